Context: an optimization exercise on an open-source flow, tuned for a short achievable clock period and few clock cycles. The choices shown serve that exercise and are no tape-out recipe. At most, simulation tests tie the RTL to the original design; equivalence was not proved. Order is by start time. A run may have started before the one above it ended, and the first run may already hold edits. Not every run is shown, and edits may drop behaviour that the tests do not exercise. Function not checked in runs 1 to 3: the RTL went through the layout flow alone. Power figures rest on the tool's default switching activity, not on a simulated workload.

==> flow/design.v <==
module ALU (
    input [63:0] operand1,
    input [63:0] operand2,
    input [63:0] operand2_x,    
    input        carry_in,      
    input [4:0]  sh,
    input [15:0] imm,
    input [63:0] mem_data,
    input sel_add, sel_and, sel_or, sel_xor, sel_not,
    input sel_shl, sel_shr, sel_rol, sel_ror, sel_imm, sel_mem,
    output [63:0] result,
    output zero_flag,
    output lt_flag,
    output gt_flag
);
wire [63:0]  sum = operand1 + operand2_x + {63'b0, carry_in};
wire [127:0] dbl = {operand1, operand1};
wire [127:0] rl  = dbl << sh;
wire [127:0] rr  = dbl >> sh;
assign result = ({64{sel_add}} & sum)
              | ({64{sel_and}} & (operand1 & operand2))
              | ({64{sel_or }} & (operand1 | operand2))
              | ({64{sel_xor}} & (operand1 ^ operand2))
              | ({64{sel_not}} & ~operand1)
              | ({64{sel_shl}} & (operand1 << sh))
              | ({64{sel_shr}} & (operand1 >> sh))
              | ({64{sel_rol}} & rl[127:64])
              | ({64{sel_ror}} & rr[63:0])
              | ({64{sel_imm}} & {48'b0, imm})
              | ({64{sel_mem}} & mem_data);
assign zero_flag = (operand1 == operand2);
assign lt_flag   = ($signed(operand1) < $signed(operand2));
assign gt_flag   = ($signed(operand1) > $signed(operand2));
endmodule
module RegisterFile (
    input clk,
    input [4:0] read_reg1_addr,
    input [4:0] read_reg2_addr,
    input [4:0] write_reg_addr,
    input [63:0] write_data,
    input write_enable,
    output [63:0] read_data1,
    output [63:0] read_data2
);
reg [63:0] registers [1:31];
assign read_data1 = (read_reg1_addr == 0) ? 64'b0 : registers[read_reg1_addr];
assign read_data2 = (read_reg2_addr == 0) ? 64'b0 : registers[read_reg2_addr];
always @(posedge clk)
begin
    if (write_enable && write_reg_addr != 0)
        registers[write_reg_addr] <= write_data;
end
endmodule
module SpecialRegFile (
    input clk,
    input reset,
    input link_write,
    input [15:0] link_data,
    input flag_write,
    input [2:0] flag_data,
    output reg [15:0] link_reg_out,
    output reg [2:0] flag_reg_out
);
always @(posedge clk)
begin
    if (reset)
    begin
        link_reg_out <= 16'b0;
        flag_reg_out <= 3'b0;
    end
    else
    begin
        if (link_write)
            link_reg_out <= link_data;
        if (flag_write)
            flag_reg_out <= flag_data;
    end
end
endmodule
module InstructionDecoder (
    input [63:0] instruction,
    output [4:0] rs1,
    output [4:0] rs2,
    output [4:0] rd,
    output [15:0] imm,
    output writes_rd,      
    output is_sub,         
    output sel_add, sel_and, sel_or, sel_xor, sel_not,
    output sel_shl, sel_shr, sel_rol, sel_ror, sel_imm, sel_mem,
    output is_store,
    output is_branch,
    output is_call,
    output is_cmp,
    output is_halt
);
wire [5:0] t  = instruction[63:58];
wire [5:0] op = instruction[57:52];
assign rs1 = instruction[51:47];
assign rs2 = instruction[46:42];
assign rd  = instruction[41:37];
assign imm = instruction[36:21];
wire t_alu = (t == 6'd0);
wire t_shf = (t == 6'd1);
wire t_mem = (t == 6'd2);
wire is_load = t_mem && op == 6'd1;
assign writes_rd = (t_alu || t_shf || is_load || t == 6'd6) && rd != 5'd0;
assign is_sub  = (t_alu && op == 6'd2) || t == 6'd5;
assign sel_add = t_alu && (op == 6'd1 || op == 6'd2);
assign sel_and = t_alu && op == 6'd3;
assign sel_or  = t_alu && op == 6'd4;
assign sel_xor = t_alu && op == 6'd5;
assign sel_not = t_alu && op == 6'd7;
assign sel_shl = t_shf && op == 6'd1;
assign sel_shr = t_shf && op == 6'd2;
assign sel_rol = t_shf && op == 6'd3;
assign sel_ror = t_shf && op == 6'd4;
assign sel_imm = (t == 6'd6);
assign sel_mem = is_load;
assign is_store  = t_mem && op == 6'd2;
assign is_branch = (t == 6'd3) && (op >= 6'd1 && op <= 6'd4);
assign is_call   = (t == 6'd4) && op == 6'd2;
assign is_cmp    = (t == 6'd5);
assign is_halt   = (t == 6'd7);
endmodule
module ControlUnit (
    input clk,
    input reset,
    input [63:0] instruction,         
    output reg [15:0] pc,
    input stop,                       
    output reg d_valid,
    output reg [63:0] d_instr,
    output reg [15:0] d_pc,
    input d_is_call,
    input d_is_cmp,
    input d_is_branch,
    input e_cmp_valid,                
    input [2:0] flags_d,              
    input [2:0] flag_reg,             
    input [15:0] link_reg,
    output d_mispredict
);
wire [5:0]  f_type = instruction[63:58];
wire [5:0]  f_op   = instruction[57:52];
wire [15:0] f_imm  = instruction[36:21];
wire f_jmp_call = (f_type == 6'd4) && (f_op == 6'd1 || f_op == 6'd2);
wire f_ret      = (f_type == 6'd4) && (f_op == 6'd3);
wire f_branch   = (f_type == 6'd3) && (f_op >= 6'd1 && f_op <= 6'd4);
function cond;
    input [5:0] op;
    input [2:0] fl;    
    case (op)
        6'd1: cond = fl[0];
        6'd2: cond = !fl[0];
        6'd3: cond = fl[2];
        6'd4: cond = fl[1];
        default: cond = 1'b0;
    endcase
endfunction
wire flags_final = !(d_valid && d_is_cmp) && !e_cmp_valid;
wire f_static = f_imm[15] || (f_op == 6'd2);
wire f_pred = flags_final ? cond(f_op, flag_reg) : f_static;
wire [15:0] pc_inc = pc + 16'd1;
wire [15:0] f_btarget = pc + f_imm;
wire [15:0] f_lr = (d_valid && d_is_call) ? d_pc + 16'd1 : link_reg;
reg d_pred;           
reg d_same;           
reg [15:0] d_alt;     
assign d_mispredict = d_valid && d_is_branch && !d_same &&
                      (cond(d_instr[57:52], flags_d) != d_pred);
always @(posedge clk)
begin
    if (reset)
    begin
        pc <= 16'b0;
        d_valid <= 1'b0;
    end
    else
    begin
        d_valid <= !d_mispredict && !stop;
        if (d_mispredict)
            pc <= d_alt;
        else if (f_jmp_call)
            pc <= f_imm;
        else if (f_ret)
            pc <= f_lr;
        else if (f_branch && f_pred)
            pc <= f_btarget;
        else
            pc <= pc_inc;
    end
    d_instr <= instruction;
    d_pc <= pc;
    d_pred <= f_pred;
    d_same <= (f_imm == 16'd1);
    d_alt <= f_pred ? pc_inc : f_btarget;
end
endmodule
module InstructionProcessor (
    input clk,
    input reset,
    output [15:0] instr_addr,
    input [63:0] instr_data,
    input [63:0] mem_data_in,
    output [63:0] mem_data_out,
    output [15:0] mem_addr_out,
    output mem_write,
    output halted
);
reg        halted_r;
wire [15:0] link_reg;
wire [2:0]  flag_reg;
wire        d_valid;
wire [63:0] d_instr;
wire [15:0] d_pc;
wire        d_mispredict;
reg        e_valid;
reg        e_wr;
reg [4:0]  e_rd;
reg [63:0] e_a, e_b, e_bx;
reg        e_cin;
reg [15:0] e_imm;
reg [4:0]  e_sh;
reg        e_add, e_and, e_or, e_xor, e_not, e_shl, e_shr, e_rol, e_ror, e_movi, e_load;
reg        e_store, e_cmp, e_halt;
reg        w_wr;
reg [4:0]  w_rd;
reg [63:0] w_data;
wire [4:0]  d_rs1, d_rs2, d_rd;
wire [15:0] d_imm;
wire d_writes, d_sub;
wire d_add, d_and, d_or, d_xor, d_not, d_shl, d_shr, d_rol, d_ror, d_movi, d_load;
wire d_store, d_branch, d_call, d_cmp, d_halt;
InstructionDecoder instructionDecoder_inst (
    .instruction(d_instr),
    .rs1(d_rs1), .rs2(d_rs2), .rd(d_rd), .imm(d_imm),
    .writes_rd(d_writes), .is_sub(d_sub),
    .sel_add(d_add), .sel_and(d_and), .sel_or(d_or), .sel_xor(d_xor), .sel_not(d_not),
    .sel_shl(d_shl), .sel_shr(d_shr), .sel_rol(d_rol), .sel_ror(d_ror),
    .sel_imm(d_movi), .sel_mem(d_load),
    .is_store(d_store), .is_branch(d_branch), .is_call(d_call), .is_cmp(d_cmp),
    .is_halt(d_halt)
);
wire [63:0] rf_a, rf_b;
RegisterFile registerFile_inst (
    .clk(clk),
    .read_reg1_addr(d_rs1),
    .read_reg2_addr(d_rs2),
    .write_reg_addr(w_rd),
    .write_data(w_data),
    .write_enable(w_wr),
    .read_data1(rf_a),
    .read_data2(rf_b)
);
wire [63:0] e_result;
wire e_z, e_lt, e_gt;
ALU alu_inst (
    .operand1(e_a), .operand2(e_b), .operand2_x(e_bx), .carry_in(e_cin),
    .sh(e_sh), .imm(e_imm), .mem_data(mem_data_in),
    .sel_add(e_add), .sel_and(e_and), .sel_or(e_or), .sel_xor(e_xor), .sel_not(e_not),
    .sel_shl(e_shl), .sel_shr(e_shr), .sel_rol(e_rol), .sel_ror(e_ror),
    .sel_imm(e_movi), .sel_mem(e_load),
    .result(e_result), .zero_flag(e_z), .lt_flag(e_lt), .gt_flag(e_gt)
);
wire fa_e = e_valid && e_wr && e_rd == d_rs1;
wire fb_e = e_valid && e_wr && e_rd == d_rs2;
wire fa_w = w_wr && w_rd == d_rs1;
wire fb_w = w_wr && w_rd == d_rs2;
wire [63:0] op_a = fa_e ? e_result : fa_w ? w_data : rf_a;
wire [63:0] op_b = fb_e ? e_result : fb_w ? w_data : rf_b;
wire e_cmp_valid = e_valid && e_cmp;
wire e_halt_valid = e_valid && e_halt;
wire stop = halted_r || (d_valid && d_halt) || e_halt_valid;
ControlUnit controlUnit_inst (
    .clk(clk),
    .reset(reset),
    .instruction(instr_data),
    .pc(instr_addr),
    .stop(stop),
    .d_valid(d_valid),
    .d_instr(d_instr),
    .d_pc(d_pc),
    .d_is_call(d_call),
    .d_is_cmp(d_cmp),
    .d_is_branch(d_branch),
    .e_cmp_valid(e_cmp_valid),
    .flags_d(e_cmp_valid ? {e_lt, e_gt, e_z} : flag_reg),
    .flag_reg(flag_reg),
    .link_reg(link_reg),
    .d_mispredict(d_mispredict)
);
SpecialRegFile specialRegFile_inst (
    .clk(clk),
    .reset(reset),
    .link_write(d_valid && d_call),
    .link_data(d_pc + 16'd1),
    .flag_write(e_cmp_valid),
    .flag_data({e_lt, e_gt, e_z}),
    .link_reg_out(link_reg),
    .flag_reg_out(flag_reg)
);
always @(posedge clk)
begin
    if (reset)
    begin
        e_valid <= 1'b0;
        w_wr <= 1'b0;
        halted_r <= 1'b0;
    end
    else
    begin
        e_valid <= d_valid;
        w_wr <= e_valid && e_wr;
        if (e_halt_valid)
            halted_r <= 1'b1;
    end
    e_wr <= d_writes;
    e_rd <= d_rd;
    e_a <= op_a;
    e_b <= op_b;
    e_bx <= d_sub ? ~op_b : op_b;
    e_cin <= d_sub;
    e_imm <= d_imm;
    e_sh <= d_rs2;
    e_add <= d_add; e_and <= d_and; e_or <= d_or; e_xor <= d_xor; e_not <= d_not;
    e_shl <= d_shl; e_shr <= d_shr; e_rol <= d_rol; e_ror <= d_ror;
    e_movi <= d_movi; e_load <= d_load;
    e_store <= d_store; e_cmp <= d_cmp; e_halt <= d_halt;
    w_rd <= e_rd;
    w_data <= e_result;
end
assign mem_write = e_valid && e_store;
assign mem_addr_out = e_imm;
assign mem_data_out = e_a;
assign halted = halted_r || e_halt_valid;
endmodule
==> flow/run.sh <==
#!/bin/bash
# synth_recipe.tcl (not shown) runs the flow's synth.tcl, then flattens the netlist and writes it again
# the make line also repeats each setting of config.mk as NAME=value (left out here)
make -C /OpenROAD-flow-scripts/flow DESIGN_CONFIG=/design/flow/config.mk WORK_HOME=/design/flow/orfs CLKGATE_MAP_FILE= SYNTH_SCRIPT=/design/flow/synth_recipe.tcl finish
==> flow/config.mk <==
export PLATFORM = sky130hd
export DESIGN_NAME = InstructionProcessor
export DESIGN_NICKNAME = InstructionProcessor
export VERILOG_FILES = /design/flow/design.v
export SDC_FILE = /design/flow/constraint.sdc
export NUM_CORES = 4
export LEC_CHECK = 0
export ABC_CLOCK_PERIOD_IN_PS = 2500
export CAP_MARGIN = 20
export CORE_MARGIN = 2
export CORE_UTILIZATION = 25
export PLACE_DENSITY = 0.45
export SETUP_SLACK_MARGIN = 5
export SLEW_MARGIN = 20
==> flow/constraint.sdc <==
create_clock -name core_clock -period 10.0 [get_ports {clk}]
set_input_delay 2.0000 -clock core_clock [delete_from_list [all_inputs] [get_ports {clk}]]
set_output_delay 2.0000 -clock core_clock [all_outputs]
set_load 0.01 [all_outputs]
==> results.yml, run 1 <==
route:
  drt_iter0_drc: 10300
  vias: 89300
  antenna_left: 0
  wirelength_um: 528000
  drc_errors: 0
  drt-vias-per-instance: 5.51
  wl_per_cell_um: 32.6
  firstDrtPassIters: 9
placed_design:
  place_congestion: 0.942
  place.port_buffers: 206
  dpl.hpwl_um: 334000
  placed_area_mm2: 0.136
synthesis:
  syn_area_mm2: 0.126
  synthCells: 9168
  yosys_register_bits: 2403
  avgSynthCellArea_um2: 13.7
  synth_top_area_share_pct: 47.4
  yosysWarnings: 4
  ys_top_cells_by_area: "edfxtp_1 47%, mux4_2 15%, dfxtp_1 6.7%"
  seq_area_frac_synth_pct: 54.0
  synth_edf_count: 1984
  syn-num-nets: 9572
  async_reset_ff_share_pct: 0
  ys_types: 103
  synth_top_area_cell: "edfxtp_1"
  synthFlopType: "edfxtp_1"
sta:
  setup-violations-final: 0
  worst_pin_slew_ns: 1.29
  fin_setup_tns_ns: 0
  slew_violations: 0
  fin_crit_sh_pct: 50.3
  finClkSkew_ns: 0.0741
  fin_crit_ns: 5.03
  whs_ns: 0.323
  relSlewSlack_pct: 13.1
  hold_viol_final: 0
  rsz0062_at_grt: "no"
  max_freq_ghz: 0.199
clock_tree:
  cts_max_level: 5
  cts-root-buf: "clkbuf_16"
  cts_buffer_depth: 4
  cts_buffers: 293
  clkTransAtPathRegs_ns: 0.06
  clkSinkCount: 2403
  clk_latency_ns: 1.01
  cts_tree: "built"
  cts.hold.buffers_added: 0
global_routing:
  gr-total-overflow: 0
  globalRouteTotalUtil_pct: 20.0
  antenna_found_initial: 29
  grt_pass1_wl_um: 724000
  grt_max_degree: 106
  grt_pass1_vias: 89400
die:
  rows: 260
  coreArea_mm2: 0.501
  fp.dieH_um: 713
  dieArea_mm2: 0.509
  die_width_um: 713
  initial_core_util_pct: 25.1
  io_pins: 228
final_layout:
  layout_commonest_cell: "edfxtp_1"
  fin_nets: 9693
  drive_gt1_share_pct: 19.9
  layout_common_cells: "1984 x edfxtp_1, 840 x mux4_2, 745 x nor2_1"
  syn_to_final_growth_pct: 15.8
  fin_area_mm2: 0.146
  finish.utilization_pct: 29.1
status:
  outcome: "timing/DRC/antenna clean"
min_path:
  min_path_type: "reg -> reg"
setup_path:
  end_kind: "flip-flop"
  path_class: "reg -> reg"
  crit_path_max_fanout: 14
  required_ns: 10.89
  arrival_ns: 5.91
  cpMaxStageDelayCell: "dfxtp_1"
  startpoint_type: "flip-flop"
  crit_path_max_incr_delay_ns: 0.92
  path_cells: "ha_1, nand3_1, or3_1, a311oi_2, o2111ai_1, a211oi_1, nor3_1, o31ai_2, a2bb2oi_2, xor2_1"
power:
  p_total_mw: 24.2
  p_comb_share_pct: 11.8
  p_switching_mw: 6.49
  p_per_area_mw_per_mm2: 166
  leakagePower_nw: 52.0
  switching_share_pct: 26.8
  clockPowerShare_pct: 43.0
  peakVddDrop_uv: 135
  power.internal_mw: 17.7
  seqPwrFrac_pct: 45.2
job:
  drv_cap: 0
==> Yosys cell counts (34+ instances only) <==
cell      instances
nor3_1           95
ha_1            271
xor2_1          109
nand4_1          56
mux2_2          139
buf_2           121
mux4_2          840
a211oi_1         87
a21oi_1         628
a221oi_1        106
mux2i_1         742
nand2_1         342
a22oi_1          34
dfxtp_1         419
inv_1           211
o21a_1           42
nand2b_1         74
o211ai_1         77
o22ai_1         145
clkbuf_1        394
o221ai_1        224
buf_4            46
xnor2_1          48
edfxtp_1       1984
o21ai_0         421
a21o_1           60
buf_1           132
nor2_1          769
nor2b_1          35
nand3_1          67
==> metal layers <==
metal	vias up	part of all wire (%)	GRT usage (%)
li1	36900	-	-
met1	47200	41	26.5
met2	4387	47	32.7
met3	841	7.7	3.37
met4	8	4.1	7.59
met5	-	0.0098	0
==> critical path: cells and delay by family (launching register included) <==
kind                       cells  cell delay (ns)
adders and majority gates      1             0.43
DFF                            1             0.92
AOI/OAI and AO/OA              5             2.30
xor gates and xnor gates       1             0.19
and+or+nand+nor                3             1.07
==> path summary, 6_finish.rpt <==
| path | cells past startpoint | slack, ns | to | startpoint |
|---|---|---|---|---|
| max | 10 | 4.97 | e_bx[57] | e_a[34] |
| min | 0 | 0.32 | e_imm[14] | controlUnit_inst.d_instr[35] |
| max reg2reg | 10 | 4.97 | e_bx[57] | e_a[34] |
| min reg2reg | 0 | 0.32 | e_imm[14] | controlUnit_inst.d_instr[35] |
==> timing repair <==
item / in CTS / in global routing
endpoints found under the setup margin: 34 / 21
resized for setup: 10 / 9
pin swaps: 2 / 0
buffers inserted: 4 / 0
==> registers in the layout (all words and copies together) (netlist names), 43 cells and up <==
register                     count
e_bx                            64
e_a                             64
controlUnit_inst.d_instr        43
e_b                             64
w_data                          64
registerFile_inst.registers   1984
==> power groups by stage <==
stage / logic (mW) / clock network [mW] / registers, mW
floorplan: 1.69 / 0 / 11.1
global placement: 2.79 / 0 / 11.2
detailed placement: 2.79 / 0 / 11.2
CTS: 2.80 / 10.6 / 11.0
global route: 2.99 / 11.0 / 11.0
finish: 2.85 / 10.4 / 11.0
==> area by class of cell <==
type                            instances  area, um2
Inverter                              219        832
Sequential cell                      2403      68100
Clock buffer                          375       7900
Antenna cell                            9       22.5
Fill cell                           50300     356000
Tap cell                             6681       8360
Clock inverter                        147       1310
Multi-Input combinational cell       5839      54300
Timing Repair Buffer                  533       4830
==> kinds of logic (layout without fill, tap and decap cells) <==
kind of cell	Yosys count	count (layout)	share of synthesized area, %
other	0	9	0
multiplexers	1741	1741	22.6
XOR/XNOR	157	157	1.09
buffers and inverters	926	1274	3.12
adder cells (fa/ha/maj)	274	274	2.74
AND/OR/NAND/NOR	1576	1576	5.55
flip-flops	2403	2403	54.0
AO/OA/AOI/OAI	2091	2091	10.9
==> per-stage QoR <==
stage	cells	worst slack (ns)
global placement	15700	4.11
detailed placement	15700	4.08
global route	16200	5.00
floorplan	9168	4.25
CTS	16200	5.02
finish	16200	4.97
==> run 2: changes to the inputs <==
==> flow/flow/run.sh (new file) <==
#!/bin/bash
set -o pipefail
MARGIN=${MARGIN:-6.5}
sed "s/SETUP_SLACK_MARGIN=[0-9.]*/SETUP_SLACK_MARGIN=$MARGIN/" standard.sh > standard_margin.sh
bash standard_margin.sh > standard.log 2>&1
status=$?
cp -r orfs/logs flow_logs 2>/dev/null
exit $status
==> flow/standard.sh (new file) <==
#!/bin/bash
# synth_recipe.tcl (not shown) runs the flow's synth.tcl, then flattens the netlist and writes it again
# the make line also repeats each setting of config.mk as NAME=value (left out here)
make -C /OpenROAD-flow-scripts/flow DESIGN_CONFIG=/design/flow/config.mk WORK_HOME=/design/flow/orfs CLKGATE_MAP_FILE= SYNTH_SCRIPT=/design/flow/synth_recipe.tcl "${@:-finish}"
removed: flow/run.sh
==> run 2 against run 1 <==
Net effect: maximum frequency rose by 25%; sequential cell count did not move; combinational power rose by 36%; core utilization rose by 2.6 points; via count rose by 5.9%; clock skew fell by 0.019 ns; worst hold slack got worse by 0.0020 ns.
==> results.yml, run 2 <==
synthesis:
  yosysWarnings: 4
  avgSynthCellArea_um2: 13.7
  synth_top_area_share_pct: 47.4
  ys_types: 103
  yosysMostFrequentCell: "edfxtp_1"
  ys_top_cells_by_area: "edfxtp_1 47%, mux4_2 15%, dfxtp_1 6.7%"
  yosys_register_bits: 2403
  synthFlopType: "edfxtp_1"
  synth_edf_count: 1984
  ys_top_cells_by_count: "1984 x edfxtp_1, 840 x mux4_2, 769 x nor2_1, 742 x mux2i_1, 628 x a21oi_1"
  syn-num-nets: 9572
  seq_area_frac_synth_pct: 54.0
  synth_top_area_cell: "edfxtp_1"
  async_reset_ff_share_pct: 0
  synthCells: 9168
  syn_area_mm2: 0.126
sta:
  layout_setup_ws_ns: 5.99
  slew_violations: 0
  setup-violations-final: 0
  worst_pin_slew_ns: 1.23
  fin_crit_sh_pct: 40.1
  fin_setup_tns_ns: 0
  max_freq_ghz: 0.249
  relSlewSlack_pct: 18.0
  fin_crit_ns: 4.01
  rsz0062_at_grt: "yes"
  hold_viol_final: 0
  finClkSkew_ns: 0.0552
power:
  leakagePower_nw: 57.3
  p_per_area_mw_per_mm2: 161
  switching_share_pct: 27.3
  p_comb_share_pct: 15.2
  p_switching_mw: 6.95
  power.internal_mw: 18.5
  clockPowerShare_pct: 42.0
  p_total_mw: 25.5
  peakVddDrop_uv: 126
  seqPwrFrac_pct: 42.8
setup_path:
  r2r_cells: 15
  endpoint: "controlUnit_inst.pc[8]"
  reg2reg_slack_ns: 5.99
  cpMaxStageDelayCell: "o41ai_4"
  crit_path_max_fanout: 6
  timing.rr.end: "controlUnit_inst.pc[8]"
  cp_common_cell: "buf_12"
  regToRegStartpoint: "e_a[15]"
  arrival_ns: 4.80
  required_ns: 10.79
  startpoint: "e_a[15]"
  path_cells: "buf_12, inv_2, ha_4, nor4_2, nand3_2, a21oi_2, o41ai_4, o2111ai_4, or4b_4, a31o_1, o211ai_2, mux2i_4, buf_12, buf_16, mux2_4"
  crit_path_max_incr_delay_ns: 0.64
  path_class: "reg -> reg"
  startpoint_type: "flip-flop"
  end_kind: "flip-flop"
status:
  outcome: "timing/DRC/antenna clean"
job:
  drv_cap: 0
route:
  drt_iter0_drc: 12300
  wirelength_um: 576000
  drc_errors: 0
  firstDrtPassIters: 8
  drt-vias-per-instance: 5.63
  wl_per_cell_um: 34.3
  antenna_left: 0
  vias: 94600
final_layout:
  top_register: "registerFile_inst.registers"
  syn_to_final_growth_pct: 26.0
  finalNonFillerCells: 16800
  final-seq-area_mm2: 0.0683
  fin_nets: 10300
  largest_reg_flops: 1984
  multiInputGateArea_mm2: 0.0585
  drive_gt1_share_pct: 31.6
  layout_common_cells: "1984 x edfxtp_1, 845 x mux4_2, 702 x nor2_1"
  nFillCells: 49300
  layout_commonest_cell: "edfxtp_1"
placed_design:
  pre_cts_slack_ns: 4.29
  dpl.hpwl_um: 332000
  place_congestion: 0.943
  place.port_buffers: 206
  place_inst: 15600
die:
  initial_core_util_pct: 25.1
  dieArea_mm2: 0.509
  fp.dieH_um: 713
  rows: 260
  io_pins: 228
  coreArea_mm2: 0.501
  die_width_um: 713
clock_tree:
  clk_latency_ns: 0.93
  clkSinkCount: 2403
  cts.hold.buffers_added: 0
  cts_max_level: 5
  cts_buffer_depth: 4
  cts-root-buf: "clkbuf_16"
  clkTransAtPathRegs_ns: 0.06
  cts_buffers: 293
  cts_tree: "built"
global_routing:
  grt_max_degree: 96
  grt_pass1_wl_um: 772000
  globalRouteTotalUtil_pct: 21.5
  antenna_found_initial: 38
  gr-total-overflow: 0
  grt_pass1_vias: 92200
min_path:
  min_path_type: "reg -> reg"
==> run 2: worst min-delay path by stage <==
stage	from	end	slack [ns]	cells past startpoint
3_3_place_gp	controlUnit_inst.d_instr[32]	e_imm[11]	0.31	0
3_5_place_dp	controlUnit_inst.d_instr[21]	e_imm[0]	0.31	0
5_1_grt	controlUnit_inst.d_instr[30]	e_imm[9]	0.32	0
6_report	controlUnit_inst.d_instr[30]	e_imm[9]	0.32	0
2_1_floorplan	controlUnit_inst.d_instr[21]	e_imm[0]	0.31	0
4_1_cts	controlUnit_inst.d_instr[30]	e_imm[9]	0.32	0
==> run 2: routing by layer <==
metal  part of all wire [%]  wire, um  up-vias  GRT usage, %
met4                    4.8     27800       14          8.66
met2                     44    255000     5519          33.2
met3                    9.6     55200     1153          4.46
met1                     41    238000    49800          29.5
li1                       -         -    38100             -
met5                  0.015        88        -             0
==> run 2: what timing repair did <==
| item | in CTS | in global routing |
|---|---|---|
| gates cloned | 45 | 12 |
| buffers inserted | 409 | 151 |
| resized for setup | 1546 | 421 |
| pin swaps | 160 | 188 |
| setup endpoints to repair | 787 | 347 |
==> run 2: power by group through the flow <==
stage                     clock network [mW]  logic [mW]  registers [mW]
after floorplan                            0        1.69            11.1
after global placement                     0        2.83            11.2
after detailed placement                   0        2.81            11.2
after CTS                               10.9        3.52            10.9
after global routing                    11.3        3.99            10.9
final                                   10.7        3.87            10.9
==> run 2: cell families after synthesis <==
kind of cell | Yosys count | share of synthesized area, %
DFF | 2403 | 54.0
AOI/OAI and AO/OA | 2091 | 10.9
muxes | 1741 | 22.6
and+or+nand+nor | 1576 | 5.55
buffers and inverters | 926 | 3.12
adders and majority gates | 274 | 2.74
xor gates and xnor gates | 157 | 1.09
==> run 2: area by class of cell <==
cell class / instances / area share [%]
sequential: 2403 / 43.1
multi-input combinational: 5847 / 36.9
timing repair buffer: 1108 / 8.15
tap: 6681 / 5.28
clock buffer: 380 / 5.05
clock inverter: 149 / 0.933
inverter: 219 / 0.542
antenna: 11 / 0.0174
==> run 2: critical path, delay by kind of cell, from the launching register on <==
family,cells,cell delay (ns)
compound gates,5,1.35
simple gates,3,0.74
mux,2,0.62
flops,1,0.35
fa+ha+maj,1,0.29
buf+inv,4,0.49
==> run 2: through the flow <==
stage	cell area (um2)	hold WS (ns)	util (%)
after floorplan	126000	0.310	-
after global placement	136000	0.314	27.2
after detailed placement	136000	0.312	27.2
after CTS	155000	0.318	30.9
after global routing	158000	0.324	31.6
final	158000	0.321	31.6
==> run 3: changes to the inputs <==
--- a/flow/design.v
+++ b/flow/design.v
@@ -4,9 +4,9 @@
     input [63:0] operand2_x,    
     input        carry_in,      
-    input [4:0]  sh,
-    input [15:0] imm,
+    input [3:0]  lut,
+    input [5:0]  rot,
+    input [63:0] shift_mask,
     input [63:0] mem_data,
-    input sel_add, sel_and, sel_or, sel_xor, sel_not,
-    input sel_shl, sel_shr, sel_rol, sel_ror, sel_imm, sel_mem,
+    input sel_add, sel_mem,
     output [63:0] result,
     output zero_flag,
@@ -16,16 +16,12 @@
 wire [63:0]  sum = operand1 + operand2_x + {63'b0, carry_in};
 wire [127:0] dbl = {operand1, operand1};
-wire [127:0] rl  = dbl << sh;
-wire [127:0] rr  = dbl >> sh;
+wire [127:0] rl  = dbl << rot;
+wire [63:0] logic_res = ({64{lut[3]}} &  operand1 &  operand2)
+                      | ({64{lut[2]}} &  operand1 & ~operand2)
+                      | ({64{lut[1]}} & ~operand1 &  operand2)
+                      | ({64{lut[0]}} & ~operand1 & ~operand2);
 assign result = ({64{sel_add}} & sum)
-              | ({64{sel_and}} & (operand1 & operand2))
-              | ({64{sel_or }} & (operand1 | operand2))
-              | ({64{sel_xor}} & (operand1 ^ operand2))
-              | ({64{sel_not}} & ~operand1)
-              | ({64{sel_shl}} & (operand1 << sh))
-              | ({64{sel_shr}} & (operand1 >> sh))
-              | ({64{sel_rol}} & rl[127:64])
-              | ({64{sel_ror}} & rr[63:0])
-              | ({64{sel_imm}} & {48'b0, imm})
+              | logic_res
+              | (rl[127:64] & shift_mask)
               | ({64{sel_mem}} & mem_data);
 assign zero_flag = (operand1 == operand2);
@@ -84,8 +80,12 @@
     output [4:0] rd,
     output [15:0] imm,
-    output writes_rd,      
-    output is_sub,         
-    output sel_add, sel_and, sel_or, sel_xor, sel_not,
-    output sel_shl, sel_shr, sel_rol, sel_ror, sel_imm, sel_mem,
+    output writes_rd,        
+    output is_sub,           
+    output sel_add,
+    output reg [3:0] lut,    
+    output use_imm,          
+    output [5:0] rot,        
+    output [63:0] shift_mask,
+    output sel_mem,
     output is_store,
     output is_branch,
@@ -104,17 +104,30 @@
 wire t_mem = (t == 6'd2);
 wire is_load = t_mem && op == 6'd1;
+wire [4:0] sh = rs2;
 assign writes_rd = (t_alu || t_shf || is_load || t == 6'd6) && rd != 5'd0;
 assign is_sub  = (t_alu && op == 6'd2) || t == 6'd5;
 assign sel_add = t_alu && (op == 6'd1 || op == 6'd2);
-assign sel_and = t_alu && op == 6'd3;
-assign sel_or  = t_alu && op == 6'd4;
-assign sel_xor = t_alu && op == 6'd5;
-assign sel_not = t_alu && op == 6'd7;
-assign sel_shl = t_shf && op == 6'd1;
-assign sel_shr = t_shf && op == 6'd2;
-assign sel_rol = t_shf && op == 6'd3;
-assign sel_ror = t_shf && op == 6'd4;
-assign sel_imm = (t == 6'd6);
+assign use_imm = (t == 6'd6);
 assign sel_mem = is_load;
+always @(*)
+begin
+    lut = 4'b0000;
+    if (t_alu)
+        case (op)
+            6'd3: lut = 4'b1000;    
+            6'd4: lut = 4'b1110;    
+            6'd5: lut = 4'b0110;    
+            6'd7: lut = 4'b0011;    
+            default: lut = 4'b0000;
+        endcase
+    else if (t == 6'd6)
+        lut = 4'b1010;              
+end
+wire right = (op == 6'd2 || op == 6'd4);
+assign rot = right ? (6'd0 - {1'b0, sh}) : {1'b0, sh};
+assign shift_mask = !t_shf ? 64'b0 :
+                    op == 6'd1 ? ({64{1'b1}} << sh) :
+                    op == 6'd2 ? ({64{1'b1}} >> sh) :
+                    (op == 6'd3 || op == 6'd4) ? {64{1'b1}} : 64'b0;
 assign is_store  = t_mem && op == 6'd2;
 assign is_branch = (t == 6'd3) && (op >= 6'd1 && op <= 6'd4);
@@ -166,7 +179,19 @@
 reg d_pred;           
 reg d_same;           
-reg [15:0] d_alt;     
+reg [15:0] d_pcinc;   
+reg [15:0] d_btarget; 
 assign d_mispredict = d_valid && d_is_branch && !d_same &&
                       (cond(d_instr[57:52], flags_d) != d_pred);
+wire s_mis = d_mispredict;
+wire s_jc  = !d_mispredict && f_jmp_call;
+wire s_ret = !d_mispredict && f_ret;
+wire s_br  = !d_mispredict && f_branch && f_pred;
+wire s_inc = !d_mispredict && !f_jmp_call && !f_ret && !(f_branch && f_pred);
+wire [15:0] d_alt = d_pred ? d_pcinc : d_btarget;    
+wire [15:0] pc_next = ({16{s_mis}} & d_alt)
+                    | ({16{s_jc }} & f_imm)
+                    | ({16{s_ret}} & f_lr)
+                    | ({16{s_br }} & f_btarget)
+                    | ({16{s_inc}} & pc_inc);
 always @(posedge clk)
 begin
@@ -179,14 +204,5 @@
     begin
         d_valid <= !d_mispredict && !stop;
-        if (d_mispredict)
-            pc <= d_alt;
-        else if (f_jmp_call)
-            pc <= f_imm;
-        else if (f_ret)
-            pc <= f_lr;
-        else if (f_branch && f_pred)
-            pc <= f_btarget;
-        else
-            pc <= pc_inc;
+        pc <= pc_next;
     end
     d_instr <= instruction;
@@ -194,5 +210,6 @@
     d_pred <= f_pred;
     d_same <= (f_imm == 16'd1);
-    d_alt <= f_pred ? pc_inc : f_btarget;
+    d_pcinc <= pc_inc;
+    d_btarget <= f_btarget;
 end
 endmodule
@@ -208,5 +225,7 @@
     output halted
 );
-reg        halted_r;
+reg        halted_r;     
+reg        mem_write_r;  
+reg [63:0] store_data;   
 wire [15:0] link_reg;
 wire [2:0]  flag_reg;
@@ -221,7 +240,9 @@
 reg        e_cin;
 reg [15:0] e_imm;
-reg [4:0]  e_sh;
-reg        e_add, e_and, e_or, e_xor, e_not, e_shl, e_shr, e_rol, e_ror, e_movi, e_load;
-reg        e_store, e_cmp, e_halt;
+reg        e_add, e_load;
+reg [3:0]  e_lut;
+reg [5:0]  e_rot;
+reg [63:0] e_mask;
+reg        e_cmp;
 reg        w_wr;
 reg [4:0]  w_rd;
@@ -230,5 +251,8 @@
 wire [15:0] d_imm;
 wire d_writes, d_sub;
-wire d_add, d_and, d_or, d_xor, d_not, d_shl, d_shr, d_rol, d_ror, d_movi, d_load;
+wire d_add, d_movi, d_load;
+wire [3:0] d_lut;
+wire [5:0] d_rot;
+wire [63:0] d_mask;
 wire d_store, d_branch, d_call, d_cmp, d_halt;
 InstructionDecoder instructionDecoder_inst (
@@ -236,7 +260,6 @@
     .rs1(d_rs1), .rs2(d_rs2), .rd(d_rd), .imm(d_imm),
     .writes_rd(d_writes), .is_sub(d_sub),
-    .sel_add(d_add), .sel_and(d_and), .sel_or(d_or), .sel_xor(d_xor), .sel_not(d_not),
-    .sel_shl(d_shl), .sel_shr(d_shr), .sel_rol(d_rol), .sel_ror(d_ror),
-    .sel_imm(d_movi), .sel_mem(d_load),
+    .sel_add(d_add), .lut(d_lut), .use_imm(d_movi), .rot(d_rot), .shift_mask(d_mask),
+    .sel_mem(d_load),
     .is_store(d_store), .is_branch(d_branch), .is_call(d_call), .is_cmp(d_cmp),
     .is_halt(d_halt)
@@ -257,8 +280,6 @@
 ALU alu_inst (
     .operand1(e_a), .operand2(e_b), .operand2_x(e_bx), .carry_in(e_cin),
-    .sh(e_sh), .imm(e_imm), .mem_data(mem_data_in),
-    .sel_add(e_add), .sel_and(e_and), .sel_or(e_or), .sel_xor(e_xor), .sel_not(e_not),
-    .sel_shl(e_shl), .sel_shr(e_shr), .sel_rol(e_rol), .sel_ror(e_ror),
-    .sel_imm(e_movi), .sel_mem(e_load),
+    .lut(e_lut), .rot(e_rot), .shift_mask(e_mask), .mem_data(mem_data_in),
+    .sel_add(e_add), .sel_mem(e_load),
     .result(e_result), .zero_flag(e_z), .lt_flag(e_lt), .gt_flag(e_gt)
 );
@@ -268,8 +289,7 @@
 wire fb_w = w_wr && w_rd == d_rs2;
 wire [63:0] op_a = fa_e ? e_result : fa_w ? w_data : rf_a;
-wire [63:0] op_b = fb_e ? e_result : fb_w ? w_data : rf_b;
+wire [63:0] op_b = d_movi ? {48'b0, d_imm} : fb_e ? e_result : fb_w ? w_data : rf_b;
 wire e_cmp_valid = e_valid && e_cmp;
-wire e_halt_valid = e_valid && e_halt;
-wire stop = halted_r || (d_valid && d_halt) || e_halt_valid;
+wire stop = halted_r || (d_valid && d_halt);
 ControlUnit controlUnit_inst (
     .clk(clk),
@@ -307,4 +327,5 @@
         w_wr <= 1'b0;
         halted_r <= 1'b0;
+        mem_write_r <= 1'b0;
     end
     else
@@ -312,5 +333,6 @@
         e_valid <= d_valid;
         w_wr <= e_valid && e_wr;
-        if (e_halt_valid)
+        mem_write_r <= d_valid && d_store;
+        if (d_valid && d_halt)
             halted_r <= 1'b1;
     end
@@ -322,15 +344,15 @@
     e_cin <= d_sub;
     e_imm <= d_imm;
-    e_sh <= d_rs2;
-    e_add <= d_add; e_and <= d_and; e_or <= d_or; e_xor <= d_xor; e_not <= d_not;
-    e_shl <= d_shl; e_shr <= d_shr; e_rol <= d_rol; e_ror <= d_ror;
-    e_movi <= d_movi; e_load <= d_load;
-    e_store <= d_store; e_cmp <= d_cmp; e_halt <= d_halt;
+    e_add <= d_add; e_load <= d_load;
+    e_lut <= d_lut; e_rot <= d_rot; e_mask <= d_mask;
+    e_cmp <= d_cmp;
+    if (d_store)
+        store_data <= op_a;
     w_rd <= e_rd;
     w_data <= e_result;
 end
-assign mem_write = e_valid && e_store;
+assign mem_write = mem_write_r;
 assign mem_addr_out = e_imm;
-assign mem_data_out = e_a;
-assign halted = halted_r || e_halt_valid;
+assign mem_data_out = store_data;
+assign halted = halted_r;
 endmodule
--- a/flow/config.mk
+++ b/flow/config.mk
@@ -9,6 +9,6 @@
 export CAP_MARGIN = 20
 export CORE_MARGIN = 2
-export CORE_UTILIZATION = 25
-export PLACE_DENSITY = 0.45
+export CORE_UTILIZATION = 55
+export PLACE_DENSITY = 0.65
 export SETUP_SLACK_MARGIN = 5
 export SLEW_MARGIN = 20
==> run 3 against run 2 <==
Net effect: synthesized area is 2.4% lower; first-iteration DRC count is 18% higher; critical path depth is 1 lower; via count is 9.7% lower; die area is 55% lower; worst setup slack worse by 0.070 ns; count of clock-buffer cells in the layout is 6 lower.
==> results.yml, run 3 <==
final_layout:
  syn_to_final_growth_pct: 19.6
  fin_nets: 8691
  layout_common_cells: "2048 x edfxtp_1, 1092 x mux4_2, 440 x mux2i_1"
  top_register: "registerFile_inst.registers"
  nFillCells: 15400
  drive_gt1_share_pct: 35.6
  layout_commonest_cell: "edfxtp_1"
  largest_reg_flops: 1984
job:
  drv_cap: 0
setup_path:
  reg2reg_slack_ns: 5.92
  crit_path_max_fanout: 8
  path_cells: "ha_1, a21oi_1, o21ai_0, a21oi_2, o311ai_1, a221oi_4, a21boi_4, or4_4, and2_4, o221ai_4, nor3_4, buf_12, a221oi_2, a31oi_1"
  crit_path_max_incr_delay_ns: 0.65
  path_class: "reg -> reg"
  worst-path-buf-inv: 1
  r2r_cells: 14
  cpMaxStageDelayCell: "dfxtp_1"
  arrival_ns: 4.90
  regToRegStartpoint: "e_a[47]"
  startpoint_type: "flip-flop"
  timing.rr.end: "controlUnit_inst.pc[10]"
  crit_family: "compound AO/OA/AOI/OAI gates"
  end_kind: "flip-flop"
  required_ns: 10.82
synthesis:
  ys_types: 93
  yosys_register_bits: 2541
  syn-num-nets: 8226
  syn_area_mm2: 0.123
  synth_top_area_cell: "edfxtp_1"
  ys_top_cells_by_count: "2048 x edfxtp_1, 1092 x mux4_2, 537 x a21oi_1, 493 x dfxtp_1, 466 x mux2i_1"
  synthCells: 7945
  yosysMostFrequentCell: "edfxtp_1"
  yosysWarnings: 5
  ys_top_cells_by_area: "edfxtp_1 50%, mux4_2 20%, dfxtp_1 8.0%"
  synth_edf_count: 2048
  synth_top_area_share_pct: 50.1
  synthFlopType: "edfxtp_1"
  avgSynthCellArea_um2: 15.5
  async_reset_ff_share_pct: 0
  seq_area_frac_synth_pct: 58.1
sta:
  relSlewSlack_pct: 21.8
  fin_crit_ns: 4.08
  slew_violations: 0
  rsz0062_at_grt: "yes"
  finClkSkew_ns: 0.0506
  setup-violations-final: 0
  worst_pin_slew_ns: 1.17
  fin_crit_sh_pct: 40.8
  fin_setup_tns_ns: 0
  max_freq_ghz: 0.245
  hold_viol_final: 0
die:
  coreArea_mm2: 0.222
  rows: 173
  die_width_um: 477
  dieArea_mm2: 0.227
  io_pins: 228
  initial_core_util_pct: 55.3
  fp.dieH_um: 477
global_routing:
  gr-total-overflow: 0
  grt_pass1_wl_um: 631000
  globalRouteTotalUtil_pct: 39.5
  grt_max_degree: 79
  antenna_found_initial: 20
  grt_pass1_vias: 82500
route:
  firstDrtPassIters: 7
  antenna_left: 0
  drc_errors: 0
  drt_iter0_drc: 14500
  vias: 85400
  wl_per_cell_um: 39.5
  wirelength_um: 459000
  drt-vias-per-instance: 7.36
placed_design:
  place_congestion: 1.02
  dpl.hpwl_um: 267000
  place.port_buffers: 206
min_path:
  hp-start: "controlUnit_inst.d_instr[33]"
  hold_end: "e_imm[12]"
  min_path_type: "reg -> reg"
  whs_path_depth: 0
clock_tree:
  clkSinkCount: 2541
  cts.hold.buffers_added: 0
  clkTransAtPathRegs_ns: 0.06
  cts_buffer_depth: 4
  cts_max_level: 5
  cts-root-buf: "clkbuf_16"
  cts_buffers: 290
  cts_tree: "built"
  clk_latency_ns: 0.96
power:
  switching_share_pct: 25.8
  p_per_area_mw_per_mm2: 176
  peakVddDrop_uv: 161
  leakagePower_nw: 51.2
  p_total_mw: 25.8
  clockPowerShare_pct: 40.7
  power.internal_mw: 19.2
  p_switching_mw: 6.66
  seqPwrFrac_pct: 45.0
  p_comb_share_pct: 14.3
status:
  outcome: "timing/DRC/antenna clean"
-- run 3: what timing repair did --
action                      CTS  global route
buffers inserted            205           111
resized for setup          1183           519
setup endpoints to repair   698           413
gates cloned                 34            11
pin swaps                   137           173
-- run 3: cell type report --
class / instances / area [um2] / area share (%)
clock inverters: 128 / 1240 / 0.845
well taps: 2975 / 3720 / 2.53
clock buffers: 374 / 7920 / 5.39
repair buffers: 776 / 8440 / 5.75
inverters: 192 / 761 / 0.518
flip-flops and latches: 2541 / 71700 / 48.8
diodes: 8 / 20.0 / 0.0136
multi-input cells: 4609 / 53100 / 36.2
-- run 3: logic make-up (layout without fill, tap and decap cells) --
| kind of cell | after synthesis | after routing | share of synthesized area [%] |
|---|---|---|---|
| DFF | 2541 | 2541 | 58.1 |
| muxes | 1662 | 1662 | 24.8 |
| AOI/OAI and AO/OA | 1466 | 1466 | 7.68 |
| and+or+nand+nor | 1181 | 1185 | 4.26 |
| buffers and inverters | 799 | 1470 | 2.57 |
| adders and majority gates | 151 | 151 | 1.56 |
| xor gates and xnor gates | 145 | 145 | 1.03 |
| other | 0 | 8 | 0 |
-- run 3: metrics by stage --
stage          worst slack [ns]  cell area (um2)  hold WS [ns]  std cells  util, %
5_1_grt                    5.96           147000         0.375      11600     66.1
4_1_cts                    6.06           143000         0.373      11500     64.5
3_5_place_dp               4.29           128000         0.368      10700     57.8
6_report                   5.92           147000         0.373      11600     66.1
3_3_place_gp               4.03           128000         0.357      10700     57.8
2_1_floorplan              5.47           123000         0.323       7945        -
-- run 3: layer usage --
layer | share of wire (%) | track usage (%)
met2 | 44 | 57.2
met1 | 36 | 55.0
met4 | 5.1 | 17.4
met3 | 15 | 13.0
met5 | 0.021 | 0
-- run 3: worst max-delay path by stage --
stage,startpoint,slack [ns],end,depth (start not counted)
after floorplan,instr_data[55],5.47,controlUnit_inst.pc[7],11
after detailed placement,instr_data[55],4.29,controlUnit_inst.pc[10],11
after CTS,e_a[54],6.06,controlUnit_inst.pc[10],14
after global routing,e_b[56],5.96,controlUnit_inst.pc[7],15
final,e_a[47],5.92,controlUnit_inst.pc[10],14
after global placement,instr_data[55],4.03,controlUnit_inst.pc[9],12
-- run 3: power by group through the flow --
stage,registers [mW],clock network (mW),logic [mW]
2_1_floorplan,11.7,0,1.86
3_3_place_gp,11.9,0,2.73
3_5_place_dp,11.9,0,2.75
4_1_cts,11.6,10.5,3.24
5_1_grt,11.6,11.0,3.82
6_report,11.6,10.5,3.69
==> run 4: changes to the inputs <==
--- a/flow/design.v
+++ b/flow/design.v
@@ -2,11 +2,9 @@
     input [63:0] operand1,
     input [63:0] operand2,
-    input [63:0] operand2_x,    
-    input        carry_in,      
     input [3:0]  lut,
     input [5:0]  rot,
     input [63:0] shift_mask,
     input [63:0] mem_data,
-    input sel_add, sel_mem,
+    input sel_add, sel_sub, sel_mem,
     output [63:0] result,
     output zero_flag,
@@ -14,5 +12,7 @@
     output gt_flag
 );
-wire [63:0]  sum = operand1 + operand2_x + {63'b0, carry_in};
+wire [63:0]  sum, diff;
+PrefixAdder #(.W(64), .L(6)) add_inst (.a(operand1), .b(operand2),  .cin(1'b0), .sum(sum));
+PrefixAdder #(.W(64), .L(6)) sub_inst (.a(operand1), .b(~operand2), .cin(1'b1), .sum(diff));
 wire [127:0] dbl = {operand1, operand1};
 wire [127:0] rl  = dbl << rot;
@@ -22,10 +22,75 @@
                       | ({64{lut[0]}} & ~operand1 & ~operand2);
 assign result = ({64{sel_add}} & sum)
+              | ({64{sel_sub}} & diff)
               | logic_res
               | (rl[127:64] & shift_mask)
               | ({64{sel_mem}} & mem_data);
-assign zero_flag = (operand1 == operand2);
-assign lt_flag   = ($signed(operand1) < $signed(operand2));
-assign gt_flag   = ($signed(operand1) > $signed(operand2));
+wire [63:0] g0 = {~operand1[63] &  operand2[63], operand1[62:0] & ~operand2[62:0]};
+wire [63:0] l0 = { operand1[63] & ~operand2[63], ~operand1[62:0] & operand2[62:0]};
+wire [63:0] e0 = ~(operand1 ^ operand2);
+wire [31:0] g1, l1, e1;
+wire [15:0] g2, l2, e2;
+wire [7:0]  g3, l3, e3;
+wire [3:0]  g4, l4, e4;
+wire [1:0]  g5, l5, e5;
+genvar i;
+generate
+    for (i = 0; i < 32; i = i + 1) begin : c1
+        assign g1[i] = g0[2*i+1] | (e0[2*i+1] & g0[2*i]);
+        assign l1[i] = l0[2*i+1] | (e0[2*i+1] & l0[2*i]);
+        assign e1[i] = e0[2*i+1] & e0[2*i];
+    end
+    for (i = 0; i < 16; i = i + 1) begin : c2
+        assign g2[i] = g1[2*i+1] | (e1[2*i+1] & g1[2*i]);
+        assign l2[i] = l1[2*i+1] | (e1[2*i+1] & l1[2*i]);
+        assign e2[i] = e1[2*i+1] & e1[2*i];
+    end
+    for (i = 0; i < 8; i = i + 1) begin : c3
+        assign g3[i] = g2[2*i+1] | (e2[2*i+1] & g2[2*i]);
+        assign l3[i] = l2[2*i+1] | (e2[2*i+1] & l2[2*i]);
+        assign e3[i] = e2[2*i+1] & e2[2*i];
+    end
+    for (i = 0; i < 4; i = i + 1) begin : c4
+        assign g4[i] = g3[2*i+1] | (e3[2*i+1] & g3[2*i]);
+        assign l4[i] = l3[2*i+1] | (e3[2*i+1] & l3[2*i]);
+        assign e4[i] = e3[2*i+1] & e3[2*i];
+    end
+    for (i = 0; i < 2; i = i + 1) begin : c5
+        assign g5[i] = g4[2*i+1] | (e4[2*i+1] & g4[2*i]);
+        assign l5[i] = l4[2*i+1] | (e4[2*i+1] & l4[2*i]);
+        assign e5[i] = e4[2*i+1] & e4[2*i];
+    end
+endgenerate
+assign gt_flag   = g5[1] | (e5[1] & g5[0]);
+assign lt_flag   = l5[1] | (e5[1] & l5[0]);
+assign zero_flag = e5[1] & e5[0];
+endmodule
+module PrefixAdder #(parameter W = 64, parameter L = 6) (   
+    input [W-1:0] a,
+    input [W-1:0] b,
+    input cin,
+    output [W-1:0] sum
+);
+wire [W-1:0] p0 = a ^ b;
+wire [W-1:0] g0 = (a & b) | {{(W-1){1'b0}}, p0[0] & cin};
+wire [W-1:0] gl [0:L];
+wire [W-1:0] pl [0:L];
+assign gl[0] = g0;
+assign pl[0] = p0;
+genvar k, i;
+generate
+    for (k = 0; k < L; k = k + 1) begin : lvl
+        for (i = 0; i < W; i = i + 1) begin : bitk
+            if (i >= (1 << k)) begin : comb
+                assign gl[k+1][i] = gl[k][i] | (pl[k][i] & gl[k][i - (1 << k)]);
+                assign pl[k+1][i] = pl[k][i] & pl[k][i - (1 << k)];
+            end else begin : pass
+                assign gl[k+1][i] = gl[k][i];
+                assign pl[k+1][i] = pl[k][i];
+            end
+        end
+    end
+endgenerate
+assign sum = p0 ^ {gl[L][W-2:0], cin};
 endmodule
 module RegisterFile (
@@ -81,6 +146,6 @@
     output [15:0] imm,
     output writes_rd,        
-    output is_sub,           
     output sel_add,
+    output sel_sub,
     output reg [3:0] lut,    
     output use_imm,          
@@ -106,6 +171,6 @@
 wire [4:0] sh = rs2;
 assign writes_rd = (t_alu || t_shf || is_load || t == 6'd6) && rd != 5'd0;
-assign is_sub  = (t_alu && op == 6'd2) || t == 6'd5;
-assign sel_add = t_alu && (op == 6'd1 || op == 6'd2);
+assign sel_add = t_alu && op == 6'd1;
+assign sel_sub = t_alu && op == 6'd2;
 assign use_imm = (t == 6'd6);
 assign sel_mem = is_load;
@@ -149,8 +214,8 @@
     input d_is_branch,
     input e_cmp_valid,                
-    input [2:0] flags_d,              
     input [2:0] flag_reg,             
     input [15:0] link_reg,
-    output d_mispredict
+    output d_mispredict,
+    output e_mispredict               
 );
 wire [5:0]  f_type = instruction[63:58];
@@ -175,5 +240,6 @@
 wire f_pred = flags_final ? cond(f_op, flag_reg) : f_static;
 wire [15:0] pc_inc = pc + 16'd1;
-wire [15:0] f_btarget = pc + f_imm;
+wire [15:0] f_btarget;
+PrefixAdder #(.W(16), .L(4)) btarget_inst (.a(pc), .b(f_imm), .cin(1'b0), .sum(f_btarget));
 wire [15:0] f_lr = (d_valid && d_is_call) ? d_pc + 16'd1 : link_reg;
 reg d_pred;           
@@ -181,13 +247,23 @@
 reg [15:0] d_pcinc;   
 reg [15:0] d_btarget; 
-assign d_mispredict = d_valid && d_is_branch && !d_same &&
-                      (cond(d_instr[57:52], flags_d) != d_pred);
-wire s_mis = d_mispredict;
-wire s_jc  = !d_mispredict && f_jmp_call;
-wire s_ret = !d_mispredict && f_ret;
-wire s_br  = !d_mispredict && f_branch && f_pred;
-wire s_inc = !d_mispredict && !f_jmp_call && !f_ret && !(f_branch && f_pred);
+reg e_br;
+reg e_pred;
+reg [5:0] e_op;
+reg [15:0] e_alt;
 wire [15:0] d_alt = d_pred ? d_pcinc : d_btarget;    
-wire [15:0] pc_next = ({16{s_mis}} & d_alt)
+wire d_branch_live = d_valid && d_is_branch && !d_same;
+wire d_defer = d_branch_live && e_cmp_valid;
+assign e_mispredict = e_br && (cond(e_op, flag_reg) != e_pred);
+assign d_mispredict = !e_mispredict && d_branch_live && !e_cmp_valid &&
+                      (cond(d_instr[57:52], flag_reg) != d_pred);
+wire any_mis = e_mispredict || d_mispredict;
+wire s_emis = e_mispredict;
+wire s_mis = d_mispredict;
+wire s_jc  = !any_mis && f_jmp_call;
+wire s_ret = !any_mis && f_ret;
+wire s_br  = !any_mis && f_branch && f_pred;
+wire s_inc = !any_mis && !f_jmp_call && !f_ret && !(f_branch && f_pred);
+wire [15:0] pc_next = ({16{s_emis}} & e_alt)
+                    | ({16{s_mis}} & d_alt)
                     | ({16{s_jc }} & f_imm)
                     | ({16{s_ret}} & f_lr)
@@ -200,10 +276,15 @@
         pc <= 16'b0;
         d_valid <= 1'b0;
+        e_br <= 1'b0;
     end
     else
     begin
-        d_valid <= !d_mispredict && !stop;
+        d_valid <= !any_mis && !stop;
+        e_br <= d_defer && !e_mispredict;
         pc <= pc_next;
     end
+    e_pred <= d_pred;
+    e_op <= d_instr[57:52];
+    e_alt <= d_alt;
     d_instr <= instruction;
     d_pc <= pc;
@@ -234,11 +315,12 @@
 wire [15:0] d_pc;
 wire        d_mispredict;
+wire        e_mispredict;
+wire        d_ok;           
 reg        e_valid;
 reg        e_wr;
 reg [4:0]  e_rd;
-reg [63:0] e_a, e_b, e_bx;
-reg        e_cin;
+reg [63:0] e_a, e_b;
 reg [15:0] e_imm;
-reg        e_add, e_load;
+reg        e_add, e_sub, e_load;
 reg [3:0]  e_lut;
 reg [5:0]  e_rot;
@@ -250,6 +332,6 @@
 wire [4:0]  d_rs1, d_rs2, d_rd;
 wire [15:0] d_imm;
-wire d_writes, d_sub;
-wire d_add, d_movi, d_load;
+wire d_writes;
+wire d_add, d_sub, d_movi, d_load;
 wire [3:0] d_lut;
 wire [5:0] d_rot;
@@ -259,6 +341,6 @@
     .instruction(d_instr),
     .rs1(d_rs1), .rs2(d_rs2), .rd(d_rd), .imm(d_imm),
-    .writes_rd(d_writes), .is_sub(d_sub),
-    .sel_add(d_add), .lut(d_lut), .use_imm(d_movi), .rot(d_rot), .shift_mask(d_mask),
+    .writes_rd(d_writes),
+    .sel_add(d_add), .sel_sub(d_sub), .lut(d_lut), .use_imm(d_movi), .rot(d_rot), .shift_mask(d_mask),
     .sel_mem(d_load),
     .is_store(d_store), .is_branch(d_branch), .is_call(d_call), .is_cmp(d_cmp),
@@ -279,7 +361,7 @@
 wire e_z, e_lt, e_gt;
 ALU alu_inst (
-    .operand1(e_a), .operand2(e_b), .operand2_x(e_bx), .carry_in(e_cin),
+    .operand1(e_a), .operand2(e_b),
     .lut(e_lut), .rot(e_rot), .shift_mask(e_mask), .mem_data(mem_data_in),
-    .sel_add(e_add), .sel_mem(e_load),
+    .sel_add(e_add), .sel_sub(e_sub), .sel_mem(e_load),
     .result(e_result), .zero_flag(e_z), .lt_flag(e_lt), .gt_flag(e_gt)
 );
@@ -289,5 +371,5 @@
 wire fb_w = w_wr && w_rd == d_rs2;
 wire [63:0] op_a = fa_e ? e_result : fa_w ? w_data : rf_a;
-wire [63:0] op_b = d_movi ? {48'b0, d_imm} : fb_e ? e_result : fb_w ? w_data : rf_b;
+wire [63:0] op_b = (fb_e && !d_movi) ? e_result : d_movi ? {48'b0, d_imm} : fb_w ? w_data : rf_b;
 wire e_cmp_valid = e_valid && e_cmp;
 wire stop = halted_r || (d_valid && d_halt);
@@ -305,13 +387,14 @@
     .d_is_branch(d_branch),
     .e_cmp_valid(e_cmp_valid),
-    .flags_d(e_cmp_valid ? {e_lt, e_gt, e_z} : flag_reg),
     .flag_reg(flag_reg),
     .link_reg(link_reg),
-    .d_mispredict(d_mispredict)
+    .d_mispredict(d_mispredict),
+    .e_mispredict(e_mispredict)
 );
+assign d_ok = d_valid && !e_mispredict;
 SpecialRegFile specialRegFile_inst (
     .clk(clk),
     .reset(reset),
-    .link_write(d_valid && d_call),
+    .link_write(d_ok && d_call),
     .link_data(d_pc + 16'd1),
     .flag_write(e_cmp_valid),
@@ -331,8 +414,8 @@
     else
     begin
-        e_valid <= d_valid;
+        e_valid <= d_ok;
         w_wr <= e_valid && e_wr;
-        mem_write_r <= d_valid && d_store;
-        if (d_valid && d_halt)
+        mem_write_r <= d_ok && d_store;
+        if (d_ok && d_halt)
             halted_r <= 1'b1;
     end
@@ -341,8 +424,6 @@
     e_a <= op_a;
     e_b <= op_b;
-    e_bx <= d_sub ? ~op_b : op_b;
-    e_cin <= d_sub;
     e_imm <= d_imm;
-    e_add <= d_add; e_load <= d_load;
+    e_add <= d_add; e_sub <= d_sub; e_load <= d_load;
     e_lut <= d_lut; e_rot <= d_rot; e_mask <= d_mask;
     e_cmp <= d_cmp;
--- a/flow/config.mk
+++ b/flow/config.mk
@@ -6,5 +6,5 @@
 export NUM_CORES = 4
 export LEC_CHECK = 0
-export ABC_CLOCK_PERIOD_IN_PS = 2500
+export ABC_CLOCK_PERIOD_IN_PS = 1500
 export CAP_MARGIN = 20
 export CORE_MARGIN = 2
==> run 4 against run 3 <==
Net effect: still clean on timing, DRC and antenna; cell area increased by 2.1%; worst hold slack got worse by 0.029 ns; non-clock buffer count increased by 41; synthesized cell count increased by 8.9%; critical endpoint is now store_data[58].
==> results.yml, run 4 <==
final_layout:
  layout_commonest_cell: "edfxtp_1"
  fin_area_mm2: 0.150
  largest_reg_flops: 1984
  fin_nets: 9471
  layout_common_cells: "2048 x edfxtp_1, 1105 x mux4_2, 528 x a21oi_1"
  top_register: "registerFile_inst.registers"
  syn_to_final_growth_pct: 18.4
  drive_gt1_share_pct: 34.3
synthesis:
  synth_top_area_share_pct: 48.6
  ys_types: 98
  avgSynthCellArea_um2: 14.6
  synth_top_area_cell: "edfxtp_1"
  synthFlopType: "edfxtp_1"
  yosys_register_bits: 2501
  async_reset_ff_share_pct: 0
  ys_top_cells_by_area: "edfxtp_1 49%, mux4_2 20%, dfxtp_1 7.2%"
  yosysMostFrequentCell: "edfxtp_1"
  yosysWarnings: 7
  ys_top_cells_by_count: "2048 x edfxtp_1, 1105 x mux4_2, 611 x a21oi_1, 511 x nand2_1, 486 x nor2_1"
  synth_edf_count: 2048
  synthCells: 8651
  syn-num-nets: 9016
  seq_area_frac_synth_pct: 55.7
  syn_area_mm2: 0.127
setup_path:
  required_ns: 10.68
  path_class: "reg -> reg"
  arrival_ns: 4.59
  startpoint_type: "flip-flop"
  end_kind: "flip-flop"
  crit_path_max_fanout: 17
clock_tree:
  cts_buffer_depth: 4
  cts_max_level: 5
  cts_tree: "built"
  clkSinkCount: 2501
  clkTransAtPathRegs_ns: 0.07
  clk_latency_ns: 0.94
  cts-root-buf: "clkbuf_16"
  cts.hold.buffers_added: 0
  cts_buffers: 287
die:
  fp.dieH_um: 484
  die_width_um: 484
  dieArea_mm2: 0.234
  coreArea_mm2: 0.229
  io_pins: 228
  initial_core_util_pct: 55.2
  rows: 176
power:
  p_per_area_mw_per_mm2: 181
  leakagePower_nw: 51.6
  peakVddDrop_uv: 145
route:
  drt-vias-per-instance: 7.36
  wl_per_cell_um: 39.1
  drt_iter0_drc: 15200
  antenna_left: 0
  drc_errors: 0
  firstDrtPassIters: 6
  wirelength_um: 483000
  vias: 90900
job:
  drv_cap: 0
sta:
  fin_setup_tns_ns: 0
  setup-violations-final: 0
  fin_crit_ns: 3.91
  fin_crit_sh_pct: 39.1
  rsz0062_at_grt: "yes"
  finClkSkew_ns: 0.0807
  hold_viol_final: 0
  relSlewSlack_pct: 25.3
  whs_ns: 0.344
  slew_violations: 0
  worst_pin_slew_ns: 1.11
  max_freq_ghz: 0.256
global_routing:
  grt_max_degree: 79
  grt_pass1_vias: 87500
  globalRouteTotalUtil_pct: 40.1
  gr-total-overflow: 0
  antenna_found_initial: 23
  grt_pass1_wl_um: 663000
placed_design:
  dpl.hpwl_um: 287000
  place_congestion: 1.06
  placed_area_mm2: 0.132
  place.port_buffers: 206
min_path:
  min_path_type: "reg -> reg"
status:
  outcome: "timing/DRC/antenna clean"
## run 4: cell count changes after synthesis, moves of 44 or more
cell | before | now
mux2i_1 | 466 | 337
inv_1 | 184 | 281
nand2_1 | 415 | 511
ha_1 | 148 | 232
a211oi_1 | 58 | 140
a21oi_1 | 537 | 611
buf_2 | 65 | 138
nor3_1 | 36 | 83
xnor2_1 | 100 | 53
o221ai_1 | 110 | 66
## run 4: cell families after synthesis
family	after synthesis	synth area share (%)
DFF	2501	55.7
and+or+nand+nor	1432	5.03
adders and majority gates	235	2.34
AOI/OAI and AO/OA	1862	9.68
muxes	1582	23.6
xor gates and xnor gates	91	0.629
buffers and inverters	948	3.03
## run 4: area by class of cell
class                   count  area (um2)
inverters                 291        1160
multi-input cells        5207       56900
clock inverters           117         938
clock buffers             369        7770
flip-flops and latches   2501       71000
repair buffers            817        8320
diodes                     11        27.5
well taps                3026        3790
repair inverters            1        8.76
fillers                 16200       79500
## run 4: what timing repair did
item	CTS	global route
pin swaps	177	160
gates cloned	28	14
setup buffers	240	119
endpoints found under the setup margin	645	430
gates resized for setup	1297	343
## run 4: critical path, stage by stage, from the launching register on
cell and delay [ns]:
dfxtp_2 0.51, inv_1 0.13, ha_4 0.34, nor4_1 0.96
a21o_1 0.34, a21oi_1 0.12, o21ai_0 0.33, a31o_4 0.16
and3_4 0.20, nor4_4 0.05, buf_4 0.17, a22oi_2 0.37
## run 4: metrics by stage
stage / power (mW) / worst slack (ns) / util, % / std cells
finish: 27.1 / 6.09 / 65.3 / 12300
global route: 27.7 / 6.09 / 65.3 / 12300
CTS: 26.6 / 6.19 / 64.1 / 12200
detailed placement: 16.0 / 4.54 / 57.6 / 11400
global placement: 16.0 / 4.42 / 57.6 / 11400
floorplan: 14.5 / 5.93 / - / 8651
## run 4: power breakdown
part / leakage, nW / switching (mW) / internal (mW) / total (mW)
clock network: 4.28 / 4.23 / 5.79 / 10.0
logic: 24.6 / 2.94 / 1.97 / 4.92
registers: 22.8 / 0.518 / 11.7 / 12.2
## run 4: worst paths after layout
check                           slack (ns)  depth (start not counted)                          from             end
worst min register to register        0.34                          0  controlUnit_inst.d_instr[29]        e_imm[8]
worst max register to register        6.09                         11                       e_a[48]  store_data[58]
worst max-delay path                  6.09                         11                       e_a[48]  store_data[58]
worst min-delay path                  0.34                          0  controlUnit_inst.d_instr[29]        e_imm[8]
## run 4: routing by layer
layer	part of all wire, %	GRT usage, %
met1	36	54.6
met2	44	58.8
met3	14	12.4
met4	5.8	19.5
met5	0.020	0
Testbench counts for the RTL of run 4, summed over its fixed seeds: cycles 19,678.
==> run 5: changes to the inputs <==
--- a/flow/design.v
+++ b/flow/design.v
@@ -214,8 +214,8 @@
     input d_is_branch,
     input e_cmp_valid,                
+    input [2:0] flags_d,              
     input [2:0] flag_reg,             
     input [15:0] link_reg,
-    output d_mispredict,
-    output e_mispredict               
+    output d_mispredict
 );
 wire [5:0]  f_type = instruction[63:58];
@@ -247,23 +247,13 @@
 reg [15:0] d_pcinc;   
 reg [15:0] d_btarget; 
-reg e_br;
-reg e_pred;
-reg [5:0] e_op;
-reg [15:0] e_alt;
-wire [15:0] d_alt = d_pred ? d_pcinc : d_btarget;    
-wire d_branch_live = d_valid && d_is_branch && !d_same;
-wire d_defer = d_branch_live && e_cmp_valid;
-assign e_mispredict = e_br && (cond(e_op, flag_reg) != e_pred);
-assign d_mispredict = !e_mispredict && d_branch_live && !e_cmp_valid &&
-                      (cond(d_instr[57:52], flag_reg) != d_pred);
-wire any_mis = e_mispredict || d_mispredict;
-wire s_emis = e_mispredict;
+assign d_mispredict = d_valid && d_is_branch && !d_same &&
+                      (cond(d_instr[57:52], flags_d) != d_pred);
 wire s_mis = d_mispredict;
-wire s_jc  = !any_mis && f_jmp_call;
-wire s_ret = !any_mis && f_ret;
-wire s_br  = !any_mis && f_branch && f_pred;
-wire s_inc = !any_mis && !f_jmp_call && !f_ret && !(f_branch && f_pred);
-wire [15:0] pc_next = ({16{s_emis}} & e_alt)
-                    | ({16{s_mis}} & d_alt)
+wire s_jc  = !d_mispredict && f_jmp_call;
+wire s_ret = !d_mispredict && f_ret;
+wire s_br  = !d_mispredict && f_branch && f_pred;
+wire s_inc = !d_mispredict && !f_jmp_call && !f_ret && !(f_branch && f_pred);
+wire [15:0] d_alt = d_pred ? d_pcinc : d_btarget;    
+wire [15:0] pc_next = ({16{s_mis}} & d_alt)
                     | ({16{s_jc }} & f_imm)
                     | ({16{s_ret}} & f_lr)
@@ -276,15 +266,10 @@
         pc <= 16'b0;
         d_valid <= 1'b0;
-        e_br <= 1'b0;
     end
     else
     begin
-        d_valid <= !any_mis && !stop;
-        e_br <= d_defer && !e_mispredict;
+        d_valid <= !d_mispredict && !stop;
         pc <= pc_next;
     end
-    e_pred <= d_pred;
-    e_op <= d_instr[57:52];
-    e_alt <= d_alt;
     d_instr <= instruction;
     d_pc <= pc;
@@ -315,6 +300,4 @@
 wire [15:0] d_pc;
 wire        d_mispredict;
-wire        e_mispredict;
-wire        d_ok;           
 reg        e_valid;
 reg        e_wr;
@@ -387,14 +370,13 @@
     .d_is_branch(d_branch),
     .e_cmp_valid(e_cmp_valid),
+    .flags_d(e_cmp_valid ? {e_lt, e_gt, e_z} : flag_reg),
     .flag_reg(flag_reg),
     .link_reg(link_reg),
-    .d_mispredict(d_mispredict),
-    .e_mispredict(e_mispredict)
+    .d_mispredict(d_mispredict)
 );
-assign d_ok = d_valid && !e_mispredict;
 SpecialRegFile specialRegFile_inst (
     .clk(clk),
     .reset(reset),
-    .link_write(d_ok && d_call),
+    .link_write(d_valid && d_call),
     .link_data(d_pc + 16'd1),
     .flag_write(e_cmp_valid),
@@ -414,8 +396,8 @@
     else
     begin
-        e_valid <= d_ok;
+        e_valid <= d_valid;
         w_wr <= e_valid && e_wr;
-        mem_write_r <= d_ok && d_store;
-        if (d_ok && d_halt)
+        mem_write_r <= d_valid && d_store;
+        if (d_valid && d_halt)
             halted_r <= 1'b1;
     end
@@ -428,6 +410,5 @@
     e_lut <= d_lut; e_rot <= d_rot; e_mask <= d_mask;
     e_cmp <= d_cmp;
-    if (d_store)
-        store_data <= op_a;
+    store_data <= op_a & {64{d_store}};
     w_rd <= e_rd;
     w_data <= e_result;
==> run 5 against run 4 <==
Net effect: highest routed layer unchanged; combinational power is 8.5% higher; non-clock buffer count is 176 higher; synthesized area is 0.83% lower; clock skew is 0.0067 ns lower; critical endpoint is now controlUnit_inst.pc[3]; cell count is 0.24% lower; synthesized cell count is 2.4% lower; register-to-register slack worse by 0.09 ns; count of clock-buffer cells in the layout is 18 lower; core utilization is 1.6 points higher; largest power group unchanged; sequential power hardly changed.
==> results.yml, run 5 <==
status:
  outcome: "timing/DRC/antenna clean"
setup_path:
  crit_path_max_fanout: 8
  end_kind: "flip-flop"
  required_ns: 10.75
  worst-path-buf-inv: 4
  path_class: "reg -> reg"
  regToRegStartpoint: "e_a[44]"
  path_cells: "buf_8, inv_4, ha_4, nand4_1, nor2_4, nand4_1, nor2_1, o21ai_2, o21ai_2, or2_4, buf_12, mux2i_4, nor2_4, buf_12, a221oi_4, a21oi_1"
  cpMaxStageDelayCell: "nand4_1"
  reg2reg_slack_ns: 6.00
  startpoint_type: "flip-flop"
  crit_path_max_incr_delay_ns: 0.90
  r2r_cells: 16
  timing.rr.end: "controlUnit_inst.pc[3]"
  startpoint: "e_a[44]"
  arrival_ns: 4.75
  crit_family: "simple AND/OR/NAND/NOR gates"
synthesis:
  async_reset_ff_share_pct: 0
  synth_top_area_share_pct: 47.4
  seq_area_frac_synth_pct: 55.3
  yosys_register_bits: 2477
  synth_compound_gate_area_share_pct: 8.53
  synthCells: 8445
  syn_area_mm2: 0.126
  synth-xor-area-share_pct: 0.628
  synth_top_area_cell: "edfxtp_1"
  yosysWarnings: 7
  avgSynthCellArea_um2: 14.9
  yosysMostFrequentCell: "edfxtp_1"
  synthSimpleGateAreaFrac_pct: 5.31
  synth_top_family_by_area: "multiplexers"
  ys_top_cells_by_count: "1984 x edfxtp_1, 1227 x mux4_2, 584 x a21oi_1, 524 x nand2_1, 499 x nor2_1"
  syn-num-nets: 8792
  synthFlopType: "edfxtp_1"
  muxShareOfSynthArea_pct: 25.1
  ys_top_cells_by_area: "edfxtp_1 47%, mux4_2 22%, dfxtp_1 7.9%"
  ys_types: 102
  synthAdderAreaFrac_pct: 2.18
  synth_edf_count: 1984
sta:
  max_freq_ghz: 0.250
  slew_violations: 0
  worst_pin_slew_ns: 1.37
  rsz0062_at_grt: "yes"
  fin_crit_sh_pct: 40.0
  layout_setup_ws_ns: 6.00
  finClkSkew_ns: 0.0739
  relSlewSlack_pct: 8.56
  hold_viol_final: 0
  setup-violations-final: 0
  fin_crit_ns: 4.00
  fin_setup_tns_ns: 0
power:
  clockPowerShare_pct: 36.7
  leakagePower_nw: 52.7
  seqPwrFrac_pct: 43.8
  peakVddDrop_uv: 150
  p_per_area_mw_per_mm2: 180
  power.internal_mw: 19.6
  switching_share_pct: 28.4
  p_comb_share_pct: 19.5
  p_switching_mw: 7.78
route:
  vias: 89900
  drt_iter0_drc: 13400
  drt-vias-per-instance: 7.31
  wirelength_um: 479000
  antenna_left: 0
  wl_per_cell_um: 38.9
  drc_errors: 0
  firstDrtPassIters: 6
placed_design:
  dpl.hpwl_um: 286000
  pre_cts_slack_ns: 4.50
  place_congestion: 1.04
  place.port_buffers: 206
min_path:
  hp-start: "controlUnit_inst.d_instr[29]"
  hold_end: "e_imm[8]"
  whs_path_depth: 0
  min_path_type: "reg -> reg"
die:
  fp.dieH_um: 482
  io_pins: 228
  initial_core_util_pct: 55.3
  coreArea_mm2: 0.227
  die_width_um: 482
  rows: 175
  dieArea_mm2: 0.232
clock_tree:
  cts-root-buf: "clkbuf_16"
  clk_latency_ns: 0.95
  cts_buffers: 282
  cts_tree: "built"
  clkSinkCount: 2477
  cts_buffer_depth: 4
  cts_max_level: 5
  clkTransAtPathRegs_ns: 0.06
  cts.hold.buffers_added: 0
final_layout:
  fin_nets: 9429
  nFillCells: 15700
  largest_reg_flops: 1984
  layout_commonest_cell: "edfxtp_1"
  drive_gt1_share_pct: 37.9
  top_register: "registerFile_inst.registers"
  syn_to_final_growth_pct: 21.2
  layout_common_cells: "1984 x edfxtp_1, 1227 x mux4_2, 559 x buf_4"
global_routing:
  grt_pass1_vias: 86100
  gr-total-overflow: 0
  antenna_found_initial: 40
  globalRouteTotalUtil_pct: 40.4
  grt_pass1_wl_um: 654000
  grt_max_degree: 85
job:
  drv_cap: 0
-- run 5: changes by cell type in the layout (fill, tap and decap cells not counted), moves of 33 or more --
cell	change
a211oi_1	-62
a21oi_1	-42
a221oi_1	-54
a31oi_1	-34
buf_2	-55
buf_4	+138
edfxtp_1	-64
mux2_2	-86
mux2i_1	-52
mux4_2	+122
o21ai_0	-33
o221ai_1	-33
o22ai_1	-46
-- run 5: worst max-delay path by stage --
stage	cells past startpoint	slack (ns)	to
4_1_cts	15	6.17	store_data[48]
2_1_floorplan	4	5.95	registerFile_inst.registers[25][0]
3_5_place_dp	14	4.50	controlUnit_inst.pc[5]
6_report	16	6.00	controlUnit_inst.pc[3]
5_1_grt	17	6.04	controlUnit_inst.pc[3]
3_3_place_gp	14	4.54	controlUnit_inst.pc[0]
-- run 5: cell families after synthesis --
kind of cell,count (synthesis)
xor gates and xnor gates,90
buffers and inverters,924
adders and majority gates,217
AOI/OAI and AO/OA,1633
and+or+nand+nor,1496
muxes,1608
DFF,2477
-- run 5: power by group through the flow --
stage	logic [mW]	registers, mW	clock network [mW]
2_1_floorplan	2.37	12.0	0
3_3_place_gp	3.67	12.2	0
3_5_place_dp	3.67	12.2	0
4_1_cts	4.64	12.0	10.1
5_1_grt	5.52	12.0	10.5
6_report	5.34	12.0	10.0
-- run 5: timing repair --
item / in CTS / in global routing
hold endpoints to repair: 0 / 0
pin swaps: 233 / 305
setup endpoints to repair: 560 / 300
buffers inserted: 304 / 227
resized for setup: 1235 / 604
gates cloned: 24 / 8
-- run 5: routing by layer --
layer | global-route usage [%] | share of wire, % | vias up
met3 | 11.0 | 13 | 1311
met2 | 59.8 | 45 | 6573
met5 | 0 | 0.027 | -
met1 | 55.1 | 36 | 46700
li1 | - | - | 35300
met4 | 21.0 | 6.1 | 18
-- run 5: layout make-up --
cell class / instances / area, um2 / share of cell area [%]
repair buffers: 993 / 10100 / 6.66
diodes: 17 / 42.5 / 0.0280
repair inverters: 1 / 7.51 / 0.00493
well taps: 3009 / 3760 / 2.47
multi-input cells: 5044 / 58400 / 38.4
clock buffers: 351 / 7470 / 4.91
clock inverters: 135 / 1260 / 0.828
inverters: 283 / 1150 / 0.754
flip-flops and latches: 2477 / 69900 / 45.9
-- run 5: worst register-to-register path, delay by kind of cell (launching register included) --
family / cells / cell delay [ns]
adders and majority gates: 1 / 0.30
AOI/OAI and AO/OA: 4 / 0.62
buffers and inverters: 4 / 0.50
DFF: 1 / 0.34
muxes: 1 / 0.25
and+or+nand+nor: 6 / 1.87
-- run 5: per-stage QoR --
stage                     power, mW  instance area (um2)  instances  util, %  hold slack (ns)
after global routing           28.0               152000      12300     66.9            0.372
after detailed placement       15.9               131000      11200     57.7            0.360
final                          27.4               152000      12300     67.0            0.359
after floorplan                14.4               126000       8445        -            0.323
after global placement         15.9               131000      11200     57.7            0.349
after CTS                      26.7               147000      12100     64.9            0.360
Testbench counts for the RTL of run 5, summed over its fixed seeds: cycles 19,379.
==> run 6: changes to the inputs <==
--- a/flow/design.v
+++ b/flow/design.v
@@ -249,15 +249,14 @@
 assign d_mispredict = d_valid && d_is_branch && !d_same &&
                       (cond(d_instr[57:52], flags_d) != d_pred);
-wire s_mis = d_mispredict;
-wire s_jc  = !d_mispredict && f_jmp_call;
-wire s_ret = !d_mispredict && f_ret;
-wire s_br  = !d_mispredict && f_branch && f_pred;
-wire s_inc = !d_mispredict && !f_jmp_call && !f_ret && !(f_branch && f_pred);
+wire s_jc  = f_jmp_call;
+wire s_ret = f_ret;
+wire s_br  = f_branch && f_pred;
+wire s_inc = !f_jmp_call && !f_ret && !(f_branch && f_pred);
 wire [15:0] d_alt = d_pred ? d_pcinc : d_btarget;    
-wire [15:0] pc_next = ({16{s_mis}} & d_alt)
-                    | ({16{s_jc }} & f_imm)
-                    | ({16{s_ret}} & f_lr)
-                    | ({16{s_br }} & f_btarget)
-                    | ({16{s_inc}} & pc_inc);
+wire [15:0] pc_f = ({16{s_jc }} & f_imm)
+                 | ({16{s_ret}} & f_lr)
+                 | ({16{s_br }} & f_btarget)
+                 | ({16{s_inc}} & pc_inc);
+wire [15:0] pc_next = d_mispredict ? d_alt : pc_f;
 always @(posedge clk)
 begin
==> run 6 against run 5 <==
Net effect: still clean on timing, DRC and antenna; total power is 0.14% lower; worst setup slack worse by 0.15 ns; count of clock-buffer cells in the layout is 14 higher; critical endpoint is now e_b[50]; die area increased by 0.55%; cell area barely moved; synthesized area grew 0.56%; largest cell class unchanged; combinational power increased by 3%; clock skew grew 0.0070 ns; clock power barely moved; sequential share of layout area barely moved.
==> results.yml, run 6 <==
final_layout:
  nFillCells: 15900
  drive_gt1_share_pct: 35.5
  top_register: "registerFile_inst.registers"
  layout_commonest_cell: "edfxtp_1"
  largest_reg_flops: 1984
  finish.utilization_pct: 66.7
  fin_area_mm2: 0.152
  layout_common_cells: "1984 x edfxtp_1, 1109 x mux4_2, 543 x a21oi_1"
  syn_to_final_growth_pct: 20.4
  fin_nets: 9747
die:
  fp.dieH_um: 483
  initial_core_util_pct: 55.4
  die_width_um: 483
  coreArea_mm2: 0.228
  rows: 175
  dieArea_mm2: 0.233
  io_pins: 228
global_routing:
  grt_max_degree: 69
  antenna_found_initial: 23
  grt_pass1_vias: 89000
  gr-total-overflow: 0
  globalRouteTotalUtil_pct: 42.2
  grt_pass1_wl_um: 692000
synthesis:
  syn_area_mm2: 0.126
  synthCells: 8779
  ys_top_cells_by_area: "edfxtp_1 47%, mux4_2 20%, dfxtp_1 7.8%"
  yosysWarnings: 7
  seq_area_frac_synth_pct: 55.0
  synth_top_area_share_pct: 47.2
  yosysMostFrequentCell: "edfxtp_1"
  synth_edf_count: 1984
  ys_types: 103
  synth_top_area_cell: "edfxtp_1"
  synthFlopType: "edfxtp_1"
  yosys_register_bits: 2477
  async_reset_ff_share_pct: 0
  syn-num-nets: 9160
  ys_top_cells_by_count: "1984 x edfxtp_1, 1109 x mux4_2, 651 x a21oi_1, 532 x nand2_1, 493 x dfxtp_1"
  avgSynthCellArea_um2: 14.4
power:
  p_total_mw: 27.4
  peakVddDrop_uv: 185
  leakagePower_nw: 53.1
  p_per_area_mw_per_mm2: 180
route:
  firstDrtPassIters: 6
  antenna_left: 0
  drc_errors: 0
  vias: 92400
  drt_iter0_drc: 14000
  wirelength_um: 505000
  drt-vias-per-instance: 7.35
  wl_per_cell_um: 40.1
sta:
  worst_pin_slew_ns: 1.22
  max_freq_ghz: 0.241
  fin_crit_ns: 4.15
  fin_crit_sh_pct: 41.5
  finClkSkew_ns: 0.0810
  relSlewSlack_pct: 18.4
  fin_setup_tns_ns: 0
  whs_ns: 0.342
  slew_violations: 0
  setup-violations-final: 0
  rsz0062_at_grt: "yes"
  hold_viol_final: 0
setup_path:
  end_kind: "flip-flop"
  startpoint_type: "flip-flop"
  required_ns: 10.77
  timing.rr.end: "e_b[50]"
  arrival_ns: 4.91
  path_class: "reg -> reg"
  regToRegStartpoint: "e_a[0]"
  crit_path_max_fanout: 4
  r2r_cells: 17
  reg2reg_slack_ns: 5.85
placed_design:
  place.port_buffers: 206
  dpl.hpwl_um: 309000
  placed_area_mm2: 0.132
  place_congestion: 1.01
clock_tree:
  cts_max_level: 5
  cts_tree: "built"
  cts-root-buf: "clkbuf_16"
  clkSinkCount: 2477
  clk_latency_ns: 0.98
  cts_buffers: 283
  cts_buffer_depth: 4
  clkTransAtPathRegs_ns: 0.06
min_path:
  min_path_type: "reg -> reg"
  whs_path_depth: 0
  hold_end: "e_imm[14]"
  hp-start: "controlUnit_inst.d_instr[35]"
job:
  drv_cap: 0
status:
  outcome: "timing/DRC/antenna clean"
==> run 6: cell types whose count changed in the layout (fill, tap and decap cells not counted), sizes merged, moves of 19 or more <==
cell,delta
and2,+29
a211oi,+25
and3,+21
mux2,+47
xnor2,-25
ha,+34
a21oi,+67
o221ai,+19
mux4,-118
mux2i,+60
o22ai,+39
a31oi,+22
o21ai,+107
nor2b,-19
==> run 6: cell families after synthesis <==
kind of cell,Yosys count,synth area share (%)
and+or+nand+nor,1539,5.56
buffers and inverters,934,3.02
adders and majority gates,251,2.50
AOI/OAI and AO/OA,1910,9.69
xor gates and xnor gates,71,0.492
DFF,2477,55.0
muxes,1597,23.7
==> run 6: cell type report <==
| type | instances | area [um2] | share of cell area (%) |
|---|---|---|---|
| multi-input combinational | 5375 | 58900 | 38.7 |
| tap | 3009 | 3760 | 2.48 |
| clock inverter | 116 | 852 | 0.560 |
| sequential | 2477 | 69800 | 45.9 |
| clock buffer | 365 | 7620 | 5.01 |
| timing repair inverter | 1 | 5.00 | 0.00329 |
| antenna | 6 | 15.0 | 0.00987 |
| timing repair buffer | 961 | 9980 | 6.56 |
| inverter | 267 | 1080 | 0.711 |
==> run 6: timing repair <==
item / 4_1_cts / 5_1_grt
hold buffers: 0 / 0
pin swaps: 244 / 155
gates cloned: 27 / 10
endpoints found under the setup margin: 458 / 433
gates resized for setup: 1538 / 398
buffers inserted: 344 / 121
==> run 6: worst max path at each step <==
stage / startpoint / endpoint
after floorplan: instr_data[57] / controlUnit_inst.pc[15]
after global placement: e_a[58] / controlUnit_inst.pc[10]
after detailed placement: e_a[58] / controlUnit_inst.pc[0]
after CTS: e_a[0] / store_data[50]
after global routing: e_a[0] / e_b[50]
final: e_a[0] / e_b[50]
==> run 6: layer usage <==
metal / global-route usage, % / share of wire, % / vias up
li1: - / - / 36400
met2: 64.2 / 45 / 6872
met3: 11.1 / 13 / 1386
met5: 0 / 0.057 / -
met4: 21.9 / 6.3 / 16
met1: 56.4 / 36 / 47700
==> run 6: worst max-delay path: stages, from the launching register on <==
cell and delay (ns):
dfxtp_4 0.39, clkinvlp_4 0.14, ha_4 0.19, fa_2 0.34
nand2b_4 0.16, a21oi_4 0.20, o221ai_4 0.14, a21oi_4 0.19
buf_12 0.14, a41oi_2 0.12, buf_6 0.16, o41a_1 0.41
o21a_2 0.31, o311ai_4 0.34, a21oi_4 0.11, nor4_4 0.36
buf_4 0.20, a21oi_4 0.06
==> run 6: stage by stage <==
stage               setup WS [ns]  std cells
floorplan                    5.77       8779
global placement             3.47      11600
detailed placement           3.69      11600
CTS                          5.92      12400
global route                 5.83      12600
finish                       5.85      12600
==> run 6: report_power, final <==
| group | switching (mW) | total (mW) | internal, mW |
|---|---|---|---|
| registers | 0.491 | 12.1 | 11.6 |
| logic | 3.30 | 5.48 | 2.18 |
| clock network | 4.18 | 9.79 | 5.61 |
| total | 7.97 | 27.4 | 19.4 |
Testbench counts for the RTL of run 6, summed over its fixed seeds: cycles 19,379.
==> run 7: changes to the inputs <==
==> flow/flow/run.sh (replaced) <==
#!/bin/bash
set -o pipefail
MARGIN=${MARGIN:-6.5}
sed -e "s/SETUP_SLACK_MARGIN=[0-9.]*/SETUP_SLACK_MARGIN=$MARGIN/" \
    -e "s/CLKGATE_MAP_FILE= /CLKGATE_MAP_FILE= ADDER_MAP_FILE= /" standard.sh > standard_margin.sh
bash standard_margin.sh > standard.log 2>&1
status=$?
cp -r orfs/logs flow_logs 2>/dev/null
exit $status
==> run 7 against run 6 <==
Net effect: synthesized area down 0.72%; maximum frequency grew 7.8%; count of clock-buffer cells in the layout did not move; cell area down 0.66%; register-to-register slack improved by 0.34 ns; combinational power fell by 23%; cell count is 0.50% higher; synthesized cell count rose by 1.8%; global-route usage fell by 1.7 points; sequential cell count stayed put; largest cell class unchanged.
==> results.yml, run 7 <==
status:
  outcome: "timing/DRC/antenna clean"
sta:
  relSlewSlack_pct: 20.9
  max_freq_ghz: 0.260
  slew_violations: 0
  rsz0062_at_grt: "yes"
  worst_pin_slew_ns: 1.19
  setup-violations-final: 0
  fin_crit_ns: 3.85
  fin_setup_tns_ns: 0
  layout_setup_ws_ns: 6.15
  hold_viol_final: 0
  finClkSkew_ns: 0.0677
  fin_crit_sh_pct: 38.5
setup_path:
  startpoint: "instr_data[22]"
  end_kind: "flip-flop"
  crit_path_max_fanout: 5
  arrival_ns: 4.66
  cpMaxStageDelayCell: "maj3_2"
  regToRegStartpoint: "e_rot[0]"
  crit_path_max_incr_delay_ns: 0.37
  path_cells: "buf_12, o211ai_1, a31o_2, a31oi_4, o21a_1, maj3_2, o2111ai_2, nand2_2, maj3_2, maj3_2, nor3b_2, o21a_1, o31a_1"
  required_ns: 10.82
  path_class: "in -> reg"
  cp_common_cell: "maj3_2"
  startpoint_type: "primary input"
power:
  clockPowerShare_pct: 39.0
  power.internal_mw: 18.7
  seqPwrFrac_pct: 44.5
  peakVddDrop_uv: 208
  switching_share_pct: 27.1
  p_switching_mw: 6.94
  leakagePower_nw: 51.0
  p_comb_share_pct: 16.5
  p_per_area_mw_per_mm2: 169
synthesis:
  synth_edf_count: 1984
  syn-num-nets: 9071
  synth_top_area_cell: "edfxtp_1"
  ys_top_cells_by_area: "edfxtp_1 48%, mux4_2 18%, dfxtp_1 7.9%"
  syn_area_mm2: 0.125
  yosysMostFrequentCell: "edfxtp_1"
  synthFlopType: "edfxtp_1"
  avgSynthCellArea_um2: 14.0
  ys_types: 112
  async_reset_ff_share_pct: 0
  synthCells: 8941
  yosys_register_bits: 2477
  yosysWarnings: 7
  ys_top_cells_by_count: "1984 x edfxtp_1, 1004 x mux4_2, 607 x a21oi_1, 571 x nor2_1, 504 x mux2i_1"
  seq_area_frac_synth_pct: 55.4
  synth_top_area_share_pct: 47.5
die:
  dieArea_mm2: 0.232
  io_pins: 228
  initial_core_util_pct: 55.2
  rows: 175
  die_width_um: 481
  coreArea_mm2: 0.227
  fp.dieH_um: 481
route:
  wl_met1_um: 174000
  drt-vias-per-instance: 7.32
  antenna_left: 0
  highest_layer: "met5"
  wl_per_cell_um: 38.3
  firstDrtPassIters: 8
  wl_met3_um: 67800
  drc_errors: 0
  met2_length_um: 216000
  drt_iter0_drc: 14600
  vias: 92500
  wirelength_um: 484000
final_layout:
  largest_reg_flops: 1984
  finish.utilization_pct: 66.5
  fin_nets: 9559
  syn_to_final_growth_pct: 20.5
  drive_gt1_share_pct: 35.4
  top_register: "registerFile_inst.registers"
  layout_common_cells: "1984 x edfxtp_1, 1004 x mux4_2, 529 x buf_4"
  layout_commonest_cell: "edfxtp_1"
clock_tree:
  clkTransAtPathRegs_ns: 0.06
  cts_max_level: 5
  cts_buffers: 283
  clkSinkCount: 2477
  clk_latency_ns: 0.95
  cts_tree: "built"
  cts-root-buf: "clkbuf_16"
  cts_buffer_depth: 4
job:
  drv_cap: 0
global_routing:
  globalRouteTotalUtil_pct: 40.5
  grt_max_degree: 83
  grt_pass1_wl_um: 660000
  grt_pass1_vias: 87600
  antenna_found_initial: 29
  gr-total-overflow: 0
placed_design:
  dpl.hpwl_um: 285000
  place.port_buffers: 206
  pre_cts_slack_ns: 4.46
  place_congestion: 1.00
min_path:
  min_path_type: "reg -> reg"
  hp-start: "controlUnit_inst.d_instr[30]"
==> run 7: cell types whose count changed after synthesis, sizes merged, moves of 57 or more <==
cell and delta:
mux4 -104, mux2i +120, o221ai +65, xnor2 +155
o22ai +57, clkbuf +102, nor2 +87, inv -134
maj3 +101, ha -248
==> run 7: worst paths after layout <==
| check | cells after the start | slack [ns] | endpoint |
|---|---|---|---|
| min reg2reg | 0 | 0.38 | e_imm[9] |
| max | 13 | 6.15 | controlUnit_inst.pc[15] |
| max reg2reg | 15 | 6.19 | store_data[58] |
| min | 0 | 0.38 | e_imm[9] |
==> run 7: per-layer routing <==
layer	GRT usage, %	up-vias
met4	19.1	8
met5	0	-
li1	-	36700
met1	55.1	47400
met2	60.1	7069
met3	12.1	1363
==> run 7: power by group through the flow <==
stage                     combinational, mW  sequential (mW)  clock, mW
final                                  4.23             11.4       9.97
after global routing                   4.37             11.4       10.4
after CTS                              3.61             11.4       10.0
after global placement                 3.03             11.6          0
after detailed placement               3.03             11.6          0
after floorplan                        2.22             11.4          0
==> run 7: area by class of cell <==
class,count,area [um2]
clock buffer,365,7670
tap,3009,3760
clock inverter,113,970
timing repair buffer,972,9850
fill,15900,76000
sequential,2477,70100
inverter,133,524
multi-input combinational,5562,58200
antenna,9,22.5
==> run 7: cell families (layout without fill, tap and decap cells) <==
| logic type | Yosys count | in the layout | share of synthesized area [%] |
|---|---|---|---|
| xor+xnor | 278 | 279 | 2.05 |
| simple gates | 1702 | 1708 | 6.22 |
| flops | 2477 | 2477 | 55.4 |
| buf+inv | 909 | 1583 | 2.91 |
| mux | 1604 | 1604 | 22.9 |
| compound gates | 1870 | 1870 | 9.68 |
| fa+ha+maj | 101 | 101 | 0.823 |
| other cells | 0 | 9 | 0 |
==> run 7: per-stage QoR <==
| step | std cells | cell area [um2] | hold WS [ns] | power, mW |
|---|---|---|---|---|
| 6_report | 12600 | 151000 | 0.384 | 25.6 |
| 3_5_place_dp | 11600 | 131000 | 0.367 | 14.7 |
| 4_1_cts | 12400 | 146000 | 0.386 | 25.0 |
| 5_1_grt | 12600 | 151000 | 0.390 | 26.2 |
| 3_3_place_gp | 11600 | 131000 | 0.371 | 14.7 |
| 2_1_floorplan | 8941 | 126000 | 0.323 | 13.6 |
==> run 7: critical path: cells and delay by family <==
| family | cells | cell delay (ns) |
|---|---|---|
| AO/OA/AOI/OAI | 7 | 1.26 |
| adder cells (fa/ha/maj) | 3 | 1.04 |
| buffers and inverters | 1 | 0.11 |
| AND/OR/NAND/NOR | 2 | 0.26 |
==> run 7: what timing repair did <==
item / CTS / global route
hold buffers: 0 / 0
gates resized for setup: 1350 / 666
buffers inserted: 258 / 227
pin swaps: 174 / 266
cloned: 24 / 14
endpoints found under the setup margin: 590 / 295
endpoints found under the hold margin: 0 / 0
==> run 8: changes to the inputs <==
--- a/flow/flow/run.sh
+++ b/flow/flow/run.sh
@@ -1,5 +1,5 @@
 #!/bin/bash
 set -o pipefail
-MARGIN=${MARGIN:-6.5}
+MARGIN=${MARGIN:-7.5}
 sed -e "s/SETUP_SLACK_MARGIN=[0-9.]*/SETUP_SLACK_MARGIN=$MARGIN/" \
     -e "s/CLKGATE_MAP_FILE= /CLKGATE_MAP_FILE= ADDER_MAP_FILE= /" standard.sh > standard_margin.sh
==> run 8 against run 7 <==
Net effect: still clean; largest cell class unchanged; non-clock buffer count rose by 173; synthesized cell count did not move; critical path type is now reg -> reg; die area did not move; global-route usage rose by 3.1 points; largest power group unchanged; clock power barely moved; sequential cell count did not move.
==> results.yml, run 8 <==
route:
  drt-vias-per-instance: 7.39
  wirelength_um: 517000
  antenna_left: 0
  drc_errors: 0
  drt_iter0_drc: 15500
  firstDrtPassIters: 14
  vias: 94800
  wl_per_cell_um: 40.3
die:
  dieArea_mm2: 0.232
  io_pins: 228
  coreArea_mm2: 0.227
  die_width_um: 481
  fp.dieH_um: 481
  initial_core_util_pct: 55.2
  rows: 175
synthesis:
  avgSynthCellArea_um2: 14.0
  synth_top_area_share_pct: 47.5
  synthFlopType: "edfxtp_1"
  seq_area_frac_synth_pct: 55.4
  async_reset_ff_share_pct: 0
  yosysWarnings: 7
  ys_types: 112
  synth_edf_count: 1984
  ys_top_cells_by_area: "edfxtp_1 48%, mux4_2 18%, dfxtp_1 7.9%"
  ys_top_cells_by_count: "1984 x edfxtp_1, 1004 x mux4_2, 607 x a21oi_1, 571 x nor2_1, 504 x mux2i_1"
  yosysMostFrequentCell: "edfxtp_1"
  syn-num-nets: 9071
  yosys_register_bits: 2477
  synth_top_area_cell: "edfxtp_1"
  synthCells: 8941
  syn_area_mm2: 0.125
clock_tree:
  clkSinkCount: 2477
  clk_latency_ns: 0.96
  cts_max_level: 5
  cts-root-buf: "clkbuf_16"
  cts_buffer_depth: 4
  clkTransAtPathRegs_ns: 0.06
  cts_tree: "built"
  cts_buffers: 284
min_path:
  hold_end: "e_imm[0]"
  min_path_type: "reg -> reg"
  whs_path_depth: 0
  hp-start: "controlUnit_inst.d_instr[21]"
power:
  p_switching_mw: 7.23
  leakagePower_nw: 53.6
  peakVddDrop_uv: 207
  p_per_area_mw_per_mm2: 168
  clockPowerShare_pct: 39.1
  power.internal_mw: 19.1
  p_comb_share_pct: 17.8
  seqPwrFrac_pct: 43.1
  switching_share_pct: 27.4
final_layout:
  nFillCells: 15100
  fin_nets: 9735
  layout_commonest_cell: "edfxtp_1"
  largest_reg_flops: 1984
  top_register: "registerFile_inst.registers"
  finish.utilization_pct: 69.3
  layout_common_cells: "1984 x edfxtp_1, 1004 x mux4_2, 491 x buf_4"
  drive_gt1_share_pct: 39.5
  syn_to_final_growth_pct: 25.5
  finalNonFillerCells: 12800
sta:
  finClkSkew_ns: 0.113
  slew_violations: 0
  fin_setup_tns_ns: 0
  hold_viol_final: 0
  max_freq_ghz: 0.250
  fin_crit_ns: 4.00
  relSlewSlack_pct: 8.95
  rsz0062_at_grt: "yes"
  worst_pin_slew_ns: 1.37
  setup-violations-final: 0
  fin_crit_sh_pct: 40.0
setup_path:
  crit_path_max_incr_delay_ns: 0.81
  timing.rr.end: "e_b[53]"
  arrival_ns: 4.75
  crit_family: "compound AO/OA/AOI/OAI gates"
  crit_path_max_fanout: 4
  required_ns: 10.74
  startpoint: "e_rot[0]"
  path_cells: "buf_12, buf_16, buf_12, mux4_2, mux2i_2, nand2_1, nand2_2, mux2i_2, o211ai_1, o311ai_1, a31oi_1, o221ai_1, buf_6, a21oi_4, nor2_1"
  worst-path-buf-inv: 4
  reg2reg_slack_ns: 6.00
  startpoint_type: "flip-flop"
  path_class: "reg -> reg"
  regToRegStartpoint: "e_rot[0]"
  r2r_cells: 15
  end_kind: "flip-flop"
  cpMaxStageDelayCell: "o211ai_1"
global_routing:
  grt_max_degree: 70
  use_met2_pct: 64.7
  antenna_found_initial: 37
  grt_pass1_vias: 90400
  grtUsageMet3_pct: 13.3
  grtUsageMet1_pct: 58.0
  gr-total-overflow: 0
  grt_pass1_wl_um: 703000
  globalRouteTotalUtil_pct: 43.6
  grt-busiest-layer: "met2"
status:
  outcome: "timing/DRC/antenna clean"
placed_design:
  place.port_buffers: 206
  place_inst: 11600
  place_congestion: 1.01
  dpl.hpwl_um: 289000
job:
  drv_cap: 0
==> run 8: cell counts after synthesis <==
Identical to the previous run, type by type.
==> run 8: how the worst max path moves through the flow <==
stage                     cells after the start                       to
final                                        15                  e_b[53]
after global routing                         13  controlUnit_inst.pc[14]
after CTS                                    13  controlUnit_inst.pc[14]
after detailed placement                     13   controlUnit_inst.pc[2]
after global placement                       13   controlUnit_inst.pc[6]
after floorplan                              13  controlUnit_inst.pc[14]
==> run 8: layout make-up <==
cell class                 instances  area, um2  area share, %
sequential                      2477      70100           44.5
multi-input combinational       5564      60200           38.2
timing repair buffer            1145      13800           8.77
clock buffer                     368       7770           4.94
tap                             3009       3760           2.39
clock inverter                   121       1240          0.789
inverter                         133        509          0.324
antenna                           12       30.0         0.0191
==> run 8: routing by layer <==
layer	wire length, um	share of wire, %
met3	73100	14
met4	34300	6.6
met5	204	0.039
met2	229000	44
met1	180000	35
==> run 8: timing repair <==
item                                     CTS  global route
endpoints found under the setup margin  1755           706
endpoints found under the hold margin      0             0
gates resized for setup                 2226           451
pin swaps                                316           234
hold buffers                               0             0
setup buffers                            499           142
gates cloned                              69             9
==> run 8: kinds of logic (layout without fill, tap and decap cells) <==
kind of cell               Yosys count  after routing  share of synthesized area, %
muxes                             1604           1604                          22.9
and+or+nand+nor                   1702           1710                          6.22
buffers and inverters              909           1767                          2.91
AOI/OAI and AO/OA                 1870           1870                          9.68
other                                0             12                             0
xor gates and xnor gates           278            279                          2.05
DFF                               2477           2477                          55.4
adders and majority gates          101            101                         0.823
==> run 8: stage by stage <==
stage               area [um2]  hold slack (ns)  worst slack (ns)  power (mW)
floorplan               127000            0.323              5.32        13.7
global placement        131000            0.343              4.47        14.8
detailed placement      131000            0.346              4.43        14.8
CTS                     154000            0.351              6.17        26.0
global route            157000            0.363              6.01        26.9
finish                  157000            0.353              6.00        26.4
==> run 8: power groups by stage <==
stage	combinational (mW)	sequential [mW]	clock, mW
after global placement	3.20	11.6	0
after floorplan	2.32	11.4	0
after CTS	4.30	11.4	10.3
after global routing	4.84	11.4	10.7
final	4.70	11.4	10.3
after detailed placement	3.20	11.6	0
==> run 8: worst register-to-register path: cells and delay by family (launching register included) <==
family          cells  cell delay (ns)
compound gates      5             1.69
mux                 3             0.90
buf+inv             4             0.56
flops               1             0.38
simple gates        3             0.35
==> run 9: changes to the inputs <==
--- a/flow/design.v
+++ b/flow/design.v
@@ -241,5 +241,8 @@
 wire [15:0] pc_inc = pc + 16'd1;
 wire [15:0] f_btarget;
-PrefixAdder #(.W(16), .L(4)) btarget_inst (.a(pc), .b(f_imm), .cin(1'b0), .sum(f_btarget));
+wire [8:0] bt_lo = {1'b0, pc[7:0]} + {1'b0, f_imm[7:0]};
+wire [7:0] bt_hi0 = pc[15:8] + f_imm[15:8];
+wire [7:0] bt_hi1 = pc[15:8] + f_imm[15:8] + 8'd1;
+assign f_btarget = {bt_lo[8] ? bt_hi1 : bt_hi0, bt_lo[7:0]};
 wire [15:0] f_lr = (d_valid && d_is_call) ? d_pc + 16'd1 : link_reg;
 reg d_pred;           
--- a/flow/flow/run.sh
+++ b/flow/flow/run.sh
@@ -1,5 +1,5 @@
 #!/bin/bash
 set -o pipefail
-MARGIN=${MARGIN:-7.5}
+MARGIN=${MARGIN:-6.5}
 sed -e "s/SETUP_SLACK_MARGIN=[0-9.]*/SETUP_SLACK_MARGIN=$MARGIN/" \
     -e "s/CLKGATE_MAP_FILE= /CLKGATE_MAP_FILE= ADDER_MAP_FILE= /" standard.sh > standard_margin.sh
==> run 9 against run 8 <==
Net effect: still clean on timing, DRC and antenna; clock skew shrank 0.038 ns; clock power shrank 6%; cell count shrank 3.1%; synthesized cell count shrank 2.2%; total power shrank 3.8%; first-iteration DRC count shrank 8.8%; sequential cell count is the same; count of clock-buffer cells in the layout shrank 14; register-to-register slack gained 0.11 ns; worst setup slack gained 0.11 ns; worst hold slack gained 0.0079 ns; critical endpoint is now store_data[59].
==> results.yml, run 9 <==
power:
  leakagePower_nw: 50.6
  p_comb_share_pct: 16.8
  peakVddDrop_uv: 177
  p_switching_mw: 6.92
  p_total_mw: 25.4
  clockPowerShare_pct: 38.2
  seqPwrFrac_pct: 45.0
  switching_share_pct: 27.3
  power.internal_mw: 18.4
  p_per_area_mw_per_mm2: 168
route:
  drt-vias-per-instance: 7.29
  firstDrtPassIters: 8
  highest_layer: "met5"
  wl_met1_um: 171000
  antenna_left: 0
  wirelength_um: 480000
  met2_length_um: 217000
  wl_met3_um: 63800
  wl_per_cell_um: 38.6
  vias: 90600
  drt_iter0_drc: 14200
  drc_errors: 0
global_routing:
  globalRouteTotalUtil_pct: 40.4
  grt_pass1_wl_um: 657000
  antenna_found_initial: 23
  grt_pass1_vias: 86200
  gr-total-overflow: 0
  grt_max_degree: 115
sta:
  hold_viol_final: 0
  slew_violations: 0
  fin_crit_ns: 3.90
  layout_setup_ws_ns: 6.10
  worst_pin_slew_ns: 1.24
  rsz0062_at_grt: "yes"
  finClkSkew_ns: 0.0753
  setup-violations-final: 0
  relSlewSlack_pct: 17.5
  fin_setup_tns_ns: 0
  fin_crit_sh_pct: 39.0
  whs_ns: 0.361
  max_freq_ghz: 0.257
synthesis:
  yosysMostFrequentCell: "edfxtp_1"
  synth_edf_count: 1984
  synthFlopType: "edfxtp_1"
  syn-num-nets: 8878
  async_reset_ff_share_pct: 0
  ys_top_cells_by_count: "1984 x edfxtp_1, 1108 x mux4_2, 643 x nor2_1, 590 x a21oi_1, 493 x dfxtp_1"
  syn_area_mm2: 0.125
  ys_top_cells_by_area: "edfxtp_1 48%, mux4_2 20%, dfxtp_1 7.9%"
  synth_top_area_cell: "edfxtp_1"
  synthCells: 8748
  ys_types: 103
  yosysWarnings: 6
  yosys_register_bits: 2477
  seq_area_frac_synth_pct: 55.4
  avgSynthCellArea_um2: 14.3
  synth_top_area_share_pct: 47.5
status:
  outcome: "timing/DRC/antenna clean"
clock_tree:
  cts-root-buf: "clkbuf_16"
  clk_latency_ns: 0.97
  cts.hold.buffers_added: 0
  clkTransAtPathRegs_ns: 0.07
  cts_max_level: 5
  clkSinkCount: 2477
  cts_tree: "built"
  cts_buffers: 280
  cts_buffer_depth: 4
min_path:
  whs_path_depth: 0
  hold_end: "e_imm[2]"
  hp-start: "controlUnit_inst.d_instr[23]"
  min_path_type: "reg -> reg"
placed_design:
  place.port_buffers: 206
  dpl.hpwl_um: 287000
  place_congestion: 1.02
  place_inst: 11400
  pre_cts_slack_ns: 4.46
  placed_area_mm2: 0.131
die:
  rows: 175
  io_pins: 228
  die_width_um: 481
  fp.dieH_um: 481
  coreArea_mm2: 0.227
  initial_core_util_pct: 55.2
  dieArea_mm2: 0.232
setup_path:
  r2r_cells: 11
  cpMaxStageDelayCell: "o211ai_1"
  path_class: "reg -> reg"
  regToRegStartpoint: "e_rot[0]"
  worst-path-buf-inv: 2
  startpoint_type: "flip-flop"
  worstSetupPathDepth: 11
  path_cells: "buf_6, buf_12, mux4_2, mux2_2, o21ai_2, mux2i_1, o211ai_1, nand3_1, a221o_1, or2_1, o221a_1"
  crit_path_max_incr_delay_ns: 0.65
  reg2reg_slack_ns: 6.10
  crit_path_max_fanout: 10
  timing.rr.end: "store_data[59]"
  arrival_ns: 4.69
  crit_family: "compound AO/OA/AOI/OAI gates"
  end_kind: "flip-flop"
  required_ns: 10.79
final_layout:
  fin_area_mm2: 0.151
  syn_to_final_growth_pct: 20.4
  layout_commonest_cell: "edfxtp_1"
  fin_nets: 9356
  drive_gt1_share_pct: 36.3
  layout_common_cells: "1984 x edfxtp_1, 1108 x mux4_2, 569 x nor2_1"
  finalNonFillerCells: 12400
  largest_reg_flops: 1984
  top_register: "registerFile_inst.registers"
  finish.utilization_pct: 66.5
job:
  drv_cap: 0
[run 9: changes by cell type after synthesis, moves of 42 or more]
cell     delta
o22ai_1    -42
o21ai_0    -83
mux2i_1    -71
nor2_1     +72
mux4_2    +104
nor3_1     -75
[run 9: power by group through the flow]
stage	Combinational, mW	Clock, mW	Sequential (mW)
floorplan	2.24	0	11.4
global placement	3.06	0	11.7
detailed placement	3.06	0	11.7
CTS	3.66	9.74	11.4
global route	4.42	10.1	11.4
finish	4.26	9.68	11.4
[run 9: layout make-up]
cell class,instances,area (um2)
sequential,2477,70000
antenna,4,10.0
clock inverter,118,878
timing repair buffer,942,9920
fill,15900,76100
clock buffer,354,7490
tap,3009,3760
inverter,141,549
multi-input combinational,5384,58300
[run 9: how the worst max path moves through the flow]
| stage | start | to |
|---|---|---|
| 6_report | e_rot[0] | store_data[59] |
| 2_1_floorplan | instr_data[55] | controlUnit_inst.pc[15] |
| 4_1_cts | e_a[19] | store_data[59] |
| 3_5_place_dp | e_a[13] | store_data[58] |
| 3_3_place_gp | e_a[13] | store_data[58] |
| 5_1_grt | e_rot[0] | store_data[59] |
[run 9: cells by family after synthesis]
logic type / after synthesis / share of synthesized area [%]
AO/OA/AOI/OAI: 1725 / 8.87
XOR/XNOR: 281 / 2.01
adder cells (fa/ha/maj): 118 / 0.951
buffers and inverters: 893 / 2.81
flip-flops: 2477 / 55.4
multiplexers: 1627 / 24.2
AND/OR/NAND/NOR: 1627 / 5.80
[run 9: per-layer routing]
layer | up-vias | global-route usage, %
li1 | 36000 | -
met1 | 46600 | 54.3
met2 | 6778 | 60.9
met3 | 1330 | 11.5
met4 | 12 | 19.8
met5 | - | 0
[run 9: timing repair]
action,CTS,global route
endpoints found under the hold margin,0,0
buffers inserted,271,210
resized for setup,1329,625
gates cloned,32,16
pin swaps,202,286
endpoints found under the setup margin,521,376
Testbench counts for the RTL of run 9, summed over its fixed seeds: cycles 19,379.
==> run 10: changes to the inputs <==
--- a/flow/design.v
+++ b/flow/design.v
@@ -241,8 +241,5 @@
 wire [15:0] pc_inc = pc + 16'd1;
 wire [15:0] f_btarget;
-wire [8:0] bt_lo = {1'b0, pc[7:0]} + {1'b0, f_imm[7:0]};
-wire [7:0] bt_hi0 = pc[15:8] + f_imm[15:8];
-wire [7:0] bt_hi1 = pc[15:8] + f_imm[15:8] + 8'd1;
-assign f_btarget = {bt_lo[8] ? bt_hi1 : bt_hi0, bt_lo[7:0]};
+PrefixAdder #(.W(16), .L(4)) btarget_inst (.a(pc), .b(f_imm), .cin(1'b0), .sum(f_btarget));
 wire [15:0] f_lr = (d_valid && d_is_call) ? d_pc + 16'd1 : link_reg;
 reg d_pred;           
--- a/flow/config.mk
+++ b/flow/config.mk
@@ -9,6 +9,6 @@
 export CAP_MARGIN = 20
 export CORE_MARGIN = 2
-export CORE_UTILIZATION = 55
-export PLACE_DENSITY = 0.65
+export CORE_UTILIZATION = 40
+export PLACE_DENSITY = 0.55
 export SETUP_SLACK_MARGIN = 5
 export SLEW_MARGIN = 20
==> run 10 against run 9 <==
Net effect: combinational power hardly changed; synthesized area hardly changed; routed wire length is 6.9% higher; sequential power hardly changed; first-iteration DRC count is 2.1% lower; core utilization is 17 points lower; cell area is 1.9% higher; critical path type is now in -> reg; highest routed layer unchanged.
==> results.yml, run 10 <==
setup_path:
  timing.rr.end: "store_data[39]"
  crit_path_max_fanout: 5
  path_class: "in -> reg"
  endpoint: "controlUnit_inst.pc[15]"
  regToRegStartpoint: "e_rot[0]"
  cp_common_cell: "maj3_2"
  reg2reg_slack_ns: 6.08
  crit_path_max_incr_delay_ns: 0.37
  startpoint: "instr_data[22]"
  cpMaxStageDelayCell: "maj3_2"
  arrival_ns: 4.72
  r2r_cells: 12
  startpoint_type: "primary input"
  end_kind: "flip-flop"
  required_ns: 10.78
  path_cells: "buf_12, o211ai_1, a31o_2, a31oi_4, o21a_1, maj3_2, o2111ai_2, nand2_2, maj3_2, maj3_2, nor3b_4, o21a_1, o31a_1"
synthesis:
  ys_top_cells_by_count: "1984 x edfxtp_1, 1004 x mux4_2, 607 x a21oi_1, 571 x nor2_1, 504 x mux2i_1"
  avgSynthCellArea_um2: 14.0
  synthFlopType: "edfxtp_1"
  synth_top_area_cell: "edfxtp_1"
  synthCells: 8941
  syn-num-nets: 9071
  synth_edf_count: 1984
  syn_area_mm2: 0.125
  yosysMostFrequentCell: "edfxtp_1"
  yosys_register_bits: 2477
  async_reset_ff_share_pct: 0
  synth_top_area_share_pct: 47.5
  ys_top_cells_by_area: "edfxtp_1 48%, mux4_2 18%, dfxtp_1 7.9%"
  seq_area_frac_synth_pct: 55.4
  yosysWarnings: 7
  ys_types: 112
sta:
  relSlewSlack_pct: 16.9
  fin_setup_tns_ns: 0
  rsz0062_at_grt: "yes"
  max_freq_ghz: 0.254
  setup-violations-final: 0
  finClkSkew_ns: 0.0849
  worst_pin_slew_ns: 1.25
  fin_crit_sh_pct: 39.4
  slew_violations: 0
  fin_crit_ns: 3.94
  hold_viol_final: 0
clock_tree:
  cts.hold.buffers_added: 0
  clkTransAtPathRegs_ns: 0.06
  clk_latency_ns: 0.90
  clkSinkCount: 2477
  cts_max_level: 5
  cts_buffers: 289
  cts-root-buf: "clkbuf_16"
  cts_tree: "built"
  cts_buffer_depth: 4
power:
  peakVddDrop_uv: 134
  p_per_area_mw_per_mm2: 171
  power.internal_mw: 19.1
  seqPwrFrac_pct: 43.2
  p_switching_mw: 7.22
  leakagePower_nw: 51.5
  p_comb_share_pct: 16.2
  switching_share_pct: 27.4
  clockPowerShare_pct: 40.6
  p_total_mw: 26.3
die:
  rows: 205
  fp.dieH_um: 564
  die_width_um: 564
  coreArea_mm2: 0.312
  dieArea_mm2: 0.318
  io_pins: 228
  initial_core_util_pct: 40.2
final_layout:
  finalNonFillerCells: 13800
  layout_commonest_cell: "edfxtp_1"
  fin_nets: 9543
  top_register: "registerFile_inst.registers"
  nFillCells: 26400
  layout_common_cells: "1984 x edfxtp_1, 1004 x mux4_2, 509 x a21oi_1"
  largest_reg_flops: 1984
  finish.utilization_pct: 49.3
  drive_gt1_share_pct: 35.8
  syn_to_final_growth_pct: 22.6
route:
  drc_errors: 0
  antenna_left: 0
  wl_per_cell_um: 37.2
  wirelength_um: 513000
  firstDrtPassIters: 6
  drt_iter0_drc: 13900
  vias: 91400
  drt-vias-per-instance: 6.63
min_path:
  min_path_type: "reg -> reg"
placed_design:
  place_inst: 12800
  place_congestion: 0.993
  place.port_buffers: 206
  dpl.hpwl_um: 307000
global_routing:
  gr-total-overflow: 0
  grt_pass1_wl_um: 701000
  grt_max_degree: 100
  antenna_found_initial: 26
  grt_pass1_vias: 88100
  globalRouteTotalUtil_pct: 31.4
status:
  outcome: "timing/DRC/antenna clean"
job:
  drv_cap: 0
-- run 10: worst min-delay path by stage --
stage,to,slack (ns),start,cells after the start
after detailed placement,e_imm[1],0.35,controlUnit_inst.d_instr[22],0
after floorplan,e_rd[4],0.32,controlUnit_inst.d_instr[41],0
after CTS,e_imm[1],0.35,controlUnit_inst.d_instr[22],0
after global placement,e_imm[1],0.35,controlUnit_inst.d_instr[22],0
final,e_imm[1],0.35,controlUnit_inst.d_instr[22],0
after global routing,e_imm[1],0.35,controlUnit_inst.d_instr[22],0
-- run 10: cells by family (layout without fill, tap and decap cells) --
family | count (synthesis) | in the layout | synth area share [%]
other cells | 0 | 14 | 0
xor+xnor | 278 | 278 | 2.05
fa+ha+maj | 101 | 101 | 0.823
buf+inv | 909 | 1594 | 2.91
mux | 1604 | 1604 | 22.9
simple gates | 1702 | 1711 | 6.22
compound gates | 1870 | 1870 | 9.68
flops | 2477 | 2477 | 55.4
-- run 10: cell type report --
type / instances / area, um2 / share of cell area [%]
clock buffer: 359 / 7770 / 5.06
timing repair buffer: 948 / 10100 / 6.58
tap: 4140 / 5180 / 3.37
multi-input combinational: 5564 / 58500 / 38.0
inverter: 133 / 510 / 0.332
sequential: 2477 / 70000 / 45.5
clock inverter: 154 / 1640 / 1.07
antenna: 14 / 35.0 / 0.0228
-- run 10: power groups by stage --
stage	Sequential, mW	Combinational [mW]	Clock (mW)
floorplan	11.4	2.22	0
global placement	11.6	3.14	0
detailed placement	11.6	3.13	0
CTS	11.4	3.79	10.8
global route	11.4	4.43	11.2
finish	11.4	4.27	10.7
-- run 10: stage by stage --
step,hold slack (ns),worst slack [ns],cell area [um2]
after floorplan,0.323,5.32,126000
after global placement,0.354,4.38,132000
after detailed placement,0.350,4.37,132000
after CTS,0.349,6.16,150000
after global routing,0.352,6.01,154000
final,0.349,6.06,154000
-- run 10: per-layer routing --
metal	vias up	GRT usage, %	wire length, um	part of all wire, %
met5	-	0	20	0.0039
met4	4	12.9	23600	4.6
met3	1052	7.15	56400	11
met2	5619	48.2	233000	45
met1	48000	43.0	201000	39
li1	36800	-	-	-
-- run 10: what timing repair did --
| action | in CTS | in global routing |
|---|---|---|
| pin swaps | 186 | 274 |
| gates resized for setup | 1480 | 580 |
| endpoints found under the setup margin | 828 | 305 |
| gates cloned | 37 | 6 |
| setup buffers | 281 | 177 |
-- run 10: worst max-delay path: cells and delay by family --
| family | cells | cell delay [ns] |
|---|---|---|
| buffers and inverters | 1 | 0.11 |
| adders and majority gates | 3 | 1.05 |
| and+or+nand+nor | 2 | 0.26 |
| AOI/OAI and AO/OA | 7 | 1.29 |
Testbench counts for the RTL of run 10, summed over its fixed seeds: cycles 19,379.

[static timing again, ports no longer ideal]
The flow's constraints put no driver on any port. The routed layouts listed below were extracted and timed again, unchanged, in two steps. Step 1 assumes that a clkbuf_16 drives the clock port and a buf_2 every other input. Step 2 also shifts input and output timing later by t, the mid clock arrival at the registers, as if the neighbouring blocks saw the same clock. a / b / c = ideal ports / drivers / drivers and shift; a / b = the first two.
run | t (ns) | setup slack, ns | worst register clock-pin slew, ns | worst slew at a driven data input, ns
run 1 | 1.069 | 4.973 / 4.973 / 4.667 | 0.08 / 0.08 | 0.10
run 2 | 1.016 | 5.992 / 5.992 / 5.234 | 0.07 / 0.07 | 0.09
run 3 | 1.026 | 5.922 / 5.922 / 5.209 | 0.07 / 0.07 | 0.07
run 4 | 0.996 | 6.092 / 6.092 / 5.522 | 0.08 / 0.08 | 0.18
run 5 | 1.018 | 5.999 / 5.999 / 5.317 | 0.07 / 0.07 | 0.17
run 6 | 1.035 | 5.851 / 5.851 / 5.168 | 0.07 / 0.07 | 0.10
run 7 | 1.006 | 6.151 / 6.186 / 5.185 | 0.08 / 0.08 | 0.10
run 8 | 1.002 | 5.998 / 5.998 / 5.155 | 0.07 / 0.07 | 0.10
run 9 | 1.012 | 6.104 / 6.104 / 5.211 | 0.07 / 0.07 | 0.12
run 10 | 0.964 | 6.057 / 6.085 / 5.145 | 0.07 / 0.07 | 0.10
After both steps every run listed still meets setup and hold. The setup slack of run 7, which loses most, moves by +0.035 ns with the drivers and by -0.966 ns with both steps.
